Background: an optimization exercise with open tools, aiming at small area. Do not read the settings as production practice. Function was checked by simulation only, so behaviour that the tests miss may differ from the original. Order is by start time. A run may have started before the one above it ended, and the first run may already hold edits. Some runs may be left out. An edit can pass the tests and still lose a function that they never use. Power and IR drop assume default switching activity.

**flow/run.sh**
```bash
#!/bin/bash
# synth_recipe.tcl (not shown) runs the flow's synth.tcl, then flattens the netlist and writes it again
# the make line also repeats each setting of config.mk as NAME=value (left out here)
make -C /OpenROAD-flow-scripts/flow DESIGN_CONFIG=/design/flow/config.mk WORK_HOME=/design/flow/orfs CLKGATE_MAP_FILE= SYNTH_SCRIPT=/design/flow/synth_recipe.tcl finish
```
**flow/config.mk**
```make
export PLATFORM = sky130hd
export DESIGN_NAME = pong
export DESIGN_NICKNAME = pong
export VERILOG_FILES = /design/flow/design.v
export SDC_FILE = /design/flow/constraint.sdc
export NUM_CORES = 4
export LEC_CHECK = 0
export CAP_MARGIN = 20
export CORE_MARGIN = 2
export CORE_UTILIZATION = 40
export PLACE_DENSITY = 0.6
export SLEW_MARGIN = 20
```
**flow/constraint.sdc**
```tcl
create_clock -name core_clock -period 20.0 [get_ports {clk}]
set_input_delay 4.0000 -clock core_clock [delete_from_list [all_inputs] [get_ports {clk}]]
set_output_delay 4.0000 -clock core_clock [all_outputs]
set_load 0.01 [all_outputs]
```
**flow/design.v**
```verilog
 parameter X_MAX = 800;
parameter Y_MAX = 600;
parameter DIGIT_WIDTH = 30;
parameter DIGIT_WIDTH_HALF = DIGIT_WIDTH / 2;
parameter DIGIT_THICKNESS = 2;
parameter DIGIT_THICKNESS_HALF = DIGIT_THICKNESS / 2;
parameter SCORE_PADDING = 5;
parameter SCORE_1_X = X_MAX / 4;
parameter SCORE_2_X = (X_MAX * 3) / 4;
parameter SCORE_1A_X = SCORE_1_X + DIGIT_WIDTH_HALF + SCORE_PADDING;
parameter SCORE_1B_X = SCORE_1_X - DIGIT_WIDTH_HALF - SCORE_PADDING;
parameter SCORE_2A_X = SCORE_2_X + DIGIT_WIDTH_HALF + SCORE_PADDING;
parameter SCORE_2B_X = SCORE_2_X - DIGIT_WIDTH_HALF - SCORE_PADDING;
parameter SCORE_Y = Y_MAX / 3;
parameter BALL_WIDTH = 6;
parameter BALL_WIDTH_HALF = BALL_WIDTH / 2;
parameter PLAYER_WIDTH = 6;
parameter PLAYER_WIDTH_HALF = PLAYER_WIDTH / 2;
parameter PLAYER_HEIGHT = 40;
parameter PLAYER_HEIGHT_HALF = PLAYER_HEIGHT / 2;
parameter OBSTACLE_WIDTH = 20;
parameter OBSTACLE_WIDTH_HALF = OBSTACLE_WIDTH / 2;
parameter OBSTACLE_HEIGHT = 150;
parameter OBSTACLE_HEIGHT_HALF = OBSTACLE_HEIGHT / 2;
parameter OBSTACLE1_X = 300;
parameter OBSTACLE1_Y = OBSTACLE_HEIGHT_HALF;
parameter OBSTACLE2_X = 500;
parameter OBSTACLE2_Y = 600 - OBSTACLE_HEIGHT_HALF;
parameter BALL_INITIAL_POSITION_X = X_MAX / 2;
parameter BALL_INITIAL_POSITION_Y = Y_MAX / 2;
parameter P1_INITIAL_POSITION_X = 20;
parameter P1_INITIAL_POSITION_Y = Y_MAX / 2;
parameter P2_INITIAL_POSITION_X = X_MAX - P1_INITIAL_POSITION_X;
parameter P2_INITIAL_POSITION_Y = Y_MAX / 2;
parameter TOP_BOUNDARY = $signed(12'd0 + BALL_WIDTH_HALF);
parameter LEFT_BOUNDARY = $signed(12'd0 + BALL_WIDTH_HALF);
parameter BOTTOM_BOUNDARY = $signed(12'd600 - BALL_WIDTH_HALF);
parameter RIGHT_BOUNDARY = $signed(12'd800 - BALL_WIDTH_HALF);
parameter PLAYER_TOP_BOUNDARY = $signed(12'd0 + PLAYER_HEIGHT_HALF);
parameter PLAYER_BOTTOM_BOUNDARY = $signed(12'd600 - PLAYER_HEIGHT_HALF);
`timescale 1ns / 1ps
module score_segment_xy #(parameter WIDTH = 100, HEIGHT = 100) (
    input [11:0] x,
    input [11:0] y,
	 output [11:0] x0,
	 output [11:0] y0,
    output [11:0] x1,
    output [11:0] y1,
	 output [11:0] x2,
    output [11:0] y2,
	 output [11:0] x3,
    output [11:0] y3,
	 output [11:0] x4,
    output [11:0] y4,
	 output [11:0] x5,
    output [11:0] y5,
	 output [11:0] x6,
    output [11:0] y6
    );
	parameter WIDTH_HALF = WIDTH / 2;
	parameter HEIGHT_HALF = HEIGHT / 2;
	assign x0 = x;
	assign y0 = y - HEIGHT;	
	assign x1 = x + WIDTH_HALF;
	assign y1 = y - HEIGHT_HALF;
	assign x2 = x + WIDTH_HALF;
	assign y2 = y + HEIGHT_HALF;
	assign x3 = x;
	assign y3 = y + HEIGHT;
	assign x4 = x - WIDTH_HALF;
	assign y4 = y + HEIGHT_HALF;
	assign x5 = x - WIDTH_HALF;
	assign y5 = y - HEIGHT_HALF;
	assign x6 = x;
	assign y6 = y;
endmodule
`timescale 1ns / 1ps
module score_segment_control(
    input [3:0] score,
    output reg en0,
    output reg en1,
    output reg en2,
    output reg en3,
    output reg en4,
    output reg en5,
    output reg en6
    );
	always @*
	begin
                case (score)
                    0:
                        begin
                            en0 <= 1;
                            en1 <= 1;
                            en2 <= 1;
                            en3 <= 1;
                            en4 <= 1;
                            en5 <= 1;
                            en6 <= 0;
                        end
                    1:
                        begin
                            en0 <= 0;
                            en1 <= 1;
                            en2 <= 1;
                            en3 <= 0;
                            en4 <= 0;
                            en5 <= 0;
                            en6 <= 0;
                        end
                    2:
                        begin
                            en0 <= 1;
                            en1 <= 1;
                            en2 <= 0;
                            en3 <= 1;
                            en4 <= 1;
                            en5 <= 0;
                            en6 <= 1;
                        end
                    3:
                        begin
                            en0 <= 1;
                            en1 <= 1;
                            en2 <= 1;
                            en3 <= 1;
                            en4 <= 0;
                            en5 <= 0;
                            en6 <= 1;
                        end
                    4:
                        begin
                            en0 <= 0;
                            en1 <= 1;
                            en2 <= 1;
                            en3 <= 0;
                            en4 <= 0;
                            en5 <= 1;
                            en6 <= 1;
                        end
                    5:
                        begin
                            en0 <= 1;
                            en1 <= 0;
                            en2 <= 1;
                            en3 <= 1;
                            en4 <= 0;
                            en5 <= 1;
                            en6 <= 1;
                        end
                    6:
                        begin
                            en0 <= 1;
                            en1 <= 0;
                            en2 <= 1;
                            en3 <= 1;
                            en4 <= 1;
                            en5 <= 1;
                            en6 <= 1;
                        end
                    7:
                        begin
                            en0 <= 1;
                            en1 <= 1;
                            en2 <= 1;
                            en3 <= 0;
                            en4 <= 0;
                            en5 <= 0;
                            en6 <= 0;
                        end
                    8:
                        begin
                            en0 <= 1;
                            en1 <= 1;
                            en2 <= 1;
                            en3 <= 1;
                            en4 <= 1;
                            en5 <= 1;
                            en6 <= 1;
                        end
                    9:
                        begin
                            en0 <= 1;
                            en1 <= 1;
                            en2 <= 1;
                            en3 <= 1;
                            en4 <= 0;
                            en5 <= 1;
                            en6 <= 1;
                        end
                    default:
                        begin
                            en0 <= 0;
                            en1 <= 0;
                            en2 <= 0;
                            en3 <= 0;
                            en4 <= 0;
                            en5 <= 0;
                            en6 <= 0;
                        end
                endcase
	end
endmodule
`timescale 1ns / 1ps
module mod_N_counter #(parameter N = 10)(
    input clk,
    input rst,
    input en,
    output reg [31:0] count,
    output reg tc
    );
	always @ (posedge clk)
	begin
		if (rst)
			begin
				count <= 32'd0;
				tc <= 1'b0;
			end
		else if (en)
			begin
				if (count == N - 2)
					tc <= 1'b1;
				else
					tc <= 1'b0;
				if (count == N - 1)
					count <= 32'd0;
				else
					count <= count + 1;
			end
	end
endmodule
`timescale 1ns / 1ps
module clock_N_Hz #(parameter N=1) (
    input clk,
    input rst,
	input en,
    output reg cout
    );
	parameter mod_N = 50_000_000 / N;
	wire tc;
	mod_N_counter #(mod_N) mod_N_counter_ ( 
												  .clk(clk),
												  .rst(rst),
												  .en(en),
												  .count(),
												  .tc(tc));
	always @ (posedge clk)
	begin
		if (rst)
			cout <= 1'b0;
		else if (tc)
			cout <= ~cout;
	end
endmodule
`timescale 1ns / 1ps
module graphics(
    input clk,
    input [10:0] pixel_x,
	 input [10:0] pixel_y,
	 input [11:0] score1a_x,
    input [11:0] score1a_y,
	 input [11:0] score1b_x,
    input [11:0] score1b_y,
	 input [11:0] score2a_x,
    input [11:0] score2a_y,
	 input [11:0] score2b_x,
    input [11:0] score2b_y,
	 input [3:0] score1a,
	 input [3:0] score1b,
	 input [3:0] score2a,
	 input [3:0] score2b,
	 output reg [2:0] vgaRed,
    output reg [2:0] vgaGreen,
    output reg [1:0] vgaBlue
    );
  parameter X_MAX = 800;
parameter Y_MAX = 600;
parameter DIGIT_WIDTH = 30;
parameter DIGIT_WIDTH_HALF = DIGIT_WIDTH / 2;
parameter DIGIT_THICKNESS = 2;
parameter DIGIT_THICKNESS_HALF = DIGIT_THICKNESS / 2;
parameter SCORE_PADDING = 5;
parameter SCORE_1_X = X_MAX / 4;
parameter SCORE_2_X = (X_MAX * 3) / 4;
parameter SCORE_1A_X = SCORE_1_X + DIGIT_WIDTH_HALF + SCORE_PADDING;
parameter SCORE_1B_X = SCORE_1_X - DIGIT_WIDTH_HALF - SCORE_PADDING;
parameter SCORE_2A_X = SCORE_2_X + DIGIT_WIDTH_HALF + SCORE_PADDING;
parameter SCORE_2B_X = SCORE_2_X - DIGIT_WIDTH_HALF - SCORE_PADDING;
parameter SCORE_Y = Y_MAX / 3;
parameter BALL_WIDTH = 6;
parameter BALL_WIDTH_HALF = BALL_WIDTH / 2;
parameter PLAYER_WIDTH = 6;
parameter PLAYER_WIDTH_HALF = PLAYER_WIDTH / 2;
parameter PLAYER_HEIGHT = 40;
parameter PLAYER_HEIGHT_HALF = PLAYER_HEIGHT / 2;
parameter OBSTACLE_WIDTH = 20;
parameter OBSTACLE_WIDTH_HALF = OBSTACLE_WIDTH / 2;
parameter OBSTACLE_HEIGHT = 150;
parameter OBSTACLE_HEIGHT_HALF = OBSTACLE_HEIGHT / 2;
parameter OBSTACLE1_X = 300;
parameter OBSTACLE1_Y = OBSTACLE_HEIGHT_HALF;
parameter OBSTACLE2_X = 500;
parameter OBSTACLE2_Y = 600 - OBSTACLE_HEIGHT_HALF;
parameter BALL_INITIAL_POSITION_X = X_MAX / 2;
parameter BALL_INITIAL_POSITION_Y = Y_MAX / 2;
parameter P1_INITIAL_POSITION_X = 20;
parameter P1_INITIAL_POSITION_Y = Y_MAX / 2;
parameter P2_INITIAL_POSITION_X = X_MAX - P1_INITIAL_POSITION_X;
parameter P2_INITIAL_POSITION_Y = Y_MAX / 2;
parameter TOP_BOUNDARY = $signed(12'd0 + BALL_WIDTH_HALF);
parameter LEFT_BOUNDARY = $signed(12'd0 + BALL_WIDTH_HALF);
parameter BOTTOM_BOUNDARY = $signed(12'd600 - BALL_WIDTH_HALF);
parameter RIGHT_BOUNDARY = $signed(12'd800 - BALL_WIDTH_HALF);
parameter PLAYER_TOP_BOUNDARY = $signed(12'd0 + PLAYER_HEIGHT_HALF);
parameter PLAYER_BOTTOM_BOUNDARY = $signed(12'd600 - PLAYER_HEIGHT_HALF);
	parameter DIGIT_R = 3'b111;
	parameter DIGIT_G = 3'b111;
	parameter DIGIT_B = 2'b11;
	wire [11:0] score1a_0x;
	wire [11:0] score1a_1x;
	wire [11:0] score1a_2x;
	wire [11:0] score1a_3x;
	wire [11:0] score1a_4x;
	wire [11:0] score1a_5x;
	wire [11:0] score1a_6x;
	wire [11:0] score1b_0x;
	wire [11:0] score1b_1x;
	wire [11:0] score1b_2x;
	wire [11:0] score1b_3x;
	wire [11:0] score1b_4x;
	wire [11:0] score1b_5x;
	wire [11:0] score1b_6x;
	wire [11:0] score2a_0x;
	wire [11:0] score2a_1x;
	wire [11:0] score2a_2x;
	wire [11:0] score2a_3x;
	wire [11:0] score2a_4x;
	wire [11:0] score2a_5x;
	wire [11:0] score2a_6x;
	wire [11:0] score2b_0x;
	wire [11:0] score2b_1x;
	wire [11:0] score2b_2x;
	wire [11:0] score2b_3x;
	wire [11:0] score2b_4x;
	wire [11:0] score2b_5x;
	wire [11:0] score2b_6x;
	wire [11:0] score1a_0y;
	wire [11:0] score1a_1y;
	wire [11:0] score1a_2y;
	wire [11:0] score1a_3y;
	wire [11:0] score1a_4y;
	wire [11:0] score1a_5y;
	wire [11:0] score1a_6y;
	wire [11:0] score1b_0y;
	wire [11:0] score1b_1y;
	wire [11:0] score1b_2y;
	wire [11:0] score1b_3y;
	wire [11:0] score1b_4y;
	wire [11:0] score1b_5y;
	wire [11:0] score1b_6y;
	wire [11:0] score2a_0y;
	wire [11:0] score2a_1y;
	wire [11:0] score2a_2y;
	wire [11:0] score2a_3y;
	wire [11:0] score2a_4y;
	wire [11:0] score2a_5y;
	wire [11:0] score2a_6y;
	wire [11:0] score2b_0y;
	wire [11:0] score2b_1y;
	wire [11:0] score2b_2y;
	wire [11:0] score2b_3y;
	wire [11:0] score2b_4y;
	wire [11:0] score2b_5y;
	wire [11:0] score2b_6y;	
	wire score1a_0_en;
	wire score1a_1_en;
	wire score1a_2_en;
	wire score1a_3_en;
	wire score1a_4_en;
	wire score1a_5_en;
	wire score1a_6_en;
	wire score1b_0_en;
	wire score1b_1_en;
	wire score1b_2_en;
	wire score1b_3_en;
	wire score1b_4_en;
	wire score1b_5_en;
	wire score1b_6_en;
	wire score2a_0_en;
	wire score2a_1_en;
	wire score2a_2_en;
	wire score2a_3_en;
	wire score2a_4_en;
	wire score2a_5_en;
	wire score2a_6_en;
	wire score2b_0_en;
	wire score2b_1_en;
	wire score2b_2_en;
	wire score2b_3_en;
	wire score2b_4_en;
	wire score2b_5_en;
	wire score2b_6_en;
	score_segment_xy #(DIGIT_WIDTH, DIGIT_WIDTH) ssxy1a (.x(score1a_x),
																			.y(score1a_y),
																			.x0(score1a_0x),
																			.y0(score1a_0y),
																			.x1(score1a_1x),
																			.y1(score1a_1y),
																			.x2(score1a_2x),
																			.y2(score1a_2y),
																			.x3(score1a_3x),
																			.y3(score1a_3y),
																			.x4(score1a_4x),
																			.y4(score1a_4y),
																			.x5(score1a_5x),
																			.y5(score1a_5y),
																			.x6(score1a_6x),
																			.y6(score1a_6y));
	score_segment_xy #(DIGIT_WIDTH, DIGIT_WIDTH) ssxy1b (.x(score1b_x),
																			.y(score1b_y),
																			.x0(score1b_0x),
																			.y0(score1b_0y),
																			.x1(score1b_1x),
																			.y1(score1b_1y),
																			.x2(score1b_2x),
																			.y2(score1b_2y),
																			.x3(score1b_3x),
																			.y3(score1b_3y),
																			.x4(score1b_4x),
																			.y4(score1b_4y),
																			.x5(score1b_5x),
																			.y5(score1b_5y),
																			.x6(score1b_6x),
																			.y6(score1b_6y));
	score_segment_xy #(DIGIT_WIDTH, DIGIT_WIDTH) ssxy2a (.x(score2a_x),
																			.y(score2a_y),
																			.x0(score2a_0x),
																			.y0(score2a_0y),
																			.x1(score2a_1x),
																			.y1(score2a_1y),
																			.x2(score2a_2x),
																			.y2(score2a_2y),
																			.x3(score2a_3x),
																			.y3(score2a_3y),
																			.x4(score2a_4x),
																			.y4(score2a_4y),
																			.x5(score2a_5x),
																			.y5(score2a_5y),
																			.x6(score2a_6x),
																			.y6(score2a_6y));
	score_segment_xy #(DIGIT_WIDTH, DIGIT_WIDTH) ssxy2b (.x(score2b_x),
																			.y(score2b_y),
																			.x0(score2b_0x),
																			.y0(score2b_0y),
																			.x1(score2b_1x),
																			.y1(score2b_1y),
																			.x2(score2b_2x),
																			.y2(score2b_2y),
																			.x3(score2b_3x),
																			.y3(score2b_3y),
																			.x4(score2b_4x),
																			.y4(score2b_4y),
																			.x5(score2b_5x),
																			.y5(score2b_5y),
																			.x6(score2b_6x),
																			.y6(score2b_6y));
	score_segment_control ssc1a (.score(score1a),
										  .en0(score1a_0_en),
										  .en1(score1a_1_en),
										  .en2(score1a_2_en),
										  .en3(score1a_3_en),
										  .en4(score1a_4_en),
										  .en5(score1a_5_en),
										  .en6(score1a_6_en));
	score_segment_control ssc1b (.score(score1b),
										  .en0(score1b_0_en),
										  .en1(score1b_1_en),
										  .en2(score1b_2_en),
										  .en3(score1b_3_en),
										  .en4(score1b_4_en),
										  .en5(score1b_5_en),
										  .en6(score1b_6_en));
	score_segment_control ssc2a (.score(score2a),
										  .en0(score2a_0_en),
										  .en1(score2a_1_en),
										  .en2(score2a_2_en),
										  .en3(score2a_3_en),
										  .en4(score2a_4_en),
										  .en5(score2a_5_en),
										  .en6(score2a_6_en));										
	score_segment_control ssc2b (.score(score2b),
										  .en0(score2b_0_en),
										  .en1(score2b_1_en),
										  .en2(score2b_2_en),
										  .en3(score2b_3_en),
										  .en4(score2b_4_en),
										  .en5(score2b_5_en),
										  .en6(score2b_6_en));
	always @*
	begin
		if ((pixel_x >= (400 - 1)) && 
			 (pixel_x <= (400 + 1)) && 
			 (pixel_y >= 0) && 
			 (pixel_y <= 600))
			begin
				 vgaRed = 3'b111;
				 vgaGreen = 3'b111;
				 vgaBlue = 2'b11;
			end
		else if (score1a_0_en &&
					(pixel_x >= (score1a_0x - DIGIT_WIDTH_HALF)) &&
					(pixel_x <= (score1a_0x + DIGIT_WIDTH_HALF)) &&
					(pixel_y >= (score1a_0y - DIGIT_THICKNESS_HALF)) &&
					(pixel_y <= (score1a_0y + DIGIT_THICKNESS_HALF)))
			begin
				vgaRed = DIGIT_R;
				vgaGreen = DIGIT_G;
				vgaBlue = DIGIT_B;
			end
		else if (score1a_1_en &&
					(pixel_x >= (score1a_1x - DIGIT_THICKNESS_HALF)) &&
					(pixel_x <= (score1a_1x + DIGIT_THICKNESS_HALF)) &&
					(pixel_y >= (score1a_1y - DIGIT_WIDTH_HALF)) &&
					(pixel_y <= (score1a_1y + DIGIT_WIDTH_HALF)))
			begin
				vgaRed = DIGIT_R;
				vgaGreen = DIGIT_G;
				vgaBlue = DIGIT_B;
			end
		else if (score1a_2_en &&
					(pixel_x >= (score1a_2x - DIGIT_THICKNESS_HALF)) &&
					(pixel_x <= (score1a_2x + DIGIT_THICKNESS_HALF)) &&
					(pixel_y >= (score1a_2y - DIGIT_WIDTH_HALF)) &&
					(pixel_y <= (score1a_2y + DIGIT_WIDTH_HALF)))
			begin
				vgaRed = DIGIT_R;
				vgaGreen = DIGIT_G;
				vgaBlue = DIGIT_B;
			end
		else if (score1a_3_en &&
					(pixel_x >= (score1a_3x - DIGIT_WIDTH_HALF)) &&
					(pixel_x <= (score1a_3x + DIGIT_WIDTH_HALF)) &&
					(pixel_y >= (score1a_3y - DIGIT_THICKNESS_HALF)) &&
					(pixel_y <= (score1a_3y + DIGIT_THICKNESS_HALF)))
			begin
				vgaRed = DIGIT_R;
				vgaGreen = DIGIT_G;
				vgaBlue = DIGIT_B;
			end
		else if (score1a_4_en &&
					(pixel_x >= (score1a_4x - DIGIT_THICKNESS_HALF)) &&
					(pixel_x <= (score1a_4x + DIGIT_THICKNESS_HALF)) &&
					(pixel_y >= (score1a_4y - DIGIT_WIDTH_HALF)) &&
					(pixel_y <= (score1a_4y + DIGIT_WIDTH_HALF)))
			begin
				vgaRed = DIGIT_R;
				vgaGreen = DIGIT_G;
				vgaBlue = DIGIT_B;
			end
		else if (score1a_5_en &&
					(pixel_x >= (score1a_5x - DIGIT_THICKNESS_HALF)) &&
					(pixel_x <= (score1a_5x + DIGIT_THICKNESS_HALF)) &&
					(pixel_y >= (score1a_5y - DIGIT_WIDTH_HALF)) &&
					(pixel_y <= (score1a_5y + DIGIT_WIDTH_HALF)))
			begin
				vgaRed = DIGIT_R;
				vgaGreen = DIGIT_G;
				vgaBlue = DIGIT_B;
			end
		else if (score1a_6_en &&
					(pixel_x >= (score1a_6x - DIGIT_WIDTH_HALF)) &&
					(pixel_x <= (score1a_6x + DIGIT_WIDTH_HALF)) &&
					(pixel_y >= (score1a_6y - DIGIT_THICKNESS_HALF)) &&
					(pixel_y <= (score1a_6y + DIGIT_THICKNESS_HALF)))
			begin
				vgaRed = DIGIT_R;
				vgaGreen = DIGIT_G;
				vgaBlue = DIGIT_B;
			end
		else if (score1b_0_en &&
					(pixel_x >= (score1b_0x - DIGIT_WIDTH_HALF)) &&
					(pixel_x <= (score1b_0x + DIGIT_WIDTH_HALF)) &&
					(pixel_y >= (score1b_0y - DIGIT_THICKNESS_HALF)) &&
					(pixel_y <= (score1b_0y + DIGIT_THICKNESS_HALF)))
			begin
				vgaRed = DIGIT_R;
				vgaGreen = DIGIT_G;
				vgaBlue = DIGIT_B;
			end
		else if (score1b_1_en &&
					(pixel_x >= (score1b_1x - DIGIT_THICKNESS_HALF)) &&
					(pixel_x <= (score1b_1x + DIGIT_THICKNESS_HALF)) &&
					(pixel_y >= (score1b_1y - DIGIT_WIDTH_HALF)) &&
					(pixel_y <= (score1b_1y + DIGIT_WIDTH_HALF)))
			begin
				vgaRed = DIGIT_R;
				vgaGreen = DIGIT_G;
				vgaBlue = DIGIT_B;
			end
		else if (score1b_2_en &&
					(pixel_x >= (score1b_2x - DIGIT_THICKNESS_HALF)) &&
					(pixel_x <= (score1b_2x + DIGIT_THICKNESS_HALF)) &&
					(pixel_y >= (score1b_2y - DIGIT_WIDTH_HALF)) &&
					(pixel_y <= (score1b_2y + DIGIT_WIDTH_HALF)))
			begin
				vgaRed = DIGIT_R;
				vgaGreen = DIGIT_G;
				vgaBlue = DIGIT_B;
			end
		else if (score1b_3_en &&
					(pixel_x >= (score1b_3x - DIGIT_WIDTH_HALF)) &&
					(pixel_x <= (score1b_3x + DIGIT_WIDTH_HALF)) &&
					(pixel_y >= (score1b_3y - DIGIT_THICKNESS_HALF)) &&
					(pixel_y <= (score1b_3y + DIGIT_THICKNESS_HALF)))
			begin
				vgaRed = DIGIT_R;
				vgaGreen = DIGIT_G;
				vgaBlue = DIGIT_B;
			end
		else if (score1b_4_en &&
					(pixel_x >= (score1b_4x - DIGIT_THICKNESS_HALF)) &&
					(pixel_x <= (score1b_4x + DIGIT_THICKNESS_HALF)) &&
					(pixel_y >= (score1b_4y - DIGIT_WIDTH_HALF)) &&
					(pixel_y <= (score1b_4y + DIGIT_WIDTH_HALF)))
			begin
				vgaRed = DIGIT_R;
				vgaGreen = DIGIT_G;
				vgaBlue = DIGIT_B;
			end
		else if (score1b_5_en &&
					(pixel_x >= (score1b_5x - DIGIT_THICKNESS_HALF)) &&
					(pixel_x <= (score1b_5x + DIGIT_THICKNESS_HALF)) &&
					(pixel_y >= (score1b_5y - DIGIT_WIDTH_HALF)) &&
					(pixel_y <= (score1b_5y + DIGIT_WIDTH_HALF)))
			begin
				vgaRed = DIGIT_R;
				vgaGreen = DIGIT_G;
				vgaBlue = DIGIT_B;
			end
		else if (score1b_6_en &&
					(pixel_x >= (score1b_6x - DIGIT_WIDTH_HALF)) &&
					(pixel_x <= (score1b_6x + DIGIT_WIDTH_HALF)) &&
					(pixel_y >= (score1b_6y - DIGIT_THICKNESS_HALF)) &&
					(pixel_y <= (score1b_6y + DIGIT_THICKNESS_HALF)))
			begin
				vgaRed = DIGIT_R;
				vgaGreen = DIGIT_G;
				vgaBlue = DIGIT_B;
			end
		else if (score2a_0_en &&
					(pixel_x >= (score2a_0x - DIGIT_WIDTH_HALF)) &&
					(pixel_x <= (score2a_0x + DIGIT_WIDTH_HALF)) &&
					(pixel_y >= (score2a_0y - DIGIT_THICKNESS_HALF)) &&
					(pixel_y <= (score2a_0y + DIGIT_THICKNESS_HALF)))
			begin
				vgaRed = DIGIT_R;
				vgaGreen = DIGIT_G;
				vgaBlue = DIGIT_B;
			end
		else if (score2a_1_en &&
					(pixel_x >= (score2a_1x - DIGIT_THICKNESS_HALF)) &&
					(pixel_x <= (score2a_1x + DIGIT_THICKNESS_HALF)) &&
					(pixel_y >= (score2a_1y - DIGIT_WIDTH_HALF)) &&
					(pixel_y <= (score2a_1y + DIGIT_WIDTH_HALF)))
			begin
				vgaRed = DIGIT_R;
				vgaGreen = DIGIT_G;
				vgaBlue = DIGIT_B;
			end
		else if (score2a_2_en &&
					(pixel_x >= (score2a_2x - DIGIT_THICKNESS_HALF)) &&
					(pixel_x <= (score2a_2x + DIGIT_THICKNESS_HALF)) &&
					(pixel_y >= (score2a_2y - DIGIT_WIDTH_HALF)) &&
					(pixel_y <= (score2a_2y + DIGIT_WIDTH_HALF)))
			begin
				vgaRed = DIGIT_R;
				vgaGreen = DIGIT_G;
				vgaBlue = DIGIT_B;
			end
		else if (score2a_3_en &&
					(pixel_x >= (score2a_3x - DIGIT_WIDTH_HALF)) &&
					(pixel_x <= (score2a_3x + DIGIT_WIDTH_HALF)) &&
					(pixel_y >= (score2a_3y - DIGIT_THICKNESS_HALF)) &&
					(pixel_y <= (score2a_3y + DIGIT_THICKNESS_HALF)))
			begin
				vgaRed = DIGIT_R;
				vgaGreen = DIGIT_G;
				vgaBlue = DIGIT_B;
			end
		else if (score2a_4_en &&
					(pixel_x >= (score2a_4x - DIGIT_THICKNESS_HALF)) &&
					(pixel_x <= (score2a_4x + DIGIT_THICKNESS_HALF)) &&
					(pixel_y >= (score2a_4y - DIGIT_WIDTH_HALF)) &&
					(pixel_y <= (score2a_4y + DIGIT_WIDTH_HALF)))
			begin
				vgaRed = DIGIT_R;
				vgaGreen = DIGIT_G;
				vgaBlue = DIGIT_B;
			end
		else if (score2a_5_en &&
					(pixel_x >= (score2a_5x - DIGIT_THICKNESS_HALF)) &&
					(pixel_x <= (score2a_5x + DIGIT_THICKNESS_HALF)) &&
					(pixel_y >= (score2a_5y - DIGIT_WIDTH_HALF)) &&
					(pixel_y <= (score2a_5y + DIGIT_WIDTH_HALF)))
			begin
				vgaRed = DIGIT_R;
				vgaGreen = DIGIT_G;
				vgaBlue = DIGIT_B;
			end
		else if (score2a_6_en &&
					(pixel_x >= (score2a_6x - DIGIT_WIDTH_HALF)) &&
					(pixel_x <= (score2a_6x + DIGIT_WIDTH_HALF)) &&
					(pixel_y >= (score2a_6y - DIGIT_THICKNESS_HALF)) &&
					(pixel_y <= (score2a_6y + DIGIT_THICKNESS_HALF)))
			begin
				vgaRed = DIGIT_R;
				vgaGreen = DIGIT_G;
				vgaBlue = DIGIT_B;
			end
		else if (score2b_0_en &&
					(pixel_x >= (score2b_0x - DIGIT_WIDTH_HALF)) &&
					(pixel_x <= (score2b_0x + DIGIT_WIDTH_HALF)) &&
					(pixel_y >= (score2b_0y - DIGIT_THICKNESS_HALF)) &&
					(pixel_y <= (score2b_0y + DIGIT_THICKNESS_HALF)))
			begin
				vgaRed = DIGIT_R;
				vgaGreen = DIGIT_G;
				vgaBlue = DIGIT_B;
			end
		else if (score2b_1_en &&
					(pixel_x >= (score2b_1x - DIGIT_THICKNESS_HALF)) &&
					(pixel_x <= (score2b_1x + DIGIT_THICKNESS_HALF)) &&
					(pixel_y >= (score2b_1y - DIGIT_WIDTH_HALF)) &&
					(pixel_y <= (score2b_1y + DIGIT_WIDTH_HALF)))
			begin
				vgaRed = DIGIT_R;
				vgaGreen = DIGIT_G;
				vgaBlue = DIGIT_B;
			end
		else if (score2b_2_en &&
					(pixel_x >= (score2b_2x - DIGIT_THICKNESS_HALF)) &&
					(pixel_x <= (score2b_2x + DIGIT_THICKNESS_HALF)) &&
					(pixel_y >= (score2b_2y - DIGIT_WIDTH_HALF)) &&
					(pixel_y <= (score2b_2y + DIGIT_WIDTH_HALF)))
			begin
				vgaRed = DIGIT_R;
				vgaGreen = DIGIT_G;
				vgaBlue = DIGIT_B;
			end
		else if (score2b_3_en &&
					(pixel_x >= (score2b_3x - DIGIT_WIDTH_HALF)) &&
					(pixel_x <= (score2b_3x + DIGIT_WIDTH_HALF)) &&
					(pixel_y >= (score2b_3y - DIGIT_THICKNESS_HALF)) &&
					(pixel_y <= (score2b_3y + DIGIT_THICKNESS_HALF)))
			begin
				vgaRed = DIGIT_R;
				vgaGreen = DIGIT_G;
				vgaBlue = DIGIT_B;
			end
		else if (score2b_4_en &&
					(pixel_x >= (score2b_4x - DIGIT_THICKNESS_HALF)) &&
					(pixel_x <= (score2b_4x + DIGIT_THICKNESS_HALF)) &&
					(pixel_y >= (score2b_4y - DIGIT_WIDTH_HALF)) &&
					(pixel_y <= (score2b_4y + DIGIT_WIDTH_HALF)))
			begin
				vgaRed = DIGIT_R;
				vgaGreen = DIGIT_G;
				vgaBlue = DIGIT_B;
			end
		else if (score2b_5_en &&
					(pixel_x >= (score2b_5x - DIGIT_THICKNESS_HALF)) &&
					(pixel_x <= (score2b_5x + DIGIT_THICKNESS_HALF)) &&
					(pixel_y >= (score2b_5y - DIGIT_WIDTH_HALF)) &&
					(pixel_y <= (score2b_5y + DIGIT_WIDTH_HALF)))
			begin
				vgaRed = DIGIT_R;
				vgaGreen = DIGIT_G;
				vgaBlue = DIGIT_B;
			end
		else if (score2b_6_en &&
					(pixel_x >= (score2b_6x - DIGIT_WIDTH_HALF)) &&
					(pixel_x <= (score2b_6x + DIGIT_WIDTH_HALF)) &&
					(pixel_y >= (score2b_6y - DIGIT_THICKNESS_HALF)) &&
					(pixel_y <= (score2b_6y + DIGIT_THICKNESS_HALF)))
			begin
				vgaRed = DIGIT_R;
				vgaGreen = DIGIT_G;
				vgaBlue = DIGIT_B;
			end
		else
			begin
				vgaRed = 3'b000;
				vgaGreen = 3'b000;
				vgaBlue = 2'b00;
			end
	end
endmodule
`timescale 1ns / 1ps
module vga_controller(
    input clk,
    input clr,
    output reg hsync,
    output reg vsync,
    output reg [10:0] pixel_x,
    output reg [10:0] pixel_y,
    output reg vidon
    );
	parameter TotalHorizontalPixels = 11'd1040;
	parameter HorizontalSyncWidth = 11'd120;
	parameter VerticalSyncWidth = 11'd6;
	parameter TotalVerticalLines = 11'd666;
	parameter HorizontalBackPorchTime = 11'd184;
	parameter HorizontalFrontPorchTime = 11'd984;
	parameter VerticalBackPorchTime = 11'd43;
	parameter VerticalFrontPorchTime = 11'd643;
	reg vertical_sync_enable;
	reg [10:0] horizontal_counter;
	reg [10:0] vertical_counter;
	always @ (posedge clk)
	begin
		if (clr)
			begin
				horizontal_counter <= 11'd0;
				vertical_sync_enable <= 1'b0;
			end
		else
			begin
				if (horizontal_counter == TotalHorizontalPixels - 1)
					begin
						horizontal_counter <= 11'd0;
						vertical_sync_enable <= 1'b1;
					end
				else
					begin
						horizontal_counter <= horizontal_counter + 1;
						vertical_sync_enable <= 1'b0;
					end
			end
	end
	always @ (posedge clk)
	begin
		if (clr)
			vertical_counter <= 11'd0;
		else if (vertical_sync_enable)
			begin
				if (vertical_counter == TotalVerticalLines - 1)
					vertical_counter <= 11'd0;
				else
					vertical_counter <= vertical_counter + 1;
			end
	end
	always @* 
	begin
		if (horizontal_counter < HorizontalSyncWidth)
			hsync <= 1'b1;
		else
			hsync <= 1'b0;
	end
	always @*
	begin
		if (vertical_counter < VerticalSyncWidth)
			vsync <= 1'b1;
		else
			vsync <= 1'b0;
	end
	always @ (posedge clk)
	begin
		if (horizontal_counter > HorizontalBackPorchTime && horizontal_counter < HorizontalFrontPorchTime 
			  && vertical_counter > VerticalBackPorchTime && vertical_counter < VerticalFrontPorchTime)
			begin
				pixel_x <= horizontal_counter - HorizontalBackPorchTime;
				pixel_y <= vertical_counter - VerticalBackPorchTime;
				vidon <= 1'b1;
			end
		else
			begin
				pixel_x <= 11'd0;
				pixel_y <= 11'd0;
				vidon <= 1'b0;
			end
	end
endmodule
`timescale 1ns / 1ps
module game_logic(
    input clk,
    input clk_ball,
    input rst,
    input [10:0] pixel_x,
    input [10:0] pixel_y,
    input BtnU,
    input BtnL,
    input BtnR,
    input BtnD,
    input [7:0] sw,
    output reg [2:0] vgaRed,
    output reg [2:0] vgaGreen,
    output reg [1:0] vgaBlue
    );
  parameter X_MAX = 800;
parameter Y_MAX = 600;
parameter DIGIT_WIDTH = 30;
parameter DIGIT_WIDTH_HALF = DIGIT_WIDTH / 2;
parameter DIGIT_THICKNESS = 2;
parameter DIGIT_THICKNESS_HALF = DIGIT_THICKNESS / 2;
parameter SCORE_PADDING = 5;
parameter SCORE_1_X = X_MAX / 4;
parameter SCORE_2_X = (X_MAX * 3) / 4;
parameter SCORE_1A_X = SCORE_1_X + DIGIT_WIDTH_HALF + SCORE_PADDING;
parameter SCORE_1B_X = SCORE_1_X - DIGIT_WIDTH_HALF - SCORE_PADDING;
parameter SCORE_2A_X = SCORE_2_X + DIGIT_WIDTH_HALF + SCORE_PADDING;
parameter SCORE_2B_X = SCORE_2_X - DIGIT_WIDTH_HALF - SCORE_PADDING;
parameter SCORE_Y = Y_MAX / 3;
parameter BALL_WIDTH = 6;
parameter BALL_WIDTH_HALF = BALL_WIDTH / 2;
parameter PLAYER_WIDTH = 6;
parameter PLAYER_WIDTH_HALF = PLAYER_WIDTH / 2;
parameter PLAYER_HEIGHT = 40;
parameter PLAYER_HEIGHT_HALF = PLAYER_HEIGHT / 2;
parameter OBSTACLE_WIDTH = 20;
parameter OBSTACLE_WIDTH_HALF = OBSTACLE_WIDTH / 2;
parameter OBSTACLE_HEIGHT = 150;
parameter OBSTACLE_HEIGHT_HALF = OBSTACLE_HEIGHT / 2;
parameter OBSTACLE1_X = 300;
parameter OBSTACLE1_Y = OBSTACLE_HEIGHT_HALF;
parameter OBSTACLE2_X = 500;
parameter OBSTACLE2_Y = 600 - OBSTACLE_HEIGHT_HALF;
parameter BALL_INITIAL_POSITION_X = X_MAX / 2;
parameter BALL_INITIAL_POSITION_Y = Y_MAX / 2;
parameter P1_INITIAL_POSITION_X = 20;
parameter P1_INITIAL_POSITION_Y = Y_MAX / 2;
parameter P2_INITIAL_POSITION_X = X_MAX - P1_INITIAL_POSITION_X;
parameter P2_INITIAL_POSITION_Y = Y_MAX / 2;
parameter TOP_BOUNDARY = $signed(12'd0 + BALL_WIDTH_HALF);
parameter LEFT_BOUNDARY = $signed(12'd0 + BALL_WIDTH_HALF);
parameter BOTTOM_BOUNDARY = $signed(12'd600 - BALL_WIDTH_HALF);
parameter RIGHT_BOUNDARY = $signed(12'd800 - BALL_WIDTH_HALF);
parameter PLAYER_TOP_BOUNDARY = $signed(12'd0 + PLAYER_HEIGHT_HALF);
parameter PLAYER_BOTTOM_BOUNDARY = $signed(12'd600 - PLAYER_HEIGHT_HALF);
	reg signed [11:0] ball_current_position_x;
	reg signed [11:0] ball_current_position_y;
	reg signed [11:0] p1_current_position_x;
	reg signed [11:0] p1_current_position_y;
	reg signed [11:0] p2_current_position_x;
	reg signed [11:0] p2_current_position_y;
	reg [9:0] angle;
	reg new_game;
	reg ball_dir;
	reg ball_en;
	wire clk_1Hz;
	wire tc_player;
	reg [3:0] score1a;
	reg [3:0] score1b;
	reg [3:0] score2a;
	reg [3:0] score2b;
    reg clk_ball_q;
    wire ball_tick;
    reg [31:0] lfsr;
    assign ball_tick = clk_ball & ~clk_ball_q;
	wire graphicsRed;
	wire graphicsGreen;
	wire graphicsBlue;
	graphics graphics_ ( 
                              .clk(clk),
                              .pixel_x(pixel_x),
							  .pixel_y(pixel_y),
							  .score1a_x(SCORE_1A_X),
							  .score1a_y(SCORE_Y),
							  .score1b_x(SCORE_1B_X),
							  .score1b_y(SCORE_Y),
							  .score2a_x(SCORE_2A_X),
							  .score2a_y(SCORE_Y),
							  .score2b_x(SCORE_2B_X),
							  .score2b_y(SCORE_Y),
							  .score1a(score1a),
							  .score1b(score1b),
							  .score2a(score2a),
							  .score2b(score2b),
							  .vgaRed(graphicsRed),
							  .vgaGreen(graphicsGreen),
							  .vgaBlue(graphicsBlue));
	parameter N = 31'd140;
	mod_N_counter #(N) mnc1 ( 
							 .clk(clk),
							 .rst(rst),
							 .en(1'b1),
							 .count(),
							 .tc(tc_player));
	clock_N_Hz #(1000) clock_1Hz ( 
								.clk(clk),
								.rst(rst),
								.en(1'b1),
								.cout(clk_1Hz));
	always @ (posedge clk)
	begin : player_movement
		reg signed [11:0] p1y;
		reg signed [11:0] p2y;
		p1y = p1_current_position_y;
		p2y = p2_current_position_y;
		if (rst)
			begin
				p1_current_position_x <= P1_INITIAL_POSITION_X + PLAYER_WIDTH_HALF;
				p1y = P1_INITIAL_POSITION_Y;
				p2_current_position_x <= P2_INITIAL_POSITION_X - PLAYER_WIDTH_HALF;
				p2y = P2_INITIAL_POSITION_Y;
			end
		else if (tc_player)
			begin
				if (BtnU)
					p1y = $signed(p1y) - $signed(12'd1);
				if (BtnD)
					p2y = $signed(p2y) + $signed(12'd1);
				if (BtnL)
					p1y = $signed(p1y) + $signed(12'd1);
				if (BtnR)
					p2y = $signed(p2y) - $signed(12'd1);
				if ($signed(p1y) < PLAYER_TOP_BOUNDARY)
					p1y = PLAYER_TOP_BOUNDARY;
				if ($signed(p1y) > PLAYER_BOTTOM_BOUNDARY)
					p1y = PLAYER_BOTTOM_BOUNDARY;
				if ($signed(p2y) < PLAYER_TOP_BOUNDARY)
					p2y = PLAYER_TOP_BOUNDARY;
				if ($signed(p2y) > PLAYER_BOTTOM_BOUNDARY)
					p2y = PLAYER_BOTTOM_BOUNDARY;
			end
		p1_current_position_y <= p1y;
		p2_current_position_y <= p2y;
	end
    always @ (posedge clk)
     begin
        clk_ball_q <= clk_ball;
        if (rst)
            lfsr <= 32'h0000_0001;
        else
            lfsr <= {lfsr[30:0], lfsr[31] ^ lfsr[21] ^ lfsr[1] ^ lfsr[0]};
		if (rst)
        begin
            ball_current_position_x = BALL_INITIAL_POSITION_X + BALL_WIDTH_HALF;
			ball_current_position_y = BALL_INITIAL_POSITION_Y + BALL_WIDTH_HALF;
            score1a = 0;
            score1b = 0;
            score2a = 0;
            score2b = 0;
            angle = 0;
            new_game = 1;
			ball_en = 0;
			ball_dir = 1;
        end
		else if (ball_tick)
		begin
		if (ball_en) 
		begin
			move_xy_by_angle( 
							angle,
							ball_current_position_x,
							ball_current_position_y,
							ball_current_position_x,
							ball_current_position_y);
         detect_collision_with_p1( 
									 p1_current_position_x,
									 p1_current_position_y,
									 ball_current_position_x,
									 ball_current_position_y,
									 angle,
									 angle,
									 ball_current_position_x);
			detect_collision_with_p2( 
									 p2_current_position_x,
									 p2_current_position_y,
									 ball_current_position_x,
									 ball_current_position_y,
									 angle,
									 angle,
									 ball_current_position_x);
            detect_collision_with_o( 
                                     ball_current_position_x,
                                     ball_current_position_y,
                                     angle,
                                     OBSTACLE1_X,
                                     OBSTACLE1_Y,
                                     ball_current_position_x,
                                     ball_current_position_y,
                                     angle);
            detect_collision_with_o( 
                                     ball_current_position_x,
                                     ball_current_position_y,
                                     angle,
                                     OBSTACLE2_X,
                                     OBSTACLE2_Y,
                                     ball_current_position_x,
                                     ball_current_position_y,
                                     angle);
			if ($signed(ball_current_position_y) < TOP_BOUNDARY)
			begin
				 ball_current_position_y = TOP_BOUNDARY;
				 angle = 360 - angle;
			end
			if ($signed(ball_current_position_y) > BOTTOM_BOUNDARY)
			begin
				 ball_current_position_y = BOTTOM_BOUNDARY;
				 angle = 360 - angle;
			end
			if ($signed(ball_current_position_x) < LEFT_BOUNDARY)
			begin
				 ball_current_position_x = LEFT_BOUNDARY;
				 if (score2b == 9 && score2a == 9)
					begin
					end
				 else if (score2a == 9)
					begin
						score2a = 0;
						score2b = score2b + 1;
					end
				 else
					begin
						score2a = score2a + 1;
					end
				 ball_en = 0;
				 ball_dir = 0;
				 new_game = 1;
			end
			if ($signed(ball_current_position_x) > RIGHT_BOUNDARY)
			begin
				 ball_current_position_x = RIGHT_BOUNDARY;
				 if (score1b == 9 && score1a == 9)
					begin
					end
				 else if (score1a == 9)
					begin
						score1a = 0;
						score1b = score1b + 1;
					end
				 else
					begin
						score1a = score1a + 1;
					end
                 ball_en = 0;
				 ball_dir = 1;
				 new_game = 1;
			end
		end  
        if (clk_1Hz && new_game)
        	begin
				if (ball_dir)
					begin
						ball_current_position_x = X_MAX / 2;
						ball_current_position_y = lfsr[9:0] % 601;
						angle = lfsr[17:10] % 45;
						if (lfsr[18])
							angle = 360 - angle; 
					end
				else
					begin
						ball_current_position_x = X_MAX / 2;
						ball_current_position_y = lfsr[9:0] % 601;
						angle = 180 - (lfsr[17:10] % 45);
                            angle = angle + 49;
					end
				new_game = 0;
				ball_en = 1;
			end
		end  
    end  
	always @*
	begin
		if ((pixel_x >= p1_current_position_x - PLAYER_WIDTH_HALF) &&
			(pixel_x <= p1_current_position_x + PLAYER_WIDTH_HALF) &&
			(pixel_y >= p1_current_position_y - PLAYER_HEIGHT_HALF) &&
			(pixel_y <= p1_current_position_y + PLAYER_HEIGHT_HALF))
			begin
				vgaRed = 3'b000;
				vgaGreen = 3'b000;
				vgaBlue = 2'b11;
			end
		else if ((pixel_x >= p2_current_position_x - PLAYER_WIDTH_HALF) &&
				 (pixel_x <= p2_current_position_x + PLAYER_WIDTH_HALF) &&
				 (pixel_y >= p2_current_position_y - PLAYER_HEIGHT_HALF) &&
				 (pixel_y <= p2_current_position_y + PLAYER_HEIGHT_HALF))
			begin
				vgaRed = 3'b111;
				vgaGreen = 3'b000;
				vgaBlue = 2'b00;			
			end
		else if (ball_en &&
			(pixel_x >= ball_current_position_x - BALL_WIDTH_HALF) && 
				 (pixel_x <= ball_current_position_x + BALL_WIDTH_HALF) && 
				 (pixel_y >= ball_current_position_y - BALL_WIDTH_HALF) && 
				 (pixel_y <= ball_current_position_y + BALL_WIDTH_HALF))
			begin
				 vgaRed = 3'b000;
				 vgaGreen = 3'b111;
				 vgaBlue = 2'b00;
			end
        else if ((pixel_x >= OBSTACLE1_X - OBSTACLE_WIDTH_HALF) &&
                 (pixel_x <= OBSTACLE1_X + OBSTACLE_WIDTH_HALF) &&
                 (pixel_y >= OBSTACLE1_Y - OBSTACLE_HEIGHT_HALF) &&
                 (pixel_y <= OBSTACLE1_Y + OBSTACLE_HEIGHT_HALF))
            begin
                vgaRed = 3'b111;
                vgaGreen = 3'b111;
                vgaBlue = 2'b11;
            end
        else if ((pixel_x >= OBSTACLE2_X - OBSTACLE_WIDTH_HALF) &&
                 (pixel_x <= OBSTACLE2_X + OBSTACLE_WIDTH_HALF) &&
                 (pixel_y >= OBSTACLE2_Y - OBSTACLE_HEIGHT_HALF) &&
                 (pixel_y <= OBSTACLE2_Y + OBSTACLE_HEIGHT_HALF))
            begin
                vgaRed = 3'b111;
                vgaGreen = 3'b111;
                vgaBlue = 2'b11;
            end
		else
			begin
				vgaRed = graphicsRed;
				vgaGreen = graphicsGreen;
				vgaBlue = graphicsBlue;
			end
	end
	task move_xy_by_angle;
		input [9:0] angle;
		input [11:0] x;
		input [11:0] y;
		output [11:0] nx;
		output [11:0] ny;
		begin
			if (angle >= 0 && angle < 90)
			begin
				if (angle == 0)
				  begin
						nx = x + 4;
						ny = y;
				  end
				if (angle > 0 && angle <= 15)
				  begin
						nx = x + 7;
						ny = y - 1;                        
				  end
				if (angle > 15 && angle <= 30)
				  begin
						nx = x + 6;
						ny = y - 2;                        
				  end
				if (angle > 30 && angle < 45)
				  begin
						nx = x + 5;
						ny = y - 3;                        
				  end
				if (angle == 45)
				  begin
						nx = x + 4;
						ny = y - 4;                        
				  end
				if (angle > 45 && angle <= 60)
				  begin
						nx = x + 3;
						ny = y - 5;                        
				  end
				if (angle > 60 && angle <= 75)
				  begin
						nx = x + 2;
						ny = y - 6;                        
				  end
				if (angle > 75 && angle < 90)
				  begin
						nx = x + 1;
						ny = y - 7;                        
				  end
				end
				else if (angle >= 90 && angle < 180)
				begin
				if (angle >= 90 && angle <= 115)
				  begin
						nx = x - 1;
						ny = y - 7;                        
				  end
				if (angle > 115 && angle <= 120)
				  begin
						nx = x - 2;
						ny = y - 6;                        
				  end
				if (angle > 120 && angle < 135)
				  begin
						nx = x - 3;
						ny = y - 5;                        
				  end
				if (angle == 135)
				  begin
						nx = x - 4;
						ny = y - 4;                        
				  end
				if (angle > 135 && angle <= 150)
				  begin
						nx = x - 5;
						ny = y - 3;                        
				  end
				if (angle > 150 && angle <= 165)
				  begin
						nx = x - 6;
						ny = y - 2;                        
				  end
				if (angle > 165 && angle < 180)
				  begin
						nx = x - 7;
						ny = y - 1;                        
				  end
				end
				else if (angle >= 180 && angle < 270)
				begin
				if (angle == 180)
				  begin
					nx = x - 4;
					ny = y;
				  end
				if (angle > 180 && angle <= 195)
				  begin
						nx = x - 7;
						ny = y + 1;                        
				  end
				if (angle > 195 && angle <= 210)
				  begin
						nx = x - 6;
						ny = y + 2;                        
				  end
				if (angle > 210 && angle < 225)
				  begin
						nx = x - 5;
						ny = y + 3;                        
				  end
				if (angle == 225)
				  begin
						nx = x - 4;
						ny = y + 4;                        
				  end
				if (angle > 225 && angle <= 240)
				  begin
						nx = x - 3;
						ny = y + 5;                        
				  end
				if (angle > 240 && angle <= 255)
				  begin
						nx = x - 2;
						ny = y + 6;                        
				  end
				if (angle > 255 && angle < 270)
				  begin
						nx = x - 1;
						ny = y + 7;                        
				  end
				end
				else if (angle >= 270)
				begin
				if (angle >= 270 && angle <= 285)
				  begin
						nx = x + 1;
						ny = y + 7;                        
				  end
				if (angle > 285 && angle <= 300)
				  begin
						nx = x + 2;
						ny = y + 6;                        
				  end
				if (angle > 300 && angle < 315)
				  begin
						nx = x + 3;
						ny = y + 5;                        
				  end
				if (angle == 315)
				  begin
						nx = x + 4;
						ny = y + 4;                        
				  end
				if (angle > 315 && angle <= 330)
				  begin
						nx = x + 5;
						ny = y + 3;                        
				  end
				if (angle > 330 && angle <= 345)
				  begin
						nx = x + 6;
						ny = y + 2;                        
				  end
				if (angle > 345)
				  begin
						nx = x + 7;
						ny = y + 1;                        
				  end
			end
		end
	endtask;
	task detect_collision_with_p1;
		input [11:0] p1_x;
		input [11:0] p1_y;
		input [11:0] ball_x;
		input [11:0] ball_y;
		input [9:0] c_angle;
		output [9:0] angle;
		output [11:0] ball_x_o;
		reg [11:0] cpy;
		begin
			cpy = $signed(p1_y) - $signed(ball_y);
			if (($signed(p1_x + PLAYER_WIDTH_HALF) >= $signed(ball_x - BALL_WIDTH_HALF)) &&
				($signed(cpy) < $signed(PLAYER_HEIGHT_HALF + BALL_WIDTH_HALF + 12'd7)) &&
				($signed(cpy) > $signed(~(PLAYER_HEIGHT_HALF + BALL_WIDTH_HALF + 12'd7) + 12'd1)))
				begin
					ball_x_o = $signed(p1_x + BALL_WIDTH);
					if ($signed(cpy) == $signed(12'd0))
						angle = 0;
					else if ($signed(cpy) > $signed((PLAYER_HEIGHT_HALF * 2) / 3))
						angle = 45;
					else if ($signed(cpy) > $signed(PLAYER_HEIGHT_HALF / 3))
						angle = 30;
					else if ($signed(cpy) > $signed(12'd0))
						angle = 15;
					else if ($signed(cpy) < $signed(~((PLAYER_HEIGHT_HALF * 2) / 3) + 12'd1))
						angle = 360 - 45;
					else if ($signed(cpy) < $signed(~(PLAYER_HEIGHT_HALF / 3) + 12'd1))
						angle = 360 - 30;
					else if ($signed(cpy) < $signed(12'd0))
						angle = 360 - 15;
				end
			else
				begin
					angle = c_angle;
					ball_x_o = ball_x;
				end
		end
	endtask;
	task detect_collision_with_p2;
		input [11:0] p2_x;
		input [11:0] p2_y;
		input [11:0] ball_x;
		input [11:0] ball_y;
		input [9:0] c_angle;
		output [9:0] angle;
		output [11:0] ball_x_o;
		reg [11:0] cpy;
		begin
			cpy = $signed(p2_y) - $signed(ball_y);
			if (($signed(p2_x - PLAYER_WIDTH_HALF) <= $signed(ball_x + BALL_WIDTH_HALF)) &&
				($signed(cpy) < $signed(PLAYER_HEIGHT_HALF + BALL_WIDTH_HALF + 12'd7)) &&
				($signed(cpy) > $signed(~(PLAYER_HEIGHT_HALF + BALL_WIDTH_HALF + 12'd7) + 12'd1)))
				begin
					ball_x_o = $signed(p2_x - BALL_WIDTH); 
					if ($signed(cpy) == $signed(12'd0))
						angle = 180;
					else if ($signed(cpy) > $signed((PLAYER_HEIGHT_HALF * 2) / 3))
						angle = 180 - 45;
					else if ($signed(cpy) > $signed(PLAYER_HEIGHT_HALF / 3))
						angle = 180 - 30;
					else if ($signed(cpy) > $signed(12'd0))
						angle = 180 - 15;
					else if ($signed(cpy) < $signed(~((PLAYER_HEIGHT_HALF * 2) / 3) + 12'd1))
						angle = 180 + 45;
					else if ($signed(cpy) < $signed(~(PLAYER_HEIGHT_HALF / 3) + 12'd1))
						angle = 180 + 30;
					else if ($signed(cpy) < $signed(12'd0))
						angle = 180 + 15;
				end
			else
				begin
					angle = c_angle;
					ball_x_o = ball_x;
				end
		end
	endtask;
    task detect_collision_with_o;
        input [11:0] ball_x;
        input [11:0] ball_y;
        input [9:0] angle;
        input [11:0] obj_x;
        input [11:0] obj_y;
        output [11:0] ball_x_o;
        output [11:0] ball_y_o;
        output [9:0] angle_o;
        reg [11:0] cpy;
        begin
            ball_y_o = ball_y;
            ball_x_o = ball_x;
            angle_o = angle;
            cpy = $signed(obj_y) - $signed(ball_y_o);
            if ((ball_x >= obj_x - OBSTACLE_WIDTH_HALF) &&
                (ball_x <= obj_x + OBSTACLE_WIDTH_HALF) &&
                ($signed(cpy) < $signed(OBSTACLE_HEIGHT_HALF)) &&
                ($signed(cpy) > $signed(~(OBSTACLE_HEIGHT_HALF) + 12'd1)))
                begin
                    if ((ball_x >= obj_x - OBSTACLE_WIDTH_HALF) &&
                        (ball_x < obj_x))
                        begin
                            ball_x_o = obj_x - OBSTACLE_WIDTH_HALF - BALL_WIDTH_HALF;
                            if ($signed(cpy) == $signed(12'd0))
                                angle_o = 180;
                            else if ($signed(cpy) > $signed((OBSTACLE_HEIGHT_HALF * 2) / 3))
                                angle_o = 180 - 45;
                            else if ($signed(cpy) > $signed(OBSTACLE_HEIGHT_HALF / 3))
                                angle_o = 180 - 30;
                            else if ($signed(cpy) > $signed(12'd0))
                                angle_o = 180 - 15;
                            else if ($signed(cpy) < $signed(~((OBSTACLE_HEIGHT_HALF * 2) / 3) + 12'd1))
                                angle_o = 180 + 45;
                            else if ($signed(cpy) < $signed(~(OBSTACLE_HEIGHT_HALF / 3) + 12'd1))
                                angle_o = 180 + 30;
                            else if ($signed(cpy) < $signed(12'd0))
                                angle_o = 180 + 15;
                        end
                    else if ((ball_x <= obj_x + OBSTACLE_WIDTH_HALF) &&
                             (ball_x > obj_x))
                        begin
                            ball_x_o = obj_x + OBSTACLE_WIDTH_HALF + BALL_WIDTH_HALF;
                            if ($signed(cpy) == $signed(12'd0))
                                angle_o = 0;
                            else if ($signed(cpy) > $signed((OBSTACLE_HEIGHT_HALF * 2) / 3))
                                angle_o = 45;
                            else if ($signed(cpy) > $signed(OBSTACLE_HEIGHT_HALF / 3))
                                angle_o = 30;
                            else if ($signed(cpy) > $signed(12'd0))
                                angle_o = 15;
                            else if ($signed(cpy) < $signed(~((OBSTACLE_HEIGHT_HALF * 2) / 3) + 12'd1))
                                angle_o = 360 - 45;
                            else if ($signed(cpy) < $signed(~(OBSTACLE_HEIGHT_HALF / 3) + 12'd1))
                                angle_o = 360 - 30;
                            else if ($signed(cpy) < $signed(12'd0))
                                angle_o = 360 - 15;
                        end
                end
            else
                begin
                    ball_x_o = ball_x;
                    angle_o = angle;
                end
        end
    endtask;
endmodule
`timescale 1ns / 1ps
module ball_clock(
    input clk,
    input rst,
    input [7:0] sw,
    output reg clk_ball
    );
    parameter BCN7 = 50;
    parameter BCN6 = 100;
    parameter BCN5 = 200;
    parameter BCN4 = 300;
    parameter BCN3 = 400;
    parameter BCN2 = 500;
    parameter BCN1 = 600;
    parameter BCN0 = 800;
    parameter BCNX = 1_000;
    wire clk_ball_temp7;
    wire clk_ball_temp6;
    wire clk_ball_temp5;
    wire clk_ball_temp4;
    wire clk_ball_temp3;
    wire clk_ball_temp2;
    wire clk_ball_temp1;
    wire clk_ball_temp0;
    wire clk_ball_tempx;
	clock_N_Hz #(50_000_000 / BCN7) cb7 ( 
                                        .clk(clk),
                                        .rst(rst),
                                        .en(1'b1),
                                        .cout(clk_ball_temp7));
    clock_N_Hz #(50_000_000 / BCN6) cb6 ( 
                                        .clk(clk),
                                        .rst(rst),
                                        .en(1'b1),
                                        .cout(clk_ball_temp6));
    clock_N_Hz #(50_000_000 / BCN5) cb5 ( 
                                        .clk(clk),
                                        .rst(rst),
                                        .en(1'b1),
                                        .cout(clk_ball_temp5));                               
    clock_N_Hz #(50_000_000 / BCN4) cb4 ( 
                                        .clk(clk),
                                        .rst(rst),
                                        .en(1'b1),
                                        .cout(clk_ball_temp4));
    clock_N_Hz #(50_000_000 / BCN3) cb3 ( 
                                        .clk(clk),
                                        .rst(rst),
                                        .en(1'b1),
                                        .cout(clk_ball_temp3));
    clock_N_Hz #(50_000_000 / BCN2) cb2 ( 
                                        .clk(clk),
                                        .rst(rst),
                                        .en(1'b1),
                                        .cout(clk_ball_temp2));
    clock_N_Hz #(50_000_000 / BCN1) cb1 ( 
                                        .clk(clk),
                                        .rst(rst),
                                        .en(1'b1),
                                        .cout(clk_ball_temp1));
    clock_N_Hz #(50_000_000 / BCN0) cb0 ( 
                                        .clk(clk),
                                        .rst(rst),
                                        .en(1'b1),
                                        .cout(clk_ball_temp0));
    clock_N_Hz #(50_000_000 / BCNX) cbx ( 
                                        .clk(clk),
                                        .rst(rst),
                                        .en(1'b1),
                                        .cout(clk_ball_tempx));
    always @*
    begin
        if (sw[7])
           clk_ball <= clk_ball_temp7;
        else if (sw[6])
            clk_ball <= clk_ball_temp6;
        else if (sw[5])
            clk_ball <= clk_ball_temp5;
        else if (sw[4])
            clk_ball <= clk_ball_temp4;
        else if (sw[3])
            clk_ball <= clk_ball_temp3;
        else if (sw[2])
            clk_ball <= clk_ball_temp2;
        else if (sw[1])
            clk_ball <= clk_ball_temp1;
        else if (sw[0])
           clk_ball <= clk_ball_temp0;
        else
           clk_ball <= clk_ball_tempx;
    end
endmodule
`timescale 1ns / 1ps
module pong(
    input clk,
    input [4:0] btn,
    input [7:0] sw,
    output Hsync,
    output Vsync,
    output reg [2:0] vgaRed,
    output reg [2:0] vgaGreen,
    output reg [1:0] vgaBlue
    );
	wire rst;
	wire clk_ball;
	wire hsync_out;
	wire vsync_out;
	wire [10:0] pixel_x;
	wire [10:0] pixel_y;
	wire vidon;
	assign rst = btn[0];
	assign Hsync = ~hsync_out;
	assign Vsync = ~vsync_out;
    wire [2:0] R;
    wire [2:0] G;
    wire [1:0] B;
	always @ (posedge clk)
	begin
		if (vidon)
			begin
				vgaRed <= R;
				vgaGreen <= G;
				vgaBlue <= B;
			end
		else
			begin
				vgaRed <= 3'b000;
				vgaGreen <= 3'b000;
				vgaBlue <= 2'b00;
			end
	end
    ball_clock ball_clock_( 
                           .clk(clk),
                           .rst(rst),
                           .sw(sw),
                           .clk_ball(clk_ball));
	vga_controller vga_controller_( 
											 .clk(clk),
											 .clr(btn[0]),
											 .hsync(hsync_out),
											 .vsync(vsync_out),
											 .pixel_x(pixel_x),
											 .pixel_y(pixel_y),
											 .vidon(vidon));
	game_logic game_logic_( 
								  .clk(clk),
                                  .clk_ball(clk_ball),
								  .rst(btn[0]),
								  .pixel_x(pixel_x),
								  .pixel_y(pixel_y),
								  .BtnU(btn[1]),
								  .BtnL(btn[2]),
								  .BtnD(btn[3]),
								  .BtnR(btn[4]),
                                  .sw(sw),
								  .vgaRed(R),
								  .vgaGreen(G),
								  .vgaBlue(B));
endmodule
```
==> results_dict.tcl, run 1 <==
set metrics [dict create \
    place.port_buffers 23 \
    fmax_mhz 67.8 \
    regArea_mm2 0.0113 \
    worstPathArrival_ns 15.22 \
    synth_fp_nets 6603 \
    min_path_cells 1 \
    worstRegToRegCells 44 \
    totalWireLength_um 200000 \
    async_flop_share 0 \
    grt_overflow 0 \
    wire_per_inst_um 25.6 \
    clk_transition_reported_paths_ns 0.06 \
    synth_flop_cell "dfxtp_1" \
    drcViolationCount 0 \
    period_needed_ns 14.74 \
    io_pins 24 \
    tns_ns 0 \
    min_period_over_period 0.737 \
    numCtsBuffers 67 \
    syn_avg_cell_area_um2 7.34 \
    drv_cap 0 \
    endpoint_kind "flip-flop" \
    root_buffer "clkbuf_16" \
    initial_utilization 0.403 \
    rrSetupSlack_ns 5.26 \
    synthCells 6373 \
    tightest_slew_ns 1.24 \
    setup_viol 0 \
    holdPathEnd "game_logic_.lfsr[28]" \
    layout-drive-gt1-share 0.0678 \
    crit_fanout 30 \
    status "finished clean" \
    drt_iter0_markers 6087 \
    min_path_type "flip-flop to flip-flop" \
    worstSetupPathType "flip-flop to flip-flop" \
    synth_seq_cells 563 \
    routed_via_density 6.30 \
    dp_cells 7681 \
    dp_hpwl_um 145000 \
    cts_resized 0 \
    required_ns 20.47 \
    synth.yosys.warnings 82 \
    slew-limit-headroom 0.171 \
    min-delay-start "game_logic_.lfsr[27]" \
    cp-start-kind "flip-flop" \
    dp_slack_ns 5.74 \
    regToRegEndpoint "game_logic_.graphics_.score1a_1_en" \
    vias 49100 \
    clk_path_buf_depth 3 \
    finalClockSkew_ns 0.0339 \
    grt_max_degree 56 \
    cp_slowest_cell "dfxtp_1" \
    rsz0062_at_grt "no" \
    final_max_slew_viol_count 0 \
    hold_viol_final 0 \
    final-instance-count-excl-fill 7799 \
    r2r-start "game_logic_.angle[6]" \
    clock_sinks 563 \
    utilization 0.437 \
    nets 6457 \
    cts.htree.levels 3 \
    netlist_area_mm2 0.0468 \
    synth-edff-count 0 \
    core_mm2 0.116 \
    drt_first_pass_iters 7 \
    slowest_delay_ns 1.03 \
    fill_cells 12000 \
    ys_seq_area_frac 0.241 \
    clock_latency_ns 0.63 \
    post_cts_buffers 0 \
    dieArea_mm2 0.120 \
    syn_to_final_growth_pct 8.31 \
    finalWorstSetupSlack_ns 5.26 \
    die_y_um 346 \
    cts_tree "done" \
    cpMostUsedCell "ha_1" \
    track_usage 0.320 \
    ys_types 132 \
    ant_nets 0 \
    antenna_found_initial 7 \
    cts_hold_buf 0 \
    first_global_vias 45000 \
    grt_pass1_wl_um 295000 \
    multi_input_area_mm2 0.0334 \
    rows 125 \
    place_congestion 1.14 \
    die_width_um 346 \
]
## critical path, delay by kind of cell, from the launching register on
family	cells	cell delay, ns
AND/OR/NAND/NOR	21	8.30
AO/OA/AOI/OAI	13	2.28
adder cells (fa/ha/maj)	4	1.43
buffers and inverters	5	1.20
flip-flops	1	1.03
XOR/XNOR	1	0.35
## per-layer routing
metal | wire, µm | GRT usage | part of all wire | up-vias
met5 | 92 | 0 | 0.00046 | -
met4 | 14500 | 0.197 | 0.072 | 8
met3 | 20700 | 0.0811 | 0.10 | 717
met2 | 82200 | 0.473 | 0.41 | 2562
met1 | 82400 | 0.416 | 0.41 | 23200
li1 | - | - | - | 22700
## cell type report
type	count	area share
sequential	563	0.223
clock buffer	102	0.0383
tap	1524	0.0376
timing repair buffer	167	0.0260
clock inverter	12	0.00254
multi-input combinational	5245	0.659
antenna	3	0.000148
inverter	183	0.0136
## kinds of logic after synthesis
group	after synthesis	synth area share
AO/OA/AOI/OAI	1518	0.218
XOR/XNOR	713	0.134
adder cells (fa/ha/maj)	216	0.0578
buffers and inverters	565	0.0488
flip-flops	563	0.241
multiplexers	48	0.0112
AND/OR/NAND/NOR	2750	0.290
## stage by stage
| step | area (µm²) | hold slack, ns |
|---|---|---|
| finish | 50700 | 0.436 |
| global route | 50700 | 0.459 |
| CTS | 50600 | 0.441 |
| detailed placement | 48500 | 0.428 |
| global placement | 48500 | 0.419 |
| floorplan | 46800 | 0.414 |
## synth_stat cells (all sizes together) (36+ instances only)
cell type | instances | share of area
a211oi | 69 | 0.012
a21o | 36 | 0.0058
a21oi | 397 | 0.043
a221oi | 49 | 0.0094
a31oi | 76 | 0.010
and2 | 63 | 0.0084
and3 | 108 | 0.014
buf | 117 | 0.013
clkbuf | 265 | 0.021
dfxtp | 563 | 0.24
ha | 216 | 0.058
inv | 172 | 0.014
mux2i | 38 | 0.0087
nand2 | 555 | 0.045
nand2b | 63 | 0.0084
nand3 | 307 | 0.033
nand4 | 131 | 0.018
nor2 | 871 | 0.070
nor2b | 95 | 0.013
nor3 | 189 | 0.021
nor4 | 123 | 0.018
o211ai | 72 | 0.012
o21ai | 341 | 0.037
o221ai | 37 | 0.0069
o22ai | 59 | 0.0079
o31ai | 39 | 0.0065
or2 | 40 | 0.0054
or3 | 69 | 0.0093
xnor2 | 374 | 0.070
xor2 | 339 | 0.064
## worst max path at each step
stage               cells after the start                                  to                                    from
floorplan                              55  game_logic_.graphics_.score1a_1_en  game_logic_.ball_current_position_y[3]
global placement                       44  game_logic_.graphics_.score1a_1_en                    game_logic_.angle[6]
detailed placement                     44  game_logic_.graphics_.score1a_1_en                    game_logic_.angle[6]
CTS                                    44  game_logic_.graphics_.score1a_1_en                    game_logic_.angle[6]
global route                           47  game_logic_.graphics_.score1a_1_en                    game_logic_.angle[6]
finish                                 44  game_logic_.graphics_.score1a_1_en                    game_logic_.angle[6]
## registers in the layout, summed over array words and instances (netlist names), 10 cells and up
register and count:
ball_clock_.cb6.mod_N_counter_.count 32, game_logic_.ball_current_position_x 12, game_logic_.p1_current_position_y 12, game_logic_.mnc1.count 32, ball_clock_.cb2.mod_N_counter_.count 32, ball_clock_.cb0.mod_N_counter_.count 32
ball_clock_.cb5.mod_N_counter_.count 32, game_logic_.p2_current_position_y 12, ball_clock_.cb3.mod_N_counter_.count 32, game_logic_.ball_current_position_y 12, vga_controller_.pixel_x 11, vga_controller_.pixel_y 11
ball_clock_.cb1.mod_N_counter_.count 32, game_logic_.lfsr 32, ball_clock_.cb7.mod_N_counter_.count 32, game_logic_.clock_1Hz.mod_N_counter_.count 32, game_logic_.angle 10, vga_controller_.horizontal_counter 11
vga_controller_.vertical_counter 11, ball_clock_.cbx.mod_N_counter_.count 32, ball_clock_.cb4.mod_N_counter_.count 32
## placed cells by master, fill, tap and decap left out, types with 114 or more instances in the layout
cell type and n:
a21oi_1 387, buf_4 144, dfxtp_1 558, ha_1 216
inv_1 161, nand2_1 545, nand3_1 306, nand4_1 130
nor2_1 865, nor3_1 176, nor4_1 114, o21ai_0 317
xnor2_1 374, xor2_1 337
Power of run 1 is not shown: the default activity estimate is doubtful for this run.
==> inputs of run 2 (changes only) <==
==> flow/design.v (replaced) <==
module pong(
    input clk,
    input [4:0] btn,
    input [7:0] sw,
    output Hsync,
    output Vsync,
    output [2:0] vgaRed,
    output [2:0] vgaGreen,
    output [1:0] vgaBlue
    );
    wire rst = btn[0];
    reg [10:0] hp;
    reg [9:0]  vp;
    reg        rq;
    reg        vq;
    wire        hwrap = (hp == 11'd1039);
    wire [10:0] h     = (rq | hwrap) ? 11'd0 : hp + 11'd1;
    wire        vse   = ~rq & hwrap;
    wire [9:0]  v     = rq ? 10'd0 : (vq ? ((vp == 10'd665) ? 10'd0 : vp + 10'd1) : vp);
    always @(posedge clk) begin
        hp <= h;
        vp <= v;
        rq <= rst;
        vq <= vse;
    end
    assign Hsync = ~(h < 11'd120);
    assign Vsync = ~(v < 10'd6);
    wire vis = (hp > 11'd184) && (hp < 11'd984) && (vp > 10'd43) && (vp < 10'd643);
    wire [10:0] px = hp - 11'd184;
    wire [9:0]  py = vp - 10'd43;
    reg [5:0] c50;      
    reg [4:0] ka;       
    reg [1:0] m3;       
    reg [1:0] kb;       
    reg [2:0] m5;       
    reg [1:0] kd;       
    reg [4:0] m25;      
    reg       ks;       
    reg [2:0] m7;       
    wire e50  = (c50 == 6'd49);
    wire e100 = e50 & ka[0];
    wire e500 = e100 & (m5 == 3'd4);
    wire e2k  = e500 & (kd == 2'd3);
    always @(posedge clk) begin
        if (rst) begin
            c50 <= 0; ka <= 0; m3 <= 0; kb <= 0; m5 <= 0; kd <= 0; m25 <= 0; ks <= 0; m7 <= 0;
        end else begin
            c50 <= e50 ? 6'd0 : c50 + 6'd1;
            m7  <= (m7 == 3'd6) ? 3'd0 : m7 + 3'd1;
            if (e50) ka <= ka + 5'd1;
            if (e100) begin
                m3 <= (m3 == 2'd2) ? 2'd0 : m3 + 2'd1;
                if (m3 == 2'd2) kb <= kb + 2'd1;
                m5 <= (m5 == 3'd4) ? 3'd0 : m5 + 3'd1;
            end
            if (e500) kd <= kd + 2'd1;
            if (e2k) begin
                m25 <= (m25 == 5'd24) ? 5'd0 : m25 + 5'd1;
                if (m25 == 5'd24) ks <= ~ks;
            end
        end
    end
    wire t20 = ka[0] ? (c50 == 6'd9 || c50 == 6'd29 || c50 == 6'd49)
                     : (c50 == 6'd19 || c50 == 6'd39);
    wire tc_player = t20 && (m7 == 3'd6);
    reg clk_ball;
    always @* begin
        if (sw[7])      clk_ball = ka[0];
        else if (sw[6]) clk_ball = ka[1];
        else if (sw[5]) clk_ball = ka[2];
        else if (sw[4]) clk_ball = kb[0];
        else if (sw[3]) clk_ball = ka[3];
        else if (sw[2]) clk_ball = kd[0];
        else if (sw[1]) clk_ball = kb[1];
        else if (sw[0]) clk_ball = ka[4];
        else            clk_ball = kd[1];
    end
    reg clk_ball_q;
    always @(posedge clk) clk_ball_q <= clk_ball;
    wire ball_tick = clk_ball & ~clk_ball_q;
    reg [31:0] lfsr;
    always @(posedge clk)
        if (rst) lfsr <= 32'h0000_0001;
        else     lfsr <= {lfsr[30:0], lfsr[31] ^ lfsr[21] ^ lfsr[1] ^ lfsr[0]};
    reg [9:0] p1y, p2y;
    always @(posedge clk) begin
        if (rst) begin
            p1y <= 10'd300;
            p2y <= 10'd300;
        end else if (tc_player) begin
            if (btn[1] & ~btn[2] & (p1y != 10'd20))  p1y <= p1y - 10'd1;
            if (btn[2] & ~btn[1] & (p1y != 10'd580)) p1y <= p1y + 10'd1;
            if (btn[4] & ~btn[3] & (p2y != 10'd20))  p2y <= p2y - 10'd1;
            if (btn[3] & ~btn[4] & (p2y != 10'd580)) p2y <= p2y + 10'd1;
        end
    end
    reg [9:0] bx, by;
    reg [4:0] ang;
    reg       ben;
    reg       bdir;
    reg [3:0] s1a, s1b, s2a, s2b;
    reg signed [3:0] mdx, mdy;
    always @* begin
        case (ang)
            5'b0_0000: begin mdx =  4; mdy =  0; end
            5'b1_0000: begin mdx =  7; mdy =  1; end
            5'b0_0001: begin mdx =  7; mdy = -1; end
            5'b1_0001: begin mdx =  7; mdy =  1; end
            5'b0_0010: begin mdx =  7; mdy = -1; end
            5'b1_0010: begin mdx =  6; mdy =  2; end
            5'b0_0011: begin mdx =  6; mdy = -2; end
            5'b1_0011: begin mdx =  6; mdy =  2; end
            5'b0_0100: begin mdx =  6; mdy = -2; end
            5'b1_0100: begin mdx =  5; mdy =  3; end
            5'b0_0101: begin mdx =  5; mdy = -3; end
            5'b1_0101: begin mdx =  5; mdy =  3; end
            5'b0_0110: begin mdx =  4; mdy = -4; end
            5'b1_0110: begin mdx =  4; mdy =  4; end
            5'b0_1000: begin mdx = -3; mdy = -5; end
            5'b1_1000: begin mdx = -3; mdy =  5; end
            5'b0_1001: begin mdx = -4; mdy = -4; end
            5'b1_1001: begin mdx = -4; mdy =  4; end
            5'b0_1010: begin mdx = -5; mdy = -3; end
            5'b1_1010: begin mdx = -5; mdy =  3; end
            5'b0_1011: begin mdx = -5; mdy = -3; end
            5'b1_1011: begin mdx = -6; mdy =  2; end
            5'b0_1100: begin mdx = -6; mdy = -2; end
            5'b1_1100: begin mdx = -6; mdy =  2; end
            5'b0_1101: begin mdx = -6; mdy = -2; end
            5'b1_1101: begin mdx = -7; mdy =  1; end
            5'b0_1110: begin mdx = -7; mdy = -1; end
            5'b1_1110: begin mdx = -7; mdy =  1; end
            5'b0_1111: begin mdx = -4; mdy =  0; end
            5'b1_1111: begin mdx = -4; mdy =  0; end
            default:   begin mdx =  4; mdy =  0; end
        endcase
    end
    function [4:0] cls_r;
        input signed [11:0] c;
        input signed [11:0] th2;
        input signed [11:0] th1;
        begin
            if (c == 0)          cls_r = 5'b0_0000;
            else if (c > th2)    cls_r = 5'b0_0110;
            else if (c > th1)    cls_r = 5'b0_0100;
            else if (c > 0)      cls_r = 5'b0_0010;
            else if (c < -th2)   cls_r = 5'b1_0110;
            else if (c < -th1)   cls_r = 5'b1_0100;
            else                 cls_r = 5'b1_0010;
        end
    endfunction
    function [4:0] cls_l;
        input signed [11:0] c;
        input signed [11:0] th2;
        input signed [11:0] th1;
        begin
            if (c == 0)          cls_l = 5'b0_1111;
            else if (c > th2)    cls_l = 5'b0_1001;
            else if (c > th1)    cls_l = 5'b0_1011;
            else if (c > 0)      cls_l = 5'b0_1101;
            else if (c < -th2)   cls_l = 5'b1_1001;
            else if (c < -th1)   cls_l = 5'b1_1011;
            else                 cls_l = 5'b1_1101;
        end
    endfunction
    reg signed [11:0] nx, ny, c1, c2, co;
    reg [4:0] na;
    reg       ben_n, bdir_n;
    reg [3:0] n1a, n1b, n2a, n2b;
    wire [7:0] sv = lfsr[17:10];
    wire [7:0] sv1 = (sv  >= 8'd180) ? sv  - 8'd180 : sv;
    wire [7:0] sv2 = (sv1 >= 8'd90)  ? sv1 - 8'd90  : sv1;
    wire [7:0] sa  = (sv2 >= 8'd45)  ? sv2 - 8'd45  : sv2;
    reg [4:0] serve_cls;
    always @* begin
        if (bdir_n) begin
            if (sa == 0)       serve_cls = {lfsr[18], 4'd0};
            else if (sa < 15)  serve_cls = {lfsr[18], 4'd1};
            else if (sa == 15) serve_cls = {lfsr[18], 4'd2};
            else if (sa < 30)  serve_cls = {lfsr[18], 4'd3};
            else if (sa == 30) serve_cls = {lfsr[18], 4'd4};
            else               serve_cls = {lfsr[18], 4'd5};
        end else begin
            if (sa < 4)        serve_cls = 5'b1_1000;
            else if (sa == 4)  serve_cls = 5'b1_1001;
            else if (sa < 19)  serve_cls = 5'b1_1010;
            else if (sa == 19) serve_cls = 5'b1_1011;
            else if (sa < 34)  serve_cls = 5'b1_1100;
            else if (sa == 34) serve_cls = 5'b1_1101;
            else               serve_cls = 5'b1_1110;
        end
    end
    wire [9:0] su = lfsr[9:0];
    wire [9:0] serve_y = (su >= 10'd601) ? su - 10'd601 : su;
    always @* begin
        nx = $signed({2'b00, bx}) + mdx;
        ny = $signed({2'b00, by}) + mdy;
        na = ang;
        ben_n = ben;
        bdir_n = bdir;
        n1a = s1a; n1b = s1b; n2a = s2a; n2b = s2b;
        if (ben) begin
            c1 = $signed({2'b00, p1y}) - ny;
            if ({nx} <= 12'd29 && c1 < 30 && c1 > -30) begin
                nx = 12'd29;
                na = cls_r(c1, 12'sd13, 12'sd6);
            end
            c2 = $signed({2'b00, p2y}) - ny;
            if ({nx} >= 12'd771 && c2 < 30 && c2 > -30) begin
                nx = 12'd771;
                na = cls_l(c2, 12'sd13, 12'sd6);
            end
            co = 12'sd75 - ny;
            if ({nx} >= 12'd290 && {nx} <= 12'd310 && co < 75 && co > -75) begin
                if ({nx} < 12'd300) begin
                    nx = 12'd287;
                    na = cls_l(co, 12'sd50, 12'sd25);
                end else if ({nx} > 12'd300) begin
                    nx = 12'd313;
                    na = cls_r(co, 12'sd50, 12'sd25);
                end
            end
            co = 12'sd525 - ny;
            if ({nx} >= 12'd490 && {nx} <= 12'd510 && co < 75 && co > -75) begin
                if ({nx} < 12'd500) begin
                    nx = 12'd487;
                    na = cls_l(co, 12'sd50, 12'sd25);
                end else if ({nx} > 12'd500) begin
                    nx = 12'd513;
                    na = cls_r(co, 12'sd50, 12'sd25);
                end
            end
            if (ny < 3) begin
                ny = 12'sd3;
                na = na ^ 5'b1_0000;
            end
            if (ny > 597) begin
                ny = 12'sd597;
                na = na ^ 5'b1_0000;
            end
            if (nx < 3) begin
                nx = 12'sd3;
                if (!(s2b == 9 && s2a == 9)) begin
                    if (s2a == 9) begin n2a = 0; n2b = s2b + 4'd1; end
                    else n2a = s2a + 4'd1;
                end
                ben_n = 1'b0;
                bdir_n = 1'b0;
            end
            if (nx > 797) begin
                nx = 12'sd797;
                if (!(s1b == 9 && s1a == 9)) begin
                    if (s1a == 9) begin n1a = 0; n1b = s1b + 4'd1; end
                    else n1a = s1a + 4'd1;
                end
                ben_n = 1'b0;
                bdir_n = 1'b1;
            end
        end else begin
            nx = $signed({2'b00, bx});
            ny = $signed({2'b00, by});
            c1 = 0; c2 = 0; co = 0;
        end
    end
    always @(posedge clk) begin
        if (rst) begin
            bx <= 10'd403;
            by <= 10'd303;
            ang <= 5'd0;
            ben <= 1'b0;
            bdir <= 1'b1;
            s1a <= 0; s1b <= 0; s2a <= 0; s2b <= 0;
        end else if (ball_tick) begin
            s1a <= n1a; s1b <= n1b; s2a <= n2a; s2b <= n2b;
            bdir <= bdir_n;
            if (ks && !ben_n) begin
                bx <= 10'd400;
                by <= serve_y;
                ang <= serve_cls;
                ben <= 1'b1;
            end else begin
                bx <= nx[9:0];
                by <= ny[9:0];
                ang <= na;
                ben <= ben_n;
            end
        end
    end
    function [6:0] seg7;    
        input [3:0] d;
        case (d)
            4'd0: seg7 = 7'b0111111;
            4'd1: seg7 = 7'b0000110;
            4'd2: seg7 = 7'b1011011;
            4'd3: seg7 = 7'b1001111;
            4'd4: seg7 = 7'b1100110;
            4'd5: seg7 = 7'b1101101;
            4'd6: seg7 = 7'b1111101;
            4'd7: seg7 = 7'b0000111;
            4'd8: seg7 = 7'b1111111;
            4'd9: seg7 = 7'b1101111;
            default: seg7 = 7'b0000000;
        endcase
    endfunction
    function digit_on;
        input [10:0] x;
        input [9:0]  y;
        input [10:0] cx;
        input [3:0]  d;
        reg [6:0] e;
        reg xm, xr, xl, y0, y3, y6, yu, yd;
        begin
            e  = seg7(d);
            xm = (x >= cx - 11'd15) && (x <= cx + 11'd15);
            xr = (x >= cx + 11'd14) && (x <= cx + 11'd16);
            xl = (x >= cx - 11'd16) && (x <= cx - 11'd14);
            y0 = (y >= 10'd169) && (y <= 10'd171);
            y6 = (y >= 10'd199) && (y <= 10'd201);
            y3 = (y >= 10'd229) && (y <= 10'd231);
            yu = (y >= 10'd170) && (y <= 10'd200);
            yd = (y >= 10'd200) && (y <= 10'd230);
            digit_on = (e[0] & xm & y0) | (e[1] & xr & yu) | (e[2] & xr & yd) |
                       (e[3] & xm & y3) | (e[4] & xl & yd) | (e[5] & xl & yu) |
                       (e[6] & xm & y6);
        end
    endfunction
    wire in_p1 = (px >= 11'd20) && (px <= 11'd26) &&
                 ({1'b0, py} + 11'd20 >= {1'b0, p1y}) && ({1'b0, py} <= {1'b0, p1y} + 11'd20);
    wire in_p2 = (px >= 11'd774) && (px <= 11'd780) &&
                 ({1'b0, py} + 11'd20 >= {1'b0, p2y}) && ({1'b0, py} <= {1'b0, p2y} + 11'd20);
    wire in_ball = ben && (by >= 10'd3) && (bx >= 10'd3) &&
                 (px + 11'd3 >= {1'b0, bx}) && (px <= {1'b0, bx} + 11'd3) &&
                 ({1'b0, py} + 11'd3 >= {1'b0, by}) && ({1'b0, py} <= {1'b0, by} + 11'd3);
    wire in_obs = ((px >= 11'd290) && (px <= 11'd310) && (py <= 10'd150)) ||
                  ((px >= 11'd490) && (px <= 11'd510) && (py >= 10'd450) && (py <= 10'd600));
    wire in_gfx = ((px >= 11'd399) && (px <= 11'd401)) ||
                  digit_on(px, py, 11'd220, s1a) || digit_on(px, py, 11'd180, s1b) ||
                  digit_on(px, py, 11'd620, s2a) || digit_on(px, py, 11'd580, s2b);
    reg rh, rl, gh, gl, bh, bl;
    always @(posedge clk) begin
        if (!vis) begin
            {rh, rl, gh, gl, bh, bl} <= 6'b000000;
        end else if (in_p1) begin
            {rh, rl, gh, gl, bh, bl} <= 6'b000011;
        end else if (in_p2) begin
            {rh, rl, gh, gl, bh, bl} <= 6'b110000;
        end else if (in_ball) begin
            {rh, rl, gh, gl, bh, bl} <= 6'b001100;
        end else if (in_obs) begin
            {rh, rl, gh, gl, bh, bl} <= 6'b111111;
        end else if (in_gfx) begin
            {rh, rl, gh, gl, bh, bl} <= 6'b010101;
        end else begin
            {rh, rl, gh, gl, bh, bl} <= 6'b000000;
        end
    end
    assign vgaRed   = {rh, rh, rl};
    assign vgaGreen = {gh, gh, gl};
    assign vgaBlue  = {bh, bl};
endmodule
==> results_dict.tcl, run 2 <==
set metrics [dict create \
    rows 81 \
    tightest_slew_ns 1.23 \
    power_mw 0.791 \
    cts_tree "done" \
    clock_sinks 189 \
    synth_common_cells "255 x nor2_1, 214 x nand2_1, 211 x ha_1" \
    min_path_type "flip-flop to flip-flop" \
    endpoint_kind "flip-flop" \
    die_y_um 226 \
    diodes 0 \
    final_max_slew_viol_count 0 \
    slowest_delay_ns 0.75 \
    place_congestion 0.940 \
    dp_slack_ns 9.21 \
    finalClockSkew_ns 0.0163 \
    layout-drive-gt1-share 0.0530 \
    synth_top_cell_by_area "dfxtp_1" \
    ys_types 118 \
    cts_hold_buf 0 \
    first_global_vias 17900 \
    nets 2766 \
    drt_iter0_markers 1390 \
    synth_flop_cell "dfxtp_1" \
    crit_fanout 24 \
    cts.htree.levels 4 \
    mostFrequentLayoutCells "255 x nor2_1, 214 x nand2_1, 211 x ha_1" \
    root_buffer "clkbuf_16" \
    clk_path_buf_depth 2 \
    cp_slowest_cell "xnor2_1" \
    synthTopCellsByArea "dfxtp_1 19%, ha_1 13%, xnor2_1 6.0%" \
    antenna_found_initial 0 \
    synthCells 2589 \
    initial_utilization 0.404 \
    totalWireLength_um 58500 \
    syn_to_final_growth_pct 6.93 \
    routed_via_density 5.89 \
    leakage_nw 8.06 \
    postLayoutCellArea_mm2 0.0211 \
    final_common_cell "nor2_1" \
    utilization 0.432 \
    required_ns 20.37 \
    period_needed_ns 11.00 \
    core_mm2 0.0487 \
    worstSetupPathType "flip-flop to flip-flop" \
    die_width_um 226 \
    synth-edff-count 0 \
    netlist_area_mm2 0.0197 \
    grt_max_degree 62 \
    numCtsBuffers 17 \
    io_pins 24 \
    worstPathArrival_ns 11.37 \
    syn_avg_cell_area_um2 7.61 \
    dp_hpwl_um 45100 \
    rsz0062_at_grt "no" \
    vias 18900 \
    power.density_mw_per_mm2 37.6 \
    synth_seq_cells 189 \
    postPlaceCellArea_mm2 0.0204 \
    drt_first_pass_iters 7 \
    synth_top_area_frac 0.192 \
    clk_transition_reported_paths_ns 0.08 \
    ir_drop_mv 0.0632 \
    grt_overflow 0 \
    place.port_buffers 23 \
    slew-limit-headroom 0.171 \
    setup_viol 0 \
    track_usage 0.230 \
    synth.yosys.warnings 1 \
    tns_ns 0 \
    grt_pass1_wl_um 94400 \
    min_period_over_period 0.550 \
    async_flop_share 0 \
    clock_latency_ns 0.49 \
    hold_viol_final 0 \
    wire_per_inst_um 18.2 \
    synth_most_common_cell "nor2_1" \
    finalWorstSetupSlack_ns 9.00 \
    drcViolationCount 0 \
    ant_nets 0 \
    cp-start-kind "flip-flop" \
    synth_fp_nets 2820 \
    post_cts_buffers 0 \
    status "finished clean" \
    cts_resized 0 \
    ys_seq_area_frac 0.192 \
    dieArea_mm2 0.0510 \
    fmax_mhz 90.9 \
    drv_cap 0 \
]
run 2: routing by layer:
| metal | wire [µm] | global-route usage |
|---|---|---|
| met1 | 26900 | 0.301 |
| met2 | 27000 | 0.378 |
| met3 | 2890 | 0.0370 |
| met4 | 1740 | 0.0904 |
| met5 | 0 | 0 |
run 2: where the power goes:
group / switching (mW) / internal [mW] / total (mW)
clock: 0.186 / 0.183 / 0.369
combinational: 0.0236 / 0.0154 / 0.0390
sequential: 0.00439 / 0.379 / 0.383
total: 0.214 / 0.577 / 0.791
run 2: worst max-delay path: cells and delay by family, from the launching register on:
kind            cells  cell delay, ns
xor+xnor            1            0.75
buf+inv             4            0.98
fa+ha+maj           6            2.03
compound gates     17            5.16
simple gates        8            1.43
flops               1            0.50
run 2: final timing paths:
check | start | end | slack, ns | depth (start not counted)
setup / recovery | by[0] | mdy[0] | 9.00 | 36
hold / removal | lfsr[19] | lfsr[20] | 0.44 | 1
setup reg to reg | by[0] | mdy[0] | 9.00 | 36
hold reg to reg | lfsr[19] | lfsr[20] | 0.44 | 1
run 2: cell families (layout without fill, tap and decap cells):
logic type | after synthesis | after routing | synth area share
AND/OR/NAND/NOR | 947 | 947 | 0.240
AO/OA/AOI/OAI | 719 | 719 | 0.255
buffers and inverters | 259 | 218 | 0.0526
adder cells (fa/ha/maj) | 223 | 223 | 0.143
XOR/XNOR | 196 | 196 | 0.0878
flip-flops | 189 | 189 | 0.192
multiplexers | 56 | 56 | 0.0295
run 2: area by class of cell:
cell class,instances,area [µm²]
multi-input combinational,2141,14900
fill,4977,27700
tap,664,831
clock inverter,15,208
timing repair buffer,43,378
sequential,189,3780
clock buffer,17,425
inverter,143,544
run 2: stage by stage:
| step | hold WS [ns] | cells |
|---|---|---|
| after floorplan | 0.414 | 2589 |
| after global placement | 0.415 | 3180 |
| after detailed placement | 0.422 | 3180 |
| after CTS | 0.444 | 3212 |
| after global routing | 0.462 | 3212 |
| final | 0.442 | 3212 |

## static timing again, ports no longer ideal
No port has a modelled driver above. Below, the same layouts with a new extraction and two added sets of constraints. Step 1 (the two cells are an assumption about what drives the block):
set clk [get_ports {clk}]
set_driving_cell -lib_cell sky130_fd_sc_hd__clkbuf_16 $clk
set_driving_cell -lib_cell sky130_fd_sc_hd__buf_2 [delete_from_list [all_inputs] $clk]
Step 2 moves the port delays by t, midway between the first and last clock arrival at a register: inputs arrive t later, outputs are due t later. That takes back most of the time a late clock gives input paths. a / b / c = ideal ports / drivers / drivers and shift; a / b = the first two.
run	t, ns	slack for setup (ns)	worst register clock-pin slew, ns	worst slew at a driven data input, ns
run 1	0.682	5.258 / 5.258 / 5.258	0.07 / 0.07	0.09
run 2	0.544	8.996 / 8.996 / 8.996	0.09 / 0.09	0.07
After both steps setup and hold are still met in every run listed.
